Background: an optimization exercise with open tools, aiming at small area. Do not read the settings as production practice. Where RTL was checked, it was by simulation tests only, not by an equivalence proof against the original. Runs are listed by start time; runs that overlapped did not see each other's results, and the first one shown may already differ from the original design. The series may have gaps, and a smaller design here may also do less where the tests do not look. No functional check of the RTL was part of runs 1 and 2. Power and IR drop assume default switching activity.

===== config.mk =====
export PLATFORM = sky130hd
export DESIGN_NAME = picoPPU
export DESIGN_NICKNAME = picoPPU
export VERILOG_FILES = /design/flow/design.v
export SDC_FILE = /design/flow/constraint.sdc
export NUM_CORES = 4
export LEC_CHECK = 0
export CAP_MARGIN = 20
export CORE_MARGIN = 2
export CORE_UTILIZATION = 45
export PLACE_DENSITY = 0.6
export SLEW_MARGIN = 20

===== constraint.sdc =====
create_clock -name core_clock -period 12.0 [get_ports {clk}]
set_input_delay 2.4000 -clock core_clock [delete_from_list [all_inputs] [get_ports {clk}]]
set_output_delay 2.4000 -clock core_clock [all_outputs]
set_load 0.01 [all_outputs]

===== design.v =====
module color_decoder( color , vga_color );
input wire [5:0] color ;
output reg [11:0] vga_color ;  
always @(*)
begin
    case (color)
        6'h00: vga_color = { 4'h5 , 4'h5 , 4'h5  } ;
        6'h01: vga_color = { 4'h0 , 4'h1 , 4'h7 } ;
        6'h02: vga_color = { 4'h0 , 4'h1 , 4'h9  } ; 
        6'h03: vga_color = { 4'h3 , 4'h0 , 4'h8 } ;
        6'h04: vga_color = { 4'h4 , 4'h0 , 4'h6  } ; 
        6'h05: vga_color = { 4'h5 , 4'h0 , 4'h3 } ;
        6'h06: vga_color = { 4'h5 , 4'h0 , 4'h0  } ; 
        6'h07: vga_color = { 4'h3 , 4'h1 , 4'h0 } ;
        6'h08: vga_color = { 4'h2 , 4'h2 , 4'h0  } ; 
        6'h09: vga_color = { 4'h0 , 4'h3 , 4'h0 } ;
        6'h0a: vga_color = { 4'h0 , 4'h4 , 4'h0  } ; 
        6'h0b: vga_color = { 4'h0 , 4'h4 , 4'h0 } ;
        6'h0c: vga_color = { 4'h0 , 4'h3 , 4'h3  } ;
        6'h0d: vga_color = { 4'h0 , 4'h0 , 4'h0 } ;
        6'h0e: vga_color = { 4'h0 , 4'h0 , 4'h0  } ;
        6'h0f: vga_color = { 4'h0 , 4'h0 , 4'h0 } ;
        6'h10: vga_color = { 4'h9 , 4'h9 , 4'h9  } ; 
        6'h11: vga_color = { 4'h0 , 4'h4 , 4'hC } ;
        6'h12: vga_color = { 4'h3 , 4'h3 , 4'hE  } ; 
        6'h13: vga_color = { 4'h5 , 4'h1 , 4'hE } ; 
        6'h14: vga_color = { 4'h8 , 4'h1 , 4'hB  } ; 
        6'h15: vga_color = { 4'hA , 4'h1 , 4'h6 } ; 
        6'h16: vga_color = { 4'h9 , 4'h2 , 4'h2  } ; 
        6'h17: vga_color = { 4'h7 , 4'h3 , 4'h0 } ; 
        6'h18: vga_color = { 4'h5 , 4'h5 , 4'h0  } ;  
        6'h19: vga_color = { 4'h2 , 4'h7 , 4'h0 } ; 
        6'h1a: vga_color = { 4'h0 , 4'h7 , 4'h0  } ;  
        6'h1b: vga_color = { 4'h0 , 4'h7 , 4'h2 } ;
        6'h1c: vga_color = { 4'h0 , 4'h6 , 4'h7 } ;
        6'h1d: vga_color = { 4'h0 , 4'h0 , 4'h0 } ;
        6'h1e: vga_color = { 4'h0 , 4'h0 , 4'h0 } ;
        6'h1f: vga_color = { 4'h0 , 4'h0 , 4'h0 } ;
        6'h20: vga_color = { 4'hE , 4'hE , 4'hE } ;
        6'h21: vga_color = { 4'h4 , 4'h9 , 4'hE } ;
        6'h22: vga_color = { 4'h7 , 4'h7 , 4'hE } ;
        6'h23: vga_color = { 4'hB , 4'h6 , 4'hE } ;
        6'h24: vga_color = { 4'hE , 4'h5 , 4'hE } ;
        6'h25: vga_color = { 4'hE , 4'h5 , 4'hB } ;
        6'h26: vga_color = { 4'hE , 4'h6 , 4'h6 } ;
        6'h27: vga_color = { 4'hD , 4'h8 , 4'h2 } ;
        6'h28: vga_color = { 4'hA , 4'hA , 4'h0 } ;
        6'h29: vga_color = { 4'h7 , 4'hC , 4'h0 } ;
        6'h2a: vga_color = { 4'h4 , 4'hD , 4'h2 } ;
        6'h2b: vga_color = { 4'h3 , 4'hC , 4'h6 } ;
        6'h2c: vga_color = { 4'h3 , 4'hB , 4'hC } ;
        6'h2d: vga_color = { 4'h3 , 4'h3 , 4'h3 } ;
        6'h2e: vga_color = { 4'h0 , 4'h0 , 4'h0 } ;
        6'h2f: vga_color = { 4'h0 , 4'h0 , 4'h0 } ;
        6'h30: vga_color = { 4'hE , 4'hE , 4'hE } ;
        6'h31: vga_color = { 4'hA , 4'hC , 4'hE } ;
        6'h32: vga_color = { 4'hB , 4'hB , 4'hE } ;
        6'h33: vga_color = { 4'hD , 4'hB , 4'hE } ;
        6'h34: vga_color = { 4'hE , 4'hA , 4'hE } ;
        6'h35: vga_color = { 4'hE , 4'hA , 4'hD } ;
        6'h36: vga_color = { 4'hE , 4'hB , 4'hB } ;
        6'h37: vga_color = { 4'hE , 4'hC , 4'h9 } ;
        6'h38: vga_color = { 4'hC , 4'hD , 4'h7 } ;
        6'h39: vga_color = { 4'hB , 4'hD , 4'h7 } ;
        6'h3a: vga_color = { 4'hA , 4'hE , 4'h9 } ;
        6'h3b: vga_color = { 4'h9 , 4'hE , 4'hB } ;
        6'h3c: vga_color = { 4'hA , 4'hD , 4'hE } ;
        6'h3d: vga_color = { 4'hA , 4'hA , 4'hA } ;
        6'h3e: vga_color = { 4'h0 , 4'h0 , 4'h0 } ;
        6'h3f: vga_color = { 4'h0 , 4'h0 , 4'h0 } ;
        default: vga_color = { 4'h0 , 4'h0 , 4'h0 } ; 
    endcase
end
endmodule
module vga_sync(clk , pix_en , reset_n , Hsync , Vsync , video_on , v_count , h_count , v_blank , h_blank );
  input clk , pix_en , reset_n;  
  output wire Hsync , Vsync;
	output wire video_on; 
	output reg  [9:0] v_count;
	output reg  [9:0] h_count;
  output wire v_blank , h_blank ;
    wire h_countmaxed = (h_count == 799);  
    wire v_countmaxed = (v_count == 524);  
    always @(posedge clk )
    begin
      if ( !reset_n )
        h_count <= 0 ;
      else if ( pix_en )
      begin
        if (h_countmaxed)
          h_count <= 0;
        else
          h_count <= h_count + 1;
      end
    end
    always @(posedge clk )
    begin
      if ( !reset_n )
        v_count <= 480 ;  
      else if ( pix_en )
      begin
        if (h_countmaxed)
        begin
          if(v_countmaxed)
            v_count <= 0;
          else
            v_count <= v_count + 1;
        end
      end
    end
    assign Hsync = ~(h_count >= (640 + 16) && (h_count < (640 + 16 + 96)));    
    assign Vsync = ~(v_count >= (480 + 10) && (v_count < (480 + 10 + 2)));    
    assign video_on = (h_count < 640) && (v_count < 480);
    assign v_blank = (v_count >= 480) ;
    assign h_blank = ( h_count >= 640 ) ;  
endmodule
module oam_ram #( parameter AW = 8 , parameter DEPTH = 256 ) ( clk , addr , din , dout , en , we ) ;
input wire clk ;
input wire [AW-1:0] addr ;
input wire [15:0] din ;
output reg [15:0] dout ;
input wire en , we ;
reg [15:0] mem [0:DEPTH-1] ;
always @( posedge clk )
begin
    if ( en )
    begin
        if ( we )
            mem[addr] <= din ;
        dout <= mem[addr] ;
    end
end
endmodule
module cpu_interface( clk , reset_n , data_in , data_out , data_oe , cs , we_b , reg_select ,
      oam_addr , oam_dout , oam_we , oam_en ,
      mem_addr , mem_dout , mem_en , mem_we , v_blank , cpu_nmi );
input clk , v_blank , reset_n;
input wire cs , we_b ;
input wire [2:0] reg_select ;
input wire [7:0] data_in ;
output wire [7:0] data_out ;
output wire data_oe ;
output reg cpu_nmi;
output reg [7:0] oam_addr ; 
output reg [15:0] oam_dout;
output reg oam_we , oam_en;
output reg [15:0] mem_addr ;
output reg [7:0] mem_dout;
output reg mem_en , mem_we ;
wire our_time_input = (!we_b && cs);
reg [7:0] ppu_ctrl ;
wire oam_addr_inc = ppu_ctrl[0] ;  
wire mem_addr_inc = ppu_ctrl[1] ;  
wire enable_nmi = ppu_ctrl[2] ;
wire rendering = ppu_ctrl[3] ;  
reg oam_data_second ;  
reg[1:0] state;
reg oam_write;
reg [7:0] save_data ;
reg [2:0] reg_sel_save ;
reg pipeline ;
reg pipeline2 ;
reg pipeline3 ; 
always@( posedge clk )
begin
    if ( our_time_input )
    begin
        save_data <= data_in ;
        reg_sel_save <= reg_select ;
    end
end
always @( posedge clk )
begin
    pipeline <= our_time_input ;
    pipeline2 <= pipeline ;
    pipeline3 <= pipeline2 ; 
end
always@( posedge clk )  
begin
    if ( !reset_n )
    begin
        oam_addr <= 0;
        oam_dout <= 0;
        mem_addr <= 0;
        mem_dout <= 0;
        ppu_ctrl <= 0;
        oam_write <= 0;
        state <= 2 ;
        oam_data_second <= 0 ;
    end
    else
    begin
        if ( !pipeline2 && pipeline3 && !state )
        begin
            case (reg_sel_save)
                0:  
                    ppu_ctrl <= save_data ;
                1:  
                begin
                    mem_addr <= { mem_addr[7:0] , save_data };
                end
                2:  
                begin
                    mem_dout <= save_data ;  
                    oam_write <= 0 ; 
                    state <= 1;
                end
                3:  
                begin
                    oam_addr <= save_data ; 
                end
                4:  
                begin
                    oam_data_second <= oam_data_second + 1;
                    if ( oam_data_second )  
                    begin
                        oam_write <= 1 ;  
                        state <= 1 ; 
                    end
                    oam_dout <= { oam_dout[7:0] , save_data }; 
                end
            endcase
        end
        else 
        begin
            case (state)
                1:
                begin
                    state <= 2;
                    if ( oam_write && oam_addr_inc )
                        oam_addr <= oam_addr + 1;
                    else if ( mem_addr_inc )
                        mem_addr <= mem_addr + 1;
                end
                2:
                begin
                    state <= 0;  
                end 
            endcase   
        end
    end
end
reg[7:0] driver;
assign data_out = driver ;
assign data_oe = cs && we_b ;
always @(*)
begin
    if ( cs && we_b )
    begin
        case (reg_select)
            0:
                driver = { 7'b0 , v_blank }  ;  
            1:
                driver = mem_addr[7:0] ;
            2:
                driver = mem_dout ;
            3:
                driver = oam_addr ;
            4:
                driver = oam_dout[7:0] ;
            default:
                driver = 8'hFF ;
        endcase
    end
    else begin
        driver = 8'h00 ;
    end
end
always @(*)
begin
    oam_we = 0;
    oam_en = 0;
    mem_we = 0;
    mem_en = 0;
    case(state)
        1:
        begin
            if ( oam_write )
            begin
                oam_we = 1 ;
                oam_en = 1 ;
            end
            else
            begin
                mem_we = 1;
                mem_en = 1;
            end
        end
    endcase
end
reg nmi_done;
reg [3:0] nmi_counter;
always @( posedge clk )
begin
    if ( !reset_n )
    begin
        nmi_done <= 0;
        nmi_counter <= 0;
        cpu_nmi <= 1;  
    end
    else if ( v_blank )
    begin
        if ( !nmi_done && ppu_ctrl[2] )  
        begin
            nmi_counter <= nmi_counter + 1;
            cpu_nmi <= 0;
            if ( nmi_counter == 4'b1111 )
            begin
                nmi_done <= 1 ;
                cpu_nmi <= 1 ;
            end
        end
    end
    else
    begin
        nmi_done <= 0 ;
        nmi_counter <= 0 ;
    end
end
endmodule
module sprite_engine ( clk , vga_clk , reset_n ,
          sec_oam_addr , sec_oam_din , sec_oam_dout , sec_oam_en , sec_oam_we ,
          prim_oam_addr , prim_oam_din , prim_oam_en , prim_oam_we,
          main_mem_b_addr , main_mem_b_din , main_mem_b_en ,
          inter_mem_addr , inter_mem_din , inter_mem_we ,   
                        v_counter , h_blank , v_blank , color_out ) ;
input wire [15:0] inter_mem_addr ;
input wire [7:0] inter_mem_din ;
input wire inter_mem_we ;
output reg [13:0]main_mem_b_addr ;
input wire [31:0]main_mem_b_din ;
output reg main_mem_b_en ;
input clk , vga_clk , reset_n , h_blank , v_blank ;
output reg [5:0] color_out ;
input wire [9:0] v_counter ;  
output reg [4:0] sec_oam_addr ;  
output reg sec_oam_we ;  
input wire [15:0] sec_oam_din ;  
output reg [15:0] sec_oam_dout ;  
output reg sec_oam_en ;  
output reg [7:0] prim_oam_addr ;  
input wire [15:0] prim_oam_din ;
output reg prim_oam_en ;
output reg prim_oam_we ;
reg [4:0] state ;
reg [15:0] read_buffer ;
reg [1:0] entries_to_copy ;
reg[2:0] sprites_left ;
reg[2:0] unit_index ;
reg [1:0] fields_index ;
reg [1:0] wait_counter ;  
reg [15:0] read_buffer2 ;
reg [4:0] sprite_row ;  
always @(*) sprite_row = (v_counter+1) - read_buffer ;
reg [1:0] bit_plane ; 
integer i ;
integer j ;
integer k ;
reg [15:0] x_counter [7:0] ;
reg [4:0] attr_reg[7:0] ;  
reg [31:0] pix_shift_reg [7:0][3:0] ;
reg[5:0] palette_mem[7:0][15:0] ;  
always @( posedge clk )
begin
    if ( inter_mem_we )  
    begin
        palette_mem[inter_mem_addr[6:4]][inter_mem_addr[3:0]] <= inter_mem_din[5:0]; 
    end    
end
reg[3:0] color_number;
reg[3:0] pix_shift_color[7:0] ;  
reg[2:0] palette_number;  
always@( * )
begin
    color_number = 0 ;  
    palette_number = 0 ;
        for ( k = 0 ; k < 8 ; k = k + 1 )
    begin
        pix_shift_color[k] = { pix_shift_reg[k][3][31] , pix_shift_reg[k][2][31] , pix_shift_reg[k][1][31] , pix_shift_reg[k][0][31] } ;
    end
    if ( x_counter[0] == 0 && pix_shift_color[0] )
    begin
        color_number = pix_shift_color[0] ;
        palette_number = attr_reg[0][2:0] ;
    end
    else if ( x_counter[1] == 0 && pix_shift_color[1] )
    begin
        color_number = pix_shift_color[1] ;
        palette_number = attr_reg[1][2:0] ; 
    end
    else if ( x_counter[2] == 0 && pix_shift_color[2] )
    begin
        color_number = pix_shift_color[2] ;
        palette_number = attr_reg[2][2:0] ;
    end
    else if ( x_counter[3] == 0 && pix_shift_color[3] )
    begin
        color_number = pix_shift_color[3] ;
        palette_number = attr_reg[3][2:0] ;
    end
    else if ( x_counter[4] == 0 && pix_shift_color[4] )
    begin
        color_number = pix_shift_color[4] ;
        palette_number = attr_reg[4][2:0] ;
    end
    else if ( x_counter[5] == 0 && pix_shift_color[5] )
    begin
        color_number = pix_shift_color[5] ;
        palette_number = attr_reg[5][2:0] ;
    end
    else if ( x_counter[6] == 0 && pix_shift_color[6] )
    begin
        color_number = pix_shift_color[6] ;
        palette_number = attr_reg[6][2:0] ;
    end
    else if ( x_counter[7] == 0 && pix_shift_color[7] )
    begin
        color_number = pix_shift_color[7] ;
        palette_number = attr_reg[7][2:0] ;
    end
    color_out = palette_mem[palette_number][color_number] ;  
end
reg wait_for_down ;
always@ ( posedge clk )  
begin
    if ( !reset_n )
    begin
        state <= 0 ;  
        sec_oam_addr <= 0;
        sec_oam_dout <= 16'hFFFF ;  
        prim_oam_addr <= 0 ;
        sprites_left <= 8 ;  
        unit_index <= 0 ;
        fields_index <= 0 ;
        main_mem_b_addr <= 0;
        wait_for_down <= 0;
        read_buffer <= 0 ;
        entries_to_copy <= 0 ;
        sprites_left <= 0 ;
        unit_index <= 0 ;
        fields_index <= 0 ;
        wait_counter <= 0 ;
        read_buffer2 <= 0 ;
        bit_plane <= 0 ;
    end
    else if ( !v_blank )
    begin
        if ( !vga_clk )
            wait_for_down <= 0 ;
        else if ( !h_blank && vga_clk && !wait_for_down )  
        begin
            wait_for_down <= 1; 
            for ( i = 0 ; i < 8 ; i = i + 1 )
            begin
                if ( x_counter[i] == 0 )  
                begin
                    for ( j = 0 ; j < 4 ; j = j + 1 )
                        pix_shift_reg[i][j][31:0] <= { pix_shift_reg[i][j][30:0] , 1'b0 } ;
                end
                else
                    x_counter[i] <= x_counter[i] - 1;
            end
        end
        else
        begin
            case (state)
                0:  
                begin
                    sec_oam_addr <= sec_oam_addr + 1 ;
                    if ( sec_oam_addr == 23 )  
                    begin
                        sec_oam_addr <= 0 ;
                        state <= 1 ;                
                    end
                end
                1:  
                begin
                    state <= 2 ;
                end
                2:  
                begin
                    state <= 3 ;
                end
                3:
                begin
                    read_buffer <= prim_oam_din ;  
                    state <= 4 ;
                end
                4:
                begin
                    if ( !(read_buffer > (v_counter+1) || (v_counter+1) > (read_buffer+31)) )  
                    begin
                        state <= 5;
                        entries_to_copy <= 3 ;  
                        sprites_left <= sprites_left - 1 ;
                    end
                    else if ( prim_oam_addr == 189 )  
                    begin
                        state <= 10 ;
                        sec_oam_addr <= 0 ;
                    end
                    else
                    begin
                        prim_oam_addr <= prim_oam_addr + 3 ;  
                        state <= 1 ;  
                    end
                end
                5:
                begin  
                state <= 6 ; 
                end
                6:
                begin
                    state <= 7; 
                end
                7:
                begin
                    sec_oam_dout <= prim_oam_din;  
                    entries_to_copy <= entries_to_copy-1 ; 
                    state <= 9 ;
                end
                9:
                begin
                    if ( prim_oam_addr == 191 || sprites_left == 0 )  
                    begin
                        state <= 10 ;
                        sec_oam_addr <= 0 ;
                    end
                    else 
                    begin
                        sec_oam_addr <= sec_oam_addr + 1;
                        prim_oam_addr <= prim_oam_addr + 1;
                        if ( entries_to_copy == 0 )  
                            state <= 1 ;
                        else
                            state <= 5;  
                    end
                end
                10:
                begin  
                    if ( h_blank ) 
                        state <= 11; 
                    else 
                        state <= 10 ;
                end
                11:
                begin
                    state <= 12 ;
                end
                12:
                begin
                    state <= 13 ;
                end
                13:
                begin
                    if ( fields_index == 0 )  
                    begin
                        fields_index <= fields_index + 1;
                        state <= 11 ;
                        read_buffer <= sec_oam_din ;  
                    end
                    else if ( fields_index == 1 )
                    begin
                        fields_index <= fields_index + 1;
                        state <= 11 ;
                        x_counter[unit_index] <= sec_oam_din ;  
                    end
                    else if ( fields_index == 2 )  
                    begin
                        read_buffer2 <= sec_oam_din[6:0] ;  
                        attr_reg[unit_index] <= sec_oam_din[11:7] ;  
                        state <= 14 ;
                        bit_plane <= 0;
                        wait_counter <= 0 ;  
                        fields_index <= 0 ;  
                    end
                    sec_oam_addr <= sec_oam_addr + 1;
                end
                14:  
                begin
                    main_mem_b_addr <= { read_buffer2[6:0] , bit_plane , sprite_row } ;
                    state <= 15;
                end
                15:
                begin
                    if ( wait_counter == 3 )  
                    begin
                        pix_shift_reg[unit_index][bit_plane][31:0] <= {main_mem_b_din[7:0] , main_mem_b_din[15:8] , main_mem_b_din[23:16] , main_mem_b_din[31:24] } ; 
                        if( bit_plane == 3 )  
                        begin
                            if ( sec_oam_addr == 24 )  
                                state <= 16;  
                            else
                            begin
                                state <= 11 ;  
                                unit_index <= unit_index + 1 ; 
                            end
                        end
                        else
                        begin
                            state <= 14;  
                        end
                        bit_plane <= bit_plane + 1;  
                    end
                    wait_counter <= wait_counter + 1 ;  
                end
            endcase
        end
    end
end
always@ (*)
begin
    prim_oam_en = 0 ;
    prim_oam_we = 0 ;
    sec_oam_en = 0 ;
    sec_oam_we = 0 ;
    main_mem_b_en = 0;
    case (state)
        0:
        begin
            sec_oam_en = 1 ;
            sec_oam_we = 1 ; 
        end 
        1:
        begin
            prim_oam_en = 1 ;
            prim_oam_we = 0 ;
        end
        2:
        begin
            prim_oam_en = 1 ;
            prim_oam_we = 0 ; 
        end
        5:
        begin
            prim_oam_en = 1; 
            prim_oam_we = 0; 
        end
        6:
        begin
            prim_oam_en = 1; 
            prim_oam_we = 0; 
        end
        9:
        begin
            sec_oam_en = 1;
            sec_oam_we = 1; 
        end
        11:
        begin
            sec_oam_en = 1;
            sec_oam_we = 0;
        end
        12:
        begin
            sec_oam_en = 1;
            sec_oam_we = 0;
        end
        15:
        begin
            main_mem_b_en = 1 ;
        end
    endcase
end
endmodule
module picoPPU( clk , btnC , JC , NMI , JB_i , JB_o , JB_oe , vgaRed , vgaGreen , vgaBlue , Hsync , Vsync ,
                  pat_addr , pat_en , pat_data ) ;
input clk , btnC ;
output [3:0] vgaRed ;
output [3:0] vgaGreen ;
output [3:0] vgaBlue ;
output wire Hsync , Vsync ;
input wire [7:0] JB_i ; 
output wire [7:0] JB_o ;
output wire JB_oe ;
output wire [13:0] pat_addr ;
output wire pat_en ;
input wire [31:0] pat_data ;
input wire [6:0] JC ; 
output wire NMI ;
wire video_enable;
wire [9:0] v_count ;
wire [9:0] h_count ;
reg [1:0] divider ;
always@( posedge clk )
begin
    if ( btnC )
        divider <= 0 ;
    else
        divider <= divider + 1 ;
end
wire clk_25Mhz = divider[1] ;  
wire pix_en = ( divider == 2'd1 ) ;  
wire [4:0] spr_sec_oam_addr ;
wire spr_sec_oam_we ;  
wire [15:0] spr_sec_oam_din ;  
wire [15:0] spr_sec_oam_dout ;  
wire spr_sec_oam_en ;  
reg [7:0] prim_oam_addr ;
reg prim_oam_we , prim_oam_en ; 
wire [15:0] prim_oam_din ;
wire [15:0] prim_oam_dout ; 
reg  main_mem_a_we ;
wire v_blank , h_blank ;
wire [5:0] pix_out ;
wire [7:0] spr_prim_oam_addr ;
wire [15:0] spr_prim_oam_din ;
wire  spr_prim_oam_en , spr_prim_oam_we ;
wire [13:0] spr_main_mem_b_addr ;
wire [31:0] spr_main_mem_b_din ;
wire spr_main_mem_b_en ;
wire reset_n = !btnC ;
wire spr_reset_n = !(h_count == 799) && reset_n ;
wire chip_select = !JC[1] && JC[2] && JC[3] ;  
wire [7:0] inter_prim_oam_addr ;
wire [15:0] inter_prim_oam_dout ;
wire inter_prim_oam_en , inter_prim_oam_we ; 
wire [15:0] inter_main_mem_a_addr ;
wire [7:0] inter_main_mem_a_dout ;
wire inter_main_mem_a_en , inter_main_mem_a_we  ;
assign prim_oam_din = inter_prim_oam_dout ; 
assign spr_prim_oam_din = prim_oam_dout ;  
always @(*)
begin
    if ( v_blank )  
    begin
        prim_oam_addr = inter_prim_oam_addr ;
        prim_oam_en = inter_prim_oam_en;
        prim_oam_we = inter_prim_oam_we;
        main_mem_a_we = inter_main_mem_a_we ; 
    end
    else
    begin
        prim_oam_addr = spr_prim_oam_addr ;
        prim_oam_en = spr_prim_oam_en ;
        prim_oam_we = spr_prim_oam_we ; 
        main_mem_a_we = 0 ; 
    end
end
cpu_interface pico_ppu_interface (.clk(clk) , .reset_n(reset_n) , .data_in(JB_i) , .data_out(JB_o) , .data_oe(JB_oe) , .cs(chip_select) ,
         .we_b(JC[0]) , .reg_select(JC[6:4]) ,
         .oam_addr(inter_prim_oam_addr) , .oam_dout(inter_prim_oam_dout) , .oam_we(inter_prim_oam_we) ,
         .oam_en(inter_prim_oam_en) ,
         .mem_addr(inter_main_mem_a_addr) , .mem_dout(inter_main_mem_a_dout) , .mem_en(inter_main_mem_a_en) ,
         .mem_we(inter_main_mem_a_we) , .v_blank(v_blank) , .cpu_nmi(NMI) ) ;
sprite_engine myEngine ( .clk(clk) , .vga_clk(clk_25Mhz) , .reset_n(spr_reset_n) ,
         .sec_oam_addr(spr_sec_oam_addr) , .sec_oam_din(spr_sec_oam_din) , .sec_oam_dout(spr_sec_oam_dout) , .sec_oam_en(spr_sec_oam_en) , .sec_oam_we(spr_sec_oam_we) ,
         .prim_oam_addr(spr_prim_oam_addr) , .prim_oam_din(spr_prim_oam_din) , .prim_oam_en(spr_prim_oam_en) , .prim_oam_we(spr_prim_oam_we) ,
         .main_mem_b_addr(spr_main_mem_b_addr) , .main_mem_b_din(spr_main_mem_b_din) , .main_mem_b_en(spr_main_mem_b_en) ,
         .inter_mem_addr(inter_main_mem_a_addr) , .inter_mem_din(inter_main_mem_a_dout) , .inter_mem_we(inter_main_mem_a_we) ,
         .v_counter(v_count) , .h_blank(h_blank) , .v_blank(v_blank) , .color_out(pix_out) ) ;
assign pat_addr = spr_main_mem_b_addr ;
assign pat_en = spr_main_mem_b_en ;
assign spr_main_mem_b_din = pat_data ;
oam_ram #( .AW(8) , .DEPTH(256) ) my_prim_oam ( .clk(clk) , .addr(prim_oam_addr) ,
             .din(prim_oam_din) , .dout(prim_oam_dout) , .en(prim_oam_en) , .we(prim_oam_we) ) ;
oam_ram #( .AW(5) , .DEPTH(24) ) my_sec_oam ( .clk(clk) , .addr(spr_sec_oam_addr) , .din(spr_sec_oam_dout) ,
             .dout(spr_sec_oam_din) , .en(spr_sec_oam_en) , .we(spr_sec_oam_we) ) ;
wire [11:0] decoder_out ; 
color_decoder ppu_color_decoder ( .color(pix_out) , .vga_color(decoder_out)  ) ;
vga_sync ppu_vga_sync ( .clk(clk) , .pix_en(pix_en) , .reset_n(reset_n) , .Hsync(Hsync) , .Vsync(Vsync) , .video_on(video_enable) , .v_count(v_count) , .h_count(h_count) , .v_blank(v_blank) , .h_blank(h_blank)  ) ;
assign {vgaRed , vgaGreen , vgaBlue } = video_enable ? decoder_out : 12'd0 ;  
endmodule

===== run.sh =====
#!/bin/bash
# synth_recipe.tcl (not shown) runs the flow's synth.tcl, then flattens the netlist and writes it again
# the make line also repeats each setting of config.mk as NAME=value (left out here)
make -C /OpenROAD-flow-scripts/flow DESIGN_CONFIG=/design/flow/config.mk WORK_HOME=/design/flow/orfs CLKGATE_MAP_FILE= SYNTH_SCRIPT=/design/flow/synth_recipe.tcl finish

==> notes.md, run 1 <==
Synth Instances 14500; Num CTS Buffers 676; Max-Cap Viols 0; worst-margin pin slew 1.27 ns; worst-path cell chain nor4_1, nand4_1, nand2b_1, a311o_1, a211o_1, nand2_2, buf_4, mux2i_1, mux2i_1, a21oi_1, nand3_1, o21ai_0, a21oi_1, and3_1, inv_1, ha_1, inv_1, nand2_1, o21a_1, o211ai_1, o22ai_1, clkdlybuf4s50_1; final wirelength 731000 um; setup violators final 0; Clock Skew 0.0637 ns; hpwl dp 436000 um; Main synth FF type edfxtp_1; clk sinks 6634; DR DRC count 0; largest net degree at the start of global routing 210; Final Max Slew Viols 0; CP max stage cell nor4_1; 1st-iter DRT viols 16500; Slew Limit Headroom 0.156; worst hold path stage count 0; R2R depth 12; Initial Utilization 0.451; H-tree level count 6; CP startpoint kind register; status no timing/DRC/antenna violations; min-delay worst type register to register; max FFs per register 4096; RSZ-0062 raised after global routing false; FF+latch count, synth 6634; post-synthesis net count 14600; cell taking the most area after synthesis edfxtp_1; WS Path Type register to primary output; initial antenna violation count 34; RD Place Congestion 0.921; setup bufs post-CTS 0; Worst path max stage delay 0.83 ns; CP delay by family, top simple AND/OR/NAND/NOR gates; r2r startpoint ppu_vga_sync.v_count[6]; crit path DAT 9.25 ns; reg2reg setup slack 5.02 ns; buffers added on ports 87; highest clock rate 85.8 MHz; DR WL/cell 31.3 um; grt total ovfl 0; Area Overhead vs Synth 13.2%; post-synthesis async set-or-reset flop share 0; GRT Overall Usage 0.240; Root Driver clkbuf_16; Resize count post-CTS 0; post-synthesis mux area share 0.145; Worst Setup End Kind primary output; Seq/Total Area, Yosys 0.743; Via density 6.09; crit path from myEngine.x_counter[5][9]; CTS Hold Buffers Added 0; Worst-path clk slew 0.06 ns; worst hold path startpoint pico_ppu_interface.pipeline; top cells by area, synth edfxtp_1 (73%), mux4_2 (9.7%), mux2_2 (4.3%), a22oi_1 (1.5%), dfxtp_1 (1.3%); compound-cell area share of the yosys netlist 0.0459; vias 143000; CTS tree done; largest family of logic cells by synthesized area multiplexers; Rows 282; Bufs and invs on worst path 4; commonest non-fill, non-tap cell in the layout edfxtp_1; Fin. Hold Viols 0; first-pass GRT wire length 1040000 um; final setup TNS 0 ns; syn_area_per_cell 18.3 sq um; die height 773 um; simple-gate share of the synthesized area 0.0422; worst hold slack 0.327 ns; Worst-Skew Late Latency 1.11 ns; I/O pins 88; xor-xnor portion of the synthesized cell area 0.00471; post-synth top area share 0.730; Post-synth EDFFs 6466; die area 597000 sq um; r2r endpoint my_prim_oam.dout[13]; Adder-Cell Fraction of Synth Area 0.00387; fin crit period 11.65 ns; synthesized cell area 266000 sq um; Die Wd 773 um; Synthesis Warnings 8; area post-placement 279000 sq um; layout cells sized above 1 0.259; Data required, critical path 9.60 ns; vias in the first global route 140000; Unique masters post-synth 103; Critical Path Fanout Max 21; Post-DRT Antenna Nets 0; finished layout cell area 301000 sq um; commonest cells after routing, fill and taps aside edfxtp_1 (6466), mux4_2 (1142), mux2_2 (1022); Layout Nets 15100; end of the worst hold path pico_ppu_interface.pipeline2; router iterations before antenna repair 6; CTS Buffer Depth 4; Final period util 0.971; core area 589000 sq um
## worst register-to-register path, stage by stage (launching register included)
cell	delay, ns
dfxtp_1	0.44
nand4_1	0.25
nand2b_1	0.14
buf_4	0.25
mux2i_4	0.66
buf_4	0.66
buf_12	0.52
mux4_2	0.76
a22oi_1	0.19
a21oi_1	0.17
or4_1	0.78
nor4_2	0.98
nand4_1	0.71
## cell families (layout without fill, tap and decap cells)
logic type,Yosys count,after routing
buffers and inverters,1021,2085
DFF,6634,6634
and+or+nand+nor,2480,2480
AOI/OAI and AO/OA,1833,1833
adders and majority gates,81,81
xor gates and xnor gates,143,143
other,0,15
muxes,2305,2305
## cells in the mapped netlist (all sizes together), types with 30 or more instances
library cell,instances
a311oi,36
xnor2,90
nor3,127
nand3,225
a31oi,68
mux2,1022
clkbuf,603
a22oi,530
a221oi,30
and2,36
and3,64
dfxtp,168
mux4,1142
xor2,53
nor4,98
a211oi,65
nand2,790
or4,39
inv,84
or3,37
buf,332
o21ai,169
nor2,861
nand4,69
a21oi,610
ha,79
o211ai,39
edfxtp,6466
mux2i,141
## through the flow
stage           util  setup slack, ns  instances
6_report       0.511            0.350      23400
3_3_place_gp   0.473             1.86      22100
3_5_place_dp   0.473             1.70      22100
4_1_cts        0.510            0.489      23400
2_1_floorplan      -             3.87      14500
5_1_grt        0.511           0.0677      23400
## metal layers
metal  routed length [um]  global-route usage  share of wire
met3                62500              0.0445          0.086
met1               295000               0.335           0.40
met2               344000               0.380           0.47
met5                  137                   0        0.00019
met4                30000              0.0880          0.041
## worst max path at each step
stage             endpoint  cells after the start
6_report       vgaGreen[0]                     22
5_1_grt        vgaGreen[0]                     22
4_1_cts        vgaGreen[0]                     22
3_5_place_dp   vgaGreen[0]                     22
3_3_place_gp   vgaGreen[0]                     23
2_1_floorplan   vgaBlue[1]                     29
## layout make-up
type,instances,area [sq um]
Fill cell,47300,288000
Multi-Input combinational cell,6842,64900
Antenna cell,15,37.5
Tap cell,7810,9770
Timing Repair Buffer,761,6190
Inverter,86,323
Clock inverter,392,4120
Sequential cell,6634,198000
Clock buffer,846,17800
Power of run 1 is not shown: the default activity estimate is doubtful for this run.
==> run 2, diff against run 1 <==
==> design.v (replaced) <==
module color_decoder( color , vga_color );
input wire [5:0] color ;
output reg [11:0] vga_color ;  
always @(*)
begin
    case (color)
        6'h00: vga_color = { 4'h5 , 4'h5 , 4'h5  } ;
        6'h01: vga_color = { 4'h0 , 4'h1 , 4'h7 } ;
        6'h02: vga_color = { 4'h0 , 4'h1 , 4'h9  } ; 
        6'h03: vga_color = { 4'h3 , 4'h0 , 4'h8 } ;
        6'h04: vga_color = { 4'h4 , 4'h0 , 4'h6  } ; 
        6'h05: vga_color = { 4'h5 , 4'h0 , 4'h3 } ;
        6'h06: vga_color = { 4'h5 , 4'h0 , 4'h0  } ; 
        6'h07: vga_color = { 4'h3 , 4'h1 , 4'h0 } ;
        6'h08: vga_color = { 4'h2 , 4'h2 , 4'h0  } ; 
        6'h09: vga_color = { 4'h0 , 4'h3 , 4'h0 } ;
        6'h0a: vga_color = { 4'h0 , 4'h4 , 4'h0  } ; 
        6'h0b: vga_color = { 4'h0 , 4'h4 , 4'h0 } ;
        6'h0c: vga_color = { 4'h0 , 4'h3 , 4'h3  } ;
        6'h0d: vga_color = { 4'h0 , 4'h0 , 4'h0 } ;
        6'h0e: vga_color = { 4'h0 , 4'h0 , 4'h0  } ;
        6'h0f: vga_color = { 4'h0 , 4'h0 , 4'h0 } ;
        6'h10: vga_color = { 4'h9 , 4'h9 , 4'h9  } ; 
        6'h11: vga_color = { 4'h0 , 4'h4 , 4'hC } ;
        6'h12: vga_color = { 4'h3 , 4'h3 , 4'hE  } ; 
        6'h13: vga_color = { 4'h5 , 4'h1 , 4'hE } ; 
        6'h14: vga_color = { 4'h8 , 4'h1 , 4'hB  } ; 
        6'h15: vga_color = { 4'hA , 4'h1 , 4'h6 } ; 
        6'h16: vga_color = { 4'h9 , 4'h2 , 4'h2  } ; 
        6'h17: vga_color = { 4'h7 , 4'h3 , 4'h0 } ; 
        6'h18: vga_color = { 4'h5 , 4'h5 , 4'h0  } ;  
        6'h19: vga_color = { 4'h2 , 4'h7 , 4'h0 } ; 
        6'h1a: vga_color = { 4'h0 , 4'h7 , 4'h0  } ;  
        6'h1b: vga_color = { 4'h0 , 4'h7 , 4'h2 } ;
        6'h1c: vga_color = { 4'h0 , 4'h6 , 4'h7 } ;
        6'h1d: vga_color = { 4'h0 , 4'h0 , 4'h0 } ;
        6'h1e: vga_color = { 4'h0 , 4'h0 , 4'h0 } ;
        6'h1f: vga_color = { 4'h0 , 4'h0 , 4'h0 } ;
        6'h20: vga_color = { 4'hE , 4'hE , 4'hE } ;
        6'h21: vga_color = { 4'h4 , 4'h9 , 4'hE } ;
        6'h22: vga_color = { 4'h7 , 4'h7 , 4'hE } ;
        6'h23: vga_color = { 4'hB , 4'h6 , 4'hE } ;
        6'h24: vga_color = { 4'hE , 4'h5 , 4'hE } ;
        6'h25: vga_color = { 4'hE , 4'h5 , 4'hB } ;
        6'h26: vga_color = { 4'hE , 4'h6 , 4'h6 } ;
        6'h27: vga_color = { 4'hD , 4'h8 , 4'h2 } ;
        6'h28: vga_color = { 4'hA , 4'hA , 4'h0 } ;
        6'h29: vga_color = { 4'h7 , 4'hC , 4'h0 } ;
        6'h2a: vga_color = { 4'h4 , 4'hD , 4'h2 } ;
        6'h2b: vga_color = { 4'h3 , 4'hC , 4'h6 } ;
        6'h2c: vga_color = { 4'h3 , 4'hB , 4'hC } ;
        6'h2d: vga_color = { 4'h3 , 4'h3 , 4'h3 } ;
        6'h2e: vga_color = { 4'h0 , 4'h0 , 4'h0 } ;
        6'h2f: vga_color = { 4'h0 , 4'h0 , 4'h0 } ;
        6'h30: vga_color = { 4'hE , 4'hE , 4'hE } ;
        6'h31: vga_color = { 4'hA , 4'hC , 4'hE } ;
        6'h32: vga_color = { 4'hB , 4'hB , 4'hE } ;
        6'h33: vga_color = { 4'hD , 4'hB , 4'hE } ;
        6'h34: vga_color = { 4'hE , 4'hA , 4'hE } ;
        6'h35: vga_color = { 4'hE , 4'hA , 4'hD } ;
        6'h36: vga_color = { 4'hE , 4'hB , 4'hB } ;
        6'h37: vga_color = { 4'hE , 4'hC , 4'h9 } ;
        6'h38: vga_color = { 4'hC , 4'hD , 4'h7 } ;
        6'h39: vga_color = { 4'hB , 4'hD , 4'h7 } ;
        6'h3a: vga_color = { 4'hA , 4'hE , 4'h9 } ;
        6'h3b: vga_color = { 4'h9 , 4'hE , 4'hB } ;
        6'h3c: vga_color = { 4'hA , 4'hD , 4'hE } ;
        6'h3d: vga_color = { 4'hA , 4'hA , 4'hA } ;
        6'h3e: vga_color = { 4'h0 , 4'h0 , 4'h0 } ;
        6'h3f: vga_color = { 4'h0 , 4'h0 , 4'h0 } ;
        default: vga_color = { 4'h0 , 4'h0 , 4'h0 } ; 
    endcase
end
endmodule
module vga_sync(clk , pix_en , reset_n , Hsync , Vsync , video_on , v_count , h_count , v_blank , h_blank );
  input clk , pix_en , reset_n;  
  output wire Hsync , Vsync;
	output wire video_on; 
	output reg  [9:0] v_count;
	output reg  [9:0] h_count;
  output wire v_blank , h_blank ;
    wire h_countmaxed = (h_count == 799);  
    wire v_countmaxed = (v_count == 524);  
    always @(posedge clk )
    begin
      if ( !reset_n )
        h_count <= 0 ;
      else if ( pix_en )
      begin
        if (h_countmaxed)
          h_count <= 0;
        else
          h_count <= h_count + 1;
      end
    end
    always @(posedge clk )
    begin
      if ( !reset_n )
        v_count <= 480 ;  
      else if ( pix_en )
      begin
        if (h_countmaxed)
        begin
          if(v_countmaxed)
            v_count <= 0;
          else
            v_count <= v_count + 1;
        end
      end
    end
    assign Hsync = ~(h_count >= (640 + 16) && (h_count < (640 + 16 + 96)));    
    assign Vsync = ~(v_count >= (480 + 10) && (v_count < (480 + 10 + 2)));    
    assign video_on = (h_count < 640) && (v_count < 480);
    assign v_blank = (v_count >= 480) ;
    assign h_blank = ( h_count >= 640 ) ;  
endmodule
module oam_ram ( clk , reset , cyc , st , st_addr , st_data , y , x , t ) ;
input wire clk , reset ;
input wire [5:0] cyc ;
input wire st ;
input wire [7:0] st_addr ;
input wire [15:0] st_data ;
output wire [8:0] y ;
output wire [9:0] x ;
output wire [9:0] t ;
wire [16:0] prod = st_addr * 9'd171 ;
wire [5:0] st_spr = prod[14:9] ;
wire [1:0] st_fld = st_addr - { st_spr , 1'b0 } - st_spr ;
reg pv ;
reg [5:0] ps ;
reg [1:0] pf ;
reg [9:0] pd ;
wire sat9 = |st_data[15:9] ;
wire sat10 = |st_data[15:10] ;
wire [5:0] pdiff = cyc + 6'd1 - ps ;
wire tap_hit = pv && ( pdiff[3:0] == 4'd0 ) ;
always @( posedge clk )
begin
    if ( reset )
        pv <= 0 ;
    else if ( st && st_addr < 8'd192 )
    begin
        pv <= 1 ;
        ps <= st_spr ;
        pf <= st_fld ;
        if ( st_fld == 2'd0 )
            pd <= { 1'b0 , sat9 ? 9'h1FF : st_data[8:0] } ;
        else if ( st_fld == 2'd1 )
            pd <= sat10 ? 10'h3FF : st_data[9:0] ;
        else
            pd <= st_data[9:0] ;
    end
    else if ( tap_hit )
        pv <= 0 ;
end
reg [64*29-1:0] r ;
genvar j ;
generate
    for ( j = 0 ; j < 64 ; j = j + 1 )
    begin : stage
        wire [28:0] prev = r[((j + 63) % 64)*29 +: 29] ;
        if ( j % 16 == 0 )
        begin : tap
            wire hit = tap_hit && ( pdiff[5:4] == j / 16 ) ;
            always @( posedge clk )
            begin
                r[j*29 +: 9]      <= ( hit && pf == 2'd0 ) ? pd[8:0] : prev[8:0] ;
                r[j*29 + 9 +: 10] <= ( hit && pf == 2'd1 ) ? pd : prev[18:9] ;
                r[j*29 + 19 +: 10] <= ( hit && pf == 2'd2 ) ? pd : prev[28:19] ;
            end
        end
        else
        begin : sh
            always @( posedge clk )
                r[j*29 +: 29] <= prev ;
        end
    end
endgenerate
assign y = r[8:0] ;
assign x = r[18:9] ;
assign t = r[28:19] ;
endmodule
module cpu_interface( clk , reset_n , data_in , data_out , data_oe , cs , we_b , reg_select ,
      oam_addr , oam_dout , oam_we , oam_en ,
      mem_addr , mem_dout , mem_en , mem_we , v_blank , cpu_nmi );
input clk , v_blank , reset_n;
input wire cs , we_b ;
input wire [2:0] reg_select ;
input wire [7:0] data_in ;
output wire [7:0] data_out ;
output wire data_oe ;
output reg cpu_nmi;
output reg [7:0] oam_addr ; 
output reg [15:0] oam_dout;
output reg oam_we , oam_en;
output reg [15:0] mem_addr ;
output reg [7:0] mem_dout;
output reg mem_en , mem_we ;
wire our_time_input = (!we_b && cs);
reg [7:0] ppu_ctrl ;
wire oam_addr_inc = ppu_ctrl[0] ;  
wire mem_addr_inc = ppu_ctrl[1] ;  
wire enable_nmi = ppu_ctrl[2] ;
wire rendering = ppu_ctrl[3] ;  
reg oam_data_second ;  
reg[1:0] state;
reg oam_write;
reg [7:0] save_data ;
reg [2:0] reg_sel_save ;
reg pipeline ;
reg pipeline2 ;
reg pipeline3 ; 
always@( posedge clk )
begin
    if ( our_time_input )
    begin
        save_data <= data_in ;
        reg_sel_save <= reg_select ;
    end
end
always @( posedge clk )
begin
    pipeline <= our_time_input ;
    pipeline2 <= pipeline ;
    pipeline3 <= pipeline2 ; 
end
always@( posedge clk )  
begin
    if ( !reset_n )
    begin
        oam_addr <= 0;
        oam_dout <= 0;
        mem_addr <= 0;
        mem_dout <= 0;
        ppu_ctrl <= 0;
        oam_write <= 0;
        state <= 2 ;
        oam_data_second <= 0 ;
    end
    else
    begin
        if ( !pipeline2 && pipeline3 && !state )
        begin
            case (reg_sel_save)
                0:  
                    ppu_ctrl <= save_data ;
                1:  
                begin
                    mem_addr <= { mem_addr[7:0] , save_data };
                end
                2:  
                begin
                    mem_dout <= save_data ;  
                    oam_write <= 0 ; 
                    state <= 1;
                end
                3:  
                begin
                    oam_addr <= save_data ; 
                end
                4:  
                begin
                    oam_data_second <= oam_data_second + 1;
                    if ( oam_data_second )  
                    begin
                        oam_write <= 1 ;  
                        state <= 1 ; 
                    end
                    oam_dout <= { oam_dout[7:0] , save_data }; 
                end
            endcase
        end
        else 
        begin
            case (state)
                1:
                begin
                    state <= 2;
                    if ( oam_write && oam_addr_inc )
                        oam_addr <= oam_addr + 1;
                    else if ( mem_addr_inc )
                        mem_addr <= mem_addr + 1;
                end
                2:
                begin
                    state <= 0;  
                end 
            endcase   
        end
    end
end
reg[7:0] driver;
assign data_out = driver ;
assign data_oe = cs && we_b ;
always @(*)
begin
    if ( cs && we_b )
    begin
        case (reg_select)
            0:
                driver = { 7'b0 , v_blank }  ;  
            1:
                driver = mem_addr[7:0] ;
            2:
                driver = mem_dout ;
            3:
                driver = oam_addr ;
            4:
                driver = oam_dout[7:0] ;
            default:
                driver = 8'hFF ;
        endcase
    end
    else begin
        driver = 8'h00 ;
    end
end
always @(*)
begin
    oam_we = 0;
    oam_en = 0;
    mem_we = 0;
    mem_en = 0;
    case(state)
        1:
        begin
            if ( oam_write )
            begin
                oam_we = 1 ;
                oam_en = 1 ;
            end
            else
            begin
                mem_we = 1;
                mem_en = 1;
            end
        end
    endcase
end
reg nmi_done;
reg [3:0] nmi_counter;
always @( posedge clk )
begin
    if ( !reset_n )
    begin
        nmi_done <= 0;
        nmi_counter <= 0;
        cpu_nmi <= 1;  
    end
    else if ( v_blank )
    begin
        if ( !nmi_done && ppu_ctrl[2] )  
        begin
            nmi_counter <= nmi_counter + 1;
            cpu_nmi <= 0;
            if ( nmi_counter == 4'b1111 )
            begin
                nmi_done <= 1 ;
                cpu_nmi <= 1 ;
            end
        end
    end
    else
    begin
        nmi_done <= 0 ;
        nmi_counter <= 0 ;
    end
end
endmodule
module sprite_engine ( clk , reset , divider , h_count , v_count , h_blank , v_blank ,
        oam_y , oam_x , oam_t ,
        pat_addr , pat_en , pat_data ,
        pal_we , pal_addr , pal_din , color_out ) ;
input wire clk , reset ;
input wire [1:0] divider ;
input wire [9:0] h_count , v_count ;
input wire h_blank , v_blank ;
input wire [8:0] oam_y ;
input wire [9:0] oam_x ;
input wire [9:0] oam_t ;
output reg [13:0] pat_addr ;
output wire pat_en ;
input wire [31:0] pat_data ;
input wire pal_we ;
input wire [6:0] pal_addr ;
input wire [5:0] pal_din ;
output wire [5:0] color_out ;
integer i ;
genvar g ;
wire [9:0] vp1 = v_count + 10'd1 ;
wire eval_win = !v_blank && ( h_count[9:4] == 6'd1 ) ;
wire [10:0] ydiff = { 1'b0 , vp1 } - { 2'b0 , oam_y } ;
wire match = ( ydiff[10:5] == 6'd0 ) ;
wire take = eval_win && match ;
reg [3:0] count ;
always @( posedge clk )
begin
    if ( h_count[9:4] == 6'd0 )
        count <= 0 ;
    else if ( take && !count[3] )
        count <= count + 1 ;
end
reg [4:0] s_row [0:7] ;
reg [9:0] s_x [0:6] ;
reg [9:0] s_t [0:6] ;
generate
    for ( g = 0 ; g < 8 ; g = g + 1 )
    begin : slot
        always @( posedge clk )
            if ( take && count == g )
                s_row[g] <= ydiff[4:0] ;
        if ( g < 7 )
        begin : xt
            always @( posedge clk )
                if ( take && count == g )
                begin
                    s_x[g] <= oam_x ;
                    s_t[g] <= oam_t ;
                end
        end
    end
endgenerate
localparam S_WAIT = 3'd0 , S_F0 = 3'd1 , S_F1 = 3'd2 , S_F2 = 3'd3 , S_ADDR = 3'd4 , S_READ = 3'd5 , S_IDLE = 3'd6 ;
reg [2:0] st ;
reg [1:0] fi , bp , wc ;
reg [2:0] ui ;
wire eng_rst = reset || ( h_count == 10'd799 ) ;
wire step = !v_blank && divider[1] && h_blank ;
wire u_valid = ( count > { 1'b0 , ui } ) ;
wire [4:0] vp2 = vp1[4:0] + 5'd1 ;
wire [6:0] f_tile = ( u_valid && ui != 3'd7 ) ? s_t[ui][6:0] : 7'h7F ;
wire [4:0] f_row = u_valid ? s_row[ui] : vp2 ;
assign pat_en = ( st == S_READ ) ;
wire pat_take = step && st == S_READ && wc == 2'd3 && ui != 3'd7 ;
always @( posedge clk )
begin
    if ( eng_rst )
    begin
        st <= S_WAIT ;
        fi <= 0 ;
        ui <= 0 ;
        bp <= 0 ;
        wc <= 0 ;
    end
    else if ( step )
    begin
        case ( st )
            S_WAIT : st <= S_F0 ;
            S_F0 : st <= S_F1 ;
            S_F1 : st <= S_F2 ;
            S_F2 :
            begin
                if ( fi == 2'd2 )
                begin
                    st <= S_ADDR ;
                    fi <= 0 ;
                    bp <= 0 ;
                    wc <= 0 ;
                end
                else
                begin
                    fi <= fi + 1 ;
                    st <= S_F0 ;
                end
            end
            S_ADDR :
            begin
                pat_addr <= { f_tile , bp , f_row } ;
                st <= S_READ ;
            end
            S_READ :
            begin
                if ( wc == 2'd3 )
                begin
                    if ( bp == 2'd3 )
                    begin
                        if ( ui == 3'd7 )
                            st <= S_IDLE ;
                        else
                        begin
                            st <= S_F0 ;
                            ui <= ui + 1 ;
                        end
                    end
                    else
                        st <= S_ADDR ;
                    bp <= bp + 1 ;
                end
                wc <= wc + 1 ;
            end
            default : ;
        endcase
    end
end
reg [32*28-1:0] w ;
wire [31:0] pat_word = { pat_data[7:0] , pat_data[15:8] , pat_data[23:16] , pat_data[31:24] } ;
always @( posedge clk )
    if ( pat_take )
        w <= { w[32*27-1:0] , pat_word } ;
wire unit_load = !v_blank && h_count == 10'd640 && divider == 2'd2 ;
reg [9:0] u_x [0:6] ;
reg [2:0] u_pal [0:6] ;
reg [6:0] u_v ;
generate
    for ( g = 0 ; g < 7 ; g = g + 1 )
    begin : unit
        always @( posedge clk )
            if ( unit_load )
            begin
                u_x[g] <= s_x[g] ;
                u_pal[g] <= s_t[g][9:7] ;
                u_v[g] <= ( count > g ) ;
            end
    end
endgenerate
wire [9:0] s_cnt = h_count + { 9'd0 , ( divider != 2'd2 ) } ;
reg [3:0] u_col [0:6] ;
reg [10:0] kd ;
reg [3:0] color_number ;
reg [2:0] palette_number ;
always @(*)
begin
    for ( i = 0 ; i < 7 ; i = i + 1 )
    begin
        kd = { 1'b0 , s_cnt } - { 1'b0 , u_x[i] } ;
        if ( u_v[i] && kd[10:5] == 6'd0 )
            u_col[i] = { w[32*(27-4*i-3) + 31 - kd[4:0]] , w[32*(27-4*i-2) + 31 - kd[4:0]] ,
                         w[32*(27-4*i-1) + 31 - kd[4:0]] , w[32*(27-4*i) + 31 - kd[4:0]] } ;
        else
            u_col[i] = 4'd0 ;
    end
    color_number = 0 ;
    palette_number = 0 ;
    for ( i = 6 ; i >= 0 ; i = i - 1 )
        if ( u_col[i] != 4'd0 )
        begin
            color_number = u_col[i] ;
            palette_number = u_pal[i] ;
        end
end
wire [128*6-1:0] pm ;
generate
    for ( g = 0 ; g < 128 ; g = g + 1 )
    begin : pal
        if ( g >= 16 && g % 16 == 0 )
        begin : unused
            assign pm[g*6 +: 6] = 6'd0 ;
        end
        else
        begin : used
            reg [5:0] e ;
            always @( posedge clk )
                if ( pal_we && pal_addr == g )
                    e <= pal_din ;
            assign pm[g*6 +: 6] = e ;
        end
    end
endgenerate
assign color_out = pm[ { palette_number , color_number } * 6 +: 6 ] ;
endmodule
module picoPPU( clk , btnC , JC , NMI , JB_i , JB_o , JB_oe , vgaRed , vgaGreen , vgaBlue , Hsync , Vsync ,
                  pat_addr , pat_en , pat_data ) ;
input clk , btnC ;
output [3:0] vgaRed ;
output [3:0] vgaGreen ;
output [3:0] vgaBlue ;
output wire Hsync , Vsync ;
input wire [7:0] JB_i ; 
output wire [7:0] JB_o ;
output wire JB_oe ;
output wire [13:0] pat_addr ;
output wire pat_en ;
input wire [31:0] pat_data ;
input wire [6:0] JC ; 
output wire NMI ;
wire video_enable ;
wire [9:0] v_count ;
wire [9:0] h_count ;
wire v_blank , h_blank ;
reg [1:0] divider ;
always @( posedge clk )
begin
    if ( btnC )
        divider <= 0 ;
    else
        divider <= divider + 1 ;
end
wire pix_en = ( divider == 2'd1 ) ;
wire reset_n = !btnC ;
wire chip_select = !JC[1] && JC[2] && JC[3] ;  
wire [7:0] inter_oam_addr ;
wire [15:0] inter_oam_dout ;
wire inter_oam_we , inter_oam_en ;
wire [15:0] inter_mem_addr ;
wire [7:0] inter_mem_dout ;
wire inter_mem_we , inter_mem_en ;
cpu_interface pico_ppu_interface (.clk(clk) , .reset_n(reset_n) , .data_in(JB_i) , .data_out(JB_o) , .data_oe(JB_oe) , .cs(chip_select) ,
         .we_b(JC[0]) , .reg_select(JC[6:4]) ,
         .oam_addr(inter_oam_addr) , .oam_dout(inter_oam_dout) , .oam_we(inter_oam_we) ,
         .oam_en(inter_oam_en) ,
         .mem_addr(inter_mem_addr) , .mem_dout(inter_mem_dout) , .mem_en(inter_mem_en) ,
         .mem_we(inter_mem_we) , .v_blank(v_blank) , .cpu_nmi(NMI) ) ;
wire [5:0] cyc = { h_count[3:0] , ~divider[1] , divider[0] } ;
wire [8:0] oam_y ;
wire [9:0] oam_x , oam_t ;
oam_ram prim_oam ( .clk(clk) , .reset(btnC) , .cyc(cyc) , .st(inter_oam_we && v_blank) , .st_addr(inter_oam_addr) ,
         .st_data(inter_oam_dout) , .y(oam_y) , .x(oam_x) , .t(oam_t) ) ;
wire [5:0] pix_out ;
sprite_engine engine ( .clk(clk) , .reset(btnC) , .divider(divider) , .h_count(h_count) , .v_count(v_count) ,
         .h_blank(h_blank) , .v_blank(v_blank) , .oam_y(oam_y) , .oam_x(oam_x) , .oam_t(oam_t) ,
         .pat_addr(pat_addr) , .pat_en(pat_en) , .pat_data(pat_data) ,
         .pal_we(inter_mem_we) , .pal_addr(inter_mem_addr[6:0]) , .pal_din(inter_mem_dout[5:0]) , .color_out(pix_out) ) ;
wire [11:0] decoder_out ;
color_decoder ppu_color_decoder ( .color(pix_out) , .vga_color(decoder_out) ) ;
vga_sync ppu_vga_sync ( .clk(clk) , .pix_en(pix_en) , .reset_n(reset_n) , .Hsync(Hsync) , .Vsync(Vsync) , .video_on(video_enable) , .v_count(v_count) , .h_count(h_count) , .v_blank(v_blank) , .h_blank(h_blank) ) ;
assign { vgaRed , vgaGreen , vgaBlue } = video_enable ? decoder_out : 12'd0 ;
endmodule
==> run 2 against run 1 <==
  * Via count decreased by 56%
  * Clock skew up 0.046 ns
  * First-iteration DRC count decreased by 66%
  * Synthesized area fell by 53%
  * Register-to-register slack improved by 2.0 ns
  * Synthesized cell count is 48% lower
  * Setup slack got worse by 0.15 ns
  * Final area fell by 52%
  * Hold slack worse by 0.063 ns
  * Final cell count decreased by 49%
  * Utilization rose by 1.2 points
  * Flip-flop and latch count shrank 2740
  * Critical path type unchanged
  * Highest routed layer unchanged
==> notes.md, run 2 <==
status no timing/DRC/antenna violations; Final period util 0.983; I/O pins 88; reg2reg setup slack 6.99 ns; Max-Cap Viols 0; area post-placement 132000 sq um; commonest non-fill, non-tap cell in the layout dfxtp_1; Synthesis Warnings 12; hpwl dp 169000 um; synthesized cell area 126000 sq um; commonest cells after routing, fill and taps aside dfxtp_1 (1945), edfxtp_1 (1943), nand2_1 (465); post-synthesis async set-or-reset flop share 0; final setup TNS 0 ns; Worst path max stage delay 0.67 ns; worst-margin pin slew 1.16 ns; DR DRC count 0; DP Worst Slack 0.276 ns; vias 63100; setup violators final 0; Area Overhead vs Synth 15.8%; Unique masters post-synth 111; Clock Skew 0.110 ns; post-synth top area share 0.464; syn_area_per_cell 16.7 sq um; final setup margin 0.204 ns; Worst-Skew Late Latency 0.97 ns; die height 533 um; Num CTS Buffers 372; Worst-path clk slew 0.07 ns; CP max stage cell fa_2; Leakage 0.0521 uW; core area 279000 sq um; H-tree level count 5; final wirelength 267000 um; Post-DRT Antenna Nets 0; Critical Path Fanout Max 20; Design Power 26800 uW; Worst IR Drop VDD 192 uV; largest net degree at the start of global routing 233; layout cells sized above 1 0.173; post-synthesis net count 7779; router iterations before antenna repair 6; CTS tree done; Initial Utilization 0.451; Seq/Total Area, Yosys 0.775; Worst Setup End Kind primary output; Via density 5.24; vias in the first global route 63900; Synth Instances 7536; die area 284000 sq um; Main synth FF type dfxtp_1; clk sinks 3894; GRT Overall Usage 0.183; cell taking the most area after synthesis edfxtp_1; first-pass GRT wire length 399000 um; Rows 194; CTS Buffer Depth 4; highest clock rate 84.8 MHz; min-delay worst type register to register; synth cell count leaders dfxtp_1 (1951), edfxtp_1 (1943), nand2_1 (467); count leader, synth dfxtp_1; Fin. Hold Viols 0; Placed Cells incl. Taps 11300; WS Path Type register to primary output; finished layout cell area 146000 sq um; Post-synth EDFFs 1943; Biggest register prim_oam.r; 1st-iter DRT viols 5678; max FFs per register 1856; CP startpoint kind register; Root Driver clkbuf_16; buffers added on ports 87; CP most frequent cell buf_4; Finished Layout Cells 12000; grt total ovfl 0; Final Max Slew Viols 0; FF+latch count, synth 3894; crit path DAT 9.40 ns; Data required, critical path 9.60 ns; Slew Limit Headroom 0.224; initial antenna violation count 8; Layout Nets 8243; DR WL/cell 22.2 um; Pwr per Cell Area 184 nW/um^2; Die Wd 533 um; fin crit period 11.80 ns; top cells by area, synth edfxtp_1 (46%), dfxtp_1 (31%), mux4_2 (4.2%), mux2i_1 (2.8%), ha_1 (1.7%); RD Place Congestion 0.887
==> run 2: cell types whose count changed after synthesis, moves of 95 or more <==
cell      delta
mux2i_1    +205
nor2_1     -540
clkbuf_1   -499
inv_1      +115
a21oi_1    -403
mux2_2     -850
ha_1        +95
a22oi_1    -496
dfxtp_1   +1783
edfxtp_1  -4523
mux4_2     -906
nand2_1    -322
buf_1      -223
==> run 2: power by group <==
group	internal (uW)	switching, uW	leakage, uW
clock	6740	4930	0.00608
combinational	643	665	0.0132
sequential	13800	5.88	0.0328
total	21200	5600	0.0521
==> run 2: kinds of logic (layout without fill, tap and decap cells) <==
family | count (synthesis) | count (layout) | synth area share
muxes | 756 | 756 | 0.0854
buffers and inverters | 465 | 1238 | 0.0178
adders and majority gates | 195 | 195 | 0.0206
xor gates and xnor gates | 80 | 80 | 0.00584
and+or+nand+nor | 1307 | 1307 | 0.0480
DFF | 3894 | 3894 | 0.775
AOI/OAI and AO/OA | 839 | 839 | 0.0475
other | 0 | 2 | 0
==> run 2: stage by stage <==
stage	hold WS, ns	util
finish	0.263	0.522
global route	0.253	0.522
CTS	0.243	0.520
detailed placement	0.312	0.474
global placement	0.310	0.474
floorplan	0.310	-
==> run 2: area by class of cell <==
class	count	area [sq um]
antenna	2	5.00
clock inverter	193	1970
sequential	3894	97400
inverter	201	754
multi-input combinational	3177	26800
tap	3724	4660
fill	22500	133000
timing repair buffer	354	3580
clock buffer	490	10400
==> run 2: worst max-delay path: cells and delay by family, from the launching register on <==
kind                     cells  cell delay, ns
AO/OA/AOI/OAI                7            1.88
buffers and inverters       12            2.54
AND/OR/NAND/NOR              6            1.60
multiplexers                 2            0.68
flip-flops                   1            0.38
adder cells (fa/ha/maj)      4            1.34
==> run 2: worst paths after layout <==
path | from | endpoint | depth (start not counted)
setup / recovery | divider[1] | vgaBlue[1] | 31
hold / removal | prim_oam.r[878] | prim_oam.r[907] | 0
setup reg to reg | ppu_vga_sync.v_count[0] | engine.s_t[3][9] | 14
hold reg to reg | prim_oam.r[878] | prim_oam.r[907] | 0
==> run 2: routing by layer <==
metal | vias to the layer above | part of all wire | track usage
met4 | 2 | 0.031 | 0.0605
met5 | - | 0.000067 | 0
met2 | 2030 | 0.48 | 0.299
li1 | 28900 | - | -
met1 | 31600 | 0.43 | 0.253
met3 | 481 | 0.062 | 0.0279
==> run 2: what timing repair did <==
item,in CTS,in global routing
endpoints found under the setup margin,12,12
resized for setup,53,90
pin swaps,8,16
gates cloned,3,6
buffers inserted,16,12
hold buffers,0,0
==> run 3, diff against run 2 <==
--- a/design.v
+++ b/design.v
@@ -115,5 +115,5 @@
     assign h_blank = ( h_count >= 640 ) ;  
 endmodule
-module oam_ram ( clk , reset , cyc , st , st_addr , st_data , y , x , t ) ;
+module oam_ram ( clk , reset , cyc , st , st_addr , st_data , y , tsel , ty , tx , tt ) ;
 input wire clk , reset ;
 input wire [5:0] cyc ;
@@ -121,7 +121,9 @@
 input wire [7:0] st_addr ;
 input wire [15:0] st_data ;
-output wire [8:0] y ;
-output wire [9:0] x ;
-output wire [9:0] t ;
+output wire [8:0] y ;       
+input wire [1:0] tsel ;     
+output reg [4:0] ty ;
+output reg [9:0] tx ;
+output reg [9:0] tt ;
 wire [16:0] prod = st_addr * 9'd171 ;
 wire [5:0] st_spr = prod[14:9] ;
@@ -178,6 +180,13 @@
 endgenerate
 assign y = r[8:0] ;
-assign x = r[18:9] ;
-assign t = r[28:19] ;
+always @(*)
+begin
+    case ( tsel )
+        2'd0 : { tt , tx , ty } = { r[0*29+9 +: 20] , r[0*29 +: 5] } ;
+        2'd1 : { tt , tx , ty } = { r[16*29+9 +: 20] , r[16*29 +: 5] } ;
+        2'd2 : { tt , tx , ty } = { r[32*29+9 +: 20] , r[32*29 +: 5] } ;
+        default : { tt , tx , ty } = { r[48*29+9 +: 20] , r[48*29 +: 5] } ;
+    endcase
+end
 endmodule
 module cpu_interface( clk , reset_n , data_in , data_out , data_oe , cs , we_b , reg_select ,
@@ -369,5 +378,5 @@
 endmodule
 module sprite_engine ( clk , reset , divider , h_count , v_count , h_blank , v_blank ,
-        oam_y , oam_x , oam_t ,
+        oam_y , tsel , oam_ty , oam_tx , oam_tt ,
         pat_addr , pat_en , pat_data ,
         pal_we , pal_addr , pal_din , color_out ) ;
@@ -377,7 +386,9 @@
 input wire h_blank , v_blank ;
 input wire [8:0] oam_y ;
-input wire [9:0] oam_x ;
-input wire [9:0] oam_t ;
-output reg [13:0] pat_addr ;
+output wire [1:0] tsel ;
+input wire [4:0] oam_ty ;
+input wire [9:0] oam_tx ;
+input wire [9:0] oam_tt ;
+output wire [13:0] pat_addr ;
 output wire pat_en ;
 input wire [31:0] pat_data ;
@@ -401,24 +412,18 @@
         count <= count + 1 ;
 end
-reg [4:0] s_row [0:7] ;
-reg [9:0] s_x [0:6] ;
-reg [9:0] s_t [0:6] ;
+wire [5:0] cyc = { h_count[3:0] , ~divider[1] , divider[0] } ;
+reg [5:0] s_idx [0:6] ;
+reg [4:0] s_row7 ;
 generate
-    for ( g = 0 ; g < 8 ; g = g + 1 )
+    for ( g = 0 ; g < 7 ; g = g + 1 )
     begin : slot
         always @( posedge clk )
             if ( take && count == g )
-                s_row[g] <= ydiff[4:0] ;
-        if ( g < 7 )
-        begin : xt
-            always @( posedge clk )
-                if ( take && count == g )
-                begin
-                    s_x[g] <= oam_x ;
-                    s_t[g] <= oam_t ;
-                end
-        end
+                s_idx[g] <= cyc ;
     end
 endgenerate
+always @( posedge clk )
+    if ( take && count == 4'd7 )
+        s_row7 <= ydiff[4:0] ;
 localparam S_WAIT = 3'd0 , S_F0 = 3'd1 , S_F1 = 3'd2 , S_F2 = 3'd3 , S_ADDR = 3'd4 , S_READ = 3'd5 , S_IDLE = 3'd6 ;
 reg [2:0] st ;
@@ -429,6 +434,24 @@
 wire u_valid = ( count > { 1'b0 , ui } ) ;
 wire [4:0] vp2 = vp1[4:0] + 5'd1 ;
-wire [6:0] f_tile = ( u_valid && ui != 3'd7 ) ? s_t[ui][6:0] : 7'h7F ;
-wire [4:0] f_row = u_valid ? s_row[ui] : vp2 ;
+wire [5:0] rd = cyc - s_idx[ui] ;
+assign tsel = rd[5:4] ;
+wire rd_hit = ( rd[3:0] == 4'd0 ) ;
+wire win = !v_blank && h_blank && ( st == S_WAIT || st == S_F0 || st == S_F1 || st == S_F2 || st == S_ADDR ) ;
+wire cap = win && ( ui == 3'd7 || !u_valid || rd_hit ) ;
+reg [6:0] pa_tile ;
+reg [1:0] pa_plane ;
+reg [4:0] pa_row ;
+assign pat_addr = { pa_tile , pa_plane , pa_row } ;
+always @( posedge clk )
+    if ( cap )
+    begin
+        pa_tile <= ( u_valid && ui != 3'd7 ) ? oam_tt[6:0] : 7'h7F ;
+        if ( !u_valid )
+            pa_row <= vp2 ;
+        else if ( ui == 3'd7 )
+            pa_row <= s_row7 ;
+        else
+            pa_row <= vp1[4:0] - oam_ty ;
+    end
 assign pat_en = ( st == S_READ ) ;
 wire pat_take = step && st == S_READ && wc == 2'd3 && ui != 3'd7 ;
@@ -466,5 +489,5 @@
             S_ADDR :
             begin
-                pat_addr <= { f_tile , bp , f_row } ;
+                pa_plane <= bp ;
                 st <= S_READ ;
             end
@@ -498,5 +521,4 @@
     if ( pat_take )
         w <= { w[32*27-1:0] , pat_word } ;
-wire unit_load = !v_blank && h_count == 10'd640 && divider == 2'd2 ;
 reg [9:0] u_x [0:6] ;
 reg [2:0] u_pal [0:6] ;
@@ -506,9 +528,9 @@
     begin : unit
         always @( posedge clk )
-            if ( unit_load )
+            if ( cap && ui == g )
             begin
-                u_x[g] <= s_x[g] ;
-                u_pal[g] <= s_t[g][9:7] ;
-                u_v[g] <= ( count > g ) ;
+                u_x[g] <= oam_tx ;
+                u_pal[g] <= oam_tt[9:7] ;
+                u_v[g] <= u_valid ;
             end
     end
@@ -603,10 +625,12 @@
 wire [5:0] cyc = { h_count[3:0] , ~divider[1] , divider[0] } ;
 wire [8:0] oam_y ;
-wire [9:0] oam_x , oam_t ;
+wire [1:0] tsel ;
+wire [4:0] oam_ty ;
+wire [9:0] oam_tx , oam_tt ;
 oam_ram prim_oam ( .clk(clk) , .reset(btnC) , .cyc(cyc) , .st(inter_oam_we && v_blank) , .st_addr(inter_oam_addr) ,
-         .st_data(inter_oam_dout) , .y(oam_y) , .x(oam_x) , .t(oam_t) ) ;
+         .st_data(inter_oam_dout) , .y(oam_y) , .tsel(tsel) , .ty(oam_ty) , .tx(oam_tx) , .tt(oam_tt) ) ;
 wire [5:0] pix_out ;
 sprite_engine engine ( .clk(clk) , .reset(btnC) , .divider(divider) , .h_count(h_count) , .v_count(v_count) ,
-         .h_blank(h_blank) , .v_blank(v_blank) , .oam_y(oam_y) , .oam_x(oam_x) , .oam_t(oam_t) ,
+         .h_blank(h_blank) , .v_blank(v_blank) , .oam_y(oam_y) , .tsel(tsel) , .oam_ty(oam_ty) , .oam_tx(oam_tx) , .oam_tt(oam_tt) ,
          .pat_addr(pat_addr) , .pat_en(pat_en) , .pat_data(pat_data) ,
          .pal_we(inter_mem_we) , .pal_addr(inter_mem_addr[6:0]) , .pal_din(inter_mem_dout[5:0]) , .color_out(pix_out) ) ;
==> run 3 against run 2 <==
  * Still clean
  * Count of clock-buffer cells in the layout is 29 higher
  * Synthesized area is 2.0% lower
  * Synthesized cell count rose by 2.2%
  * Clock power decreased by 3%
  * Sequential power decreased by 4%
  * Register-to-register slack got worse by 2.0 ns
  * Critical path type unchanged
==> notes.md, run 3 <==
status no timing/DRC/antenna violations; 1st-iter DRT viols 5869; max FFs per register 1856; Worst IR Drop VDD 142 uV; initial antenna violation count 6; CP delay by family, top compound AO/OA/AOI/OAI gates; Final Max Slew Viols 0; r2r startpoint engine.ui[2]; Biggest register prim_oam.r; setup violators final 0; Placed Cells incl. Taps 11300; CTS tree done; Worst-Skew Late Latency 1.03 ns; Worst path max stage delay 0.97 ns; post-synthesis net count 7957; vias in the first global route 64600; highest clock rate 84.8 MHz; CP max stage cell fa_4; layout cells sized above 1 0.169; final setup TNS 0 ns; post-synthesis async set-or-reset flop share 0; Via density 5.35; top cells by area, synth edfxtp_1 (44%), dfxtp_1 (32%), mux4_2 (3.8%), mux2i_1 (2.9%), ha_1 (1.9%); R2R depth 24; Main synth FF type dfxtp_1; finished layout cell area 143000 sq um; core area 273000 sq um; synthesized cell area 123000 sq um; count leader, synth dfxtp_1; largest net degree at the start of global routing 210; Rows 192; Seq/Total Area, Yosys 0.759; FF+latch count, synth 3761; synth cell count leaders dfxtp_1 (1951), edfxtp_1 (1810), nand2_1 (494); Num CTS Buffers 373; Initial Utilization 0.451; worst hold path stage count 0; WS Path Type register to primary output; end of the worst hold path prim_oam.r[1736]; Area Overhead vs Synth 16.0%; Finished Layout Cells 12000; Synth Instances 7701; I/O pins 88; Leakage 0.0516 uW; router iterations before antenna repair 8; grt total ovfl 0; Post-synth EDFFs 1810; Comb pwr share 0.057; Max-Cap Viols 0; Bufs and invs on worst path 12; die area 278000 sq um; fillcell total 22000; CP most frequent cell inv_1; buffers added on ports 87; clk sinks 3761; GRT Overall Usage 0.195; min-delay worst type register to register; sequential fraction of design power 0.512; vias 64200; Unique masters post-synth 115; first-pass GRT wire length 412000 um; Pwr per Cell Area 182 nW/um^2; commonest cells after routing, fill and taps aside dfxtp_1 (1945), edfxtp_1 (1810), nand2_1 (484); Sw Pwr 5450 uW; Critical Path Fanout Max 34; DR WL/cell 23.0 um; final wirelength 276000 um; worst-margin pin slew 1.17 ns; post-synth top area share 0.441; Data required, critical path 9.60 ns; RD Place Congestion 0.940; Worst Setup End Kind primary output; met3 wire len 17900 um; die height 527 um; r2r endpoint engine.pa_row[4]; fin crit period 11.79 ns; Sw Share 0.209; Slew Limit Headroom 0.219; Clock Skew 0.123 ns; CP startpoint kind register; crit path DAT 9.39 ns; reg2reg setup slack 4.98 ns; Root Driver clkbuf_16; worst hold path startpoint prim_oam.r[1707]; clock power share 0.432; Worst-path clk slew 0.06 ns; Final period util 0.982; Layout Nets 8397; Die Wd 527 um; top routing layer in use met5; hpwl dp 176000 um; RSZ-0062 raised after global routing true; syn_area_per_cell 16.0 sq um; commonest non-fill, non-tap cell in the layout dfxtp_1; cell taking the most area after synthesis edfxtp_1; H-tree level count 5; M1 WL 118000 um; Int Pwr 20600 uW; area post-placement 129000 sq um; DR DRC count 0; Fin. Hold Viols 0; Synthesis Warnings 10; CTS Buffer Depth 4; Post-DRT Antenna Nets 0; metal2 WL 130000 um
==> run 3: cell types whose count changed in the layout (fill, tap and decap cells not counted), sizes merged, moves of 19 or more <==
cell,before,now
a2111oi,11,48
and3,38,64
clkbuf,496,525
clkinv,133,101
edfxtp,1943,1810
inv,217,237
mux4,236,207
nand2,468,495
nor2,320,339
nor2b,34,70
nor3,79,57
nor4,16,58
o211ai,26,52
==> run 3: logic make-up (layout without fill, tap and decap cells) <==
group	Yosys count	after routing	synth area share
DFF	3761	3761	0.759
and+or+nand+nor	1463	1463	0.0567
AOI/OAI and AO/OA	907	907	0.0526
muxes	741	741	0.0831
buffers and inverters	527	1252	0.0197
adders and majority gates	207	207	0.0224
xor gates and xnor gates	95	95	0.00709
other	0	2	0
==> run 3: timing repair <==
action / in CTS / in global routing
resized for setup: 77 / 138
pin swaps: 13 / 18
gates cloned: 8 / 6
endpoints found under the setup margin: 12 / 12
buffers inserted: 27 / 26
hold buffers: 0 / 0
==> run 3: worst reg2reg max path, delay by kind of cell (launching register included) <==
| kind | cells | cell delay, ns |
|---|---|---|
| DFF | 1 | 0.88 |
| and+or+nand+nor | 3 | 0.32 |
| muxes | 1 | 0.66 |
| buffers and inverters | 4 | 1.14 |
| xor gates and xnor gates | 3 | 0.44 |
| AOI/OAI and AO/OA | 9 | 1.86 |
| adders and majority gates | 4 | 1.38 |
==> run 3: cell type report <==
class                   count  area [sq um]  area share
diodes                      2          5.00   0.0000350
well taps                3589          4490      0.0314
repair buffers            366          3870      0.0271
clock buffers             519         10600      0.0743
multi-input cells        3413         28300       0.198
clock inverters           141          1310     0.00913
inverters                 226           848     0.00594
flip-flops and latches   3761         93400       0.654
==> run 3: power groups by stage <==
| stage | sequential, uW | clock [uW] | combinational (uW) |
|---|---|---|---|
| finish | 13300 | 11300 | 1480 |
| global route | 13300 | 12000 | 1580 |
| CTS | 13300 | 11500 | 1430 |
| detailed placement | 13600 | 0 | 1360 |
| global placement | 13600 | 0 | 1350 |
| floorplan | 13600 | 0 | 933 |
==> run 3: worst max path at each step <==
stage	start	depth (start not counted)	slack (ns)	to
floorplan	ppu_vga_sync.v_count[5]	8	-20.74	engine.ui[0]
global placement	divider[0]	32	-0.16	vgaGreen[2]
detailed placement	divider[0]	32	-0.13	vgaGreen[2]
CTS	divider[0]	35	0.002	vgaRed[2]
global route	divider[0]	35	-0.1	vgaRed[0]
finish	divider[0]	34	0.21	vgaRed[0]
==> run 3: metrics by stage <==
stage               hold slack (ns)  worst slack (ns)  utilization  power [uW]
detailed placement            0.312            -0.135        0.473       15000
global route                  0.231           -0.0976        0.524       26900
floorplan                     0.310            -20.74            -       14500
finish                        0.238             0.210        0.524       26100
CTS                           0.231           0.00150        0.520       26300
global placement              0.310            -0.156        0.473       15000
==> run 3: routing by layer <==
| layer | track usage | vias up |
|---|---|---|
| met5 | 0 | - |
| met1 | 0.262 | 32000 |
| met4 | 0.0739 | 2 |
| met3 | 0.0375 | 632 |
| li1 | - | 29400 |
| met2 | 0.315 | 2166 |
==> run 4, diff against run 3 <==
--- a/config.mk
+++ b/config.mk
@@ -9,4 +9,6 @@
 export CORE_MARGIN = 2
 export CORE_UTILIZATION = 45
+export CTS_CLUSTER_DIAMETER = 80
+export CTS_CLUSTER_SIZE = 30
 export PLACE_DENSITY = 0.6
 export SLEW_MARGIN = 20
==> run 4 against run 3 <==
  * Critical path type unchanged
  * Final cell count fell by 3.2%
  * Critical path depth up 2
  * Wire length is 1.9% lower
  * Synthesized area unchanged
  * Utilization fell by 2.3 points
  * Via count decreased by 2.3%
  * Critical endpoint unchanged
  * Largest power group unchanged
  * Combinational power is 3% higher
  * Flip-flop and latch count unchanged
  * Clock power is about 40% lower
  * Sequential power hardly changed
  * Die area stayed put
==> notes.md, run 4 <==
status no timing/DRC/antenna violations; clk sinks 3761; synth cell count leaders dfxtp_1 (1951), edfxtp_1 (1810), nand2_1 (494); Final period util 0.980; initial antenna violation count 2; Via density 5.39; count leader, synth dfxtp_1; worst-margin pin slew 1.21 ns; Main synth FF type dfxtp_1; Synthesis Warnings 10; cell taking the most area after synthesis edfxtp_1; CTS Buffer Depth 3; Critical Path Fanout Max 34; commonest non-fill, non-tap cell in the layout dfxtp_1; FF+latch count, synth 3761; top cells by area, synth edfxtp_1 (44%), dfxtp_1 (32%), mux4_2 (3.8%), mux2i_1 (2.9%), ha_1 (1.9%); commonest cells after routing, fill and taps aside dfxtp_1 (1945), edfxtp_1 (1810), nand2_1 (484); syn_area_per_cell 16.0 sq um; Area Overhead vs Synth 11.0%; die height 527 um; CTS tree done; fin crit period 11.76 ns; setup violators final 0; Post-synth EDFFs 1810; Worst-path clk slew 0.10 ns; Synth Instances 7701; Data required, critical path 9.60 ns; Worst path max stage delay 0.94 ns; layout cells sized above 1 0.142; post-synth top area share 0.441; Pwr per Cell Area 159 nW/um^2; Clock Skew 0.0506 ns; first-pass GRT wire length 402000 um; Die Wd 527 um; Biggest register prim_oam.r; GRT Overall Usage 0.190; Worst IR Drop VDD 135 uV; buffers added on ports 87; die area 278000 sq um; Slew Limit Headroom 0.192; highest clock rate 85.0 MHz; DR WL/cell 23.3 um; worst hold path stage count 0; Final Max Slew Viols 0; Placed Cells incl. Taps 11300; router iterations before antenna repair 7; core area 273000 sq um; grt total ovfl 0; max FFs per register 1856; Seq/Total Area, Yosys 0.759; final wirelength 271000 um; Leakage 0.0484 uW; R2R depth 24; area post-placement 129000 sq um; CTS Hold Buffers Added 0; H-tree level count 4; Post-DRT Antenna Nets 0; crit path DAT 9.36 ns; Finished Layout Cells 11600; Layout Nets 8202; Max-Cap Viols 0; 1st-iter DRT viols 6181; DR DRC count 0; Unique masters post-synth 115; Worst-Skew Late Latency 0.88 ns; worst hold slack 0.300 ns; min-delay worst type register to register; CP most frequent cell inv_1; largest net degree at the start of global routing 210; post-synthesis async set-or-reset flop share 0; finished layout cell area 137000 sq um; Root Driver clkbuf_16; I/O pins 88; hpwl dp 176000 um; RD Place Congestion 0.940; Worst Setup End Kind primary output; Fin. Hold Viols 0; CP startpoint kind register; Initial Utilization 0.451; Num CTS Buffers 161; synthesized cell area 123000 sq um; CP max stage cell fa_4; Rows 192; vias 62800; vias in the first global route 62100; post-synthesis net count 7957; WS Path Type register to primary output
[run 4: cell counts after synthesis]
No cell type changed its count.
[run 4: metrics by stage]
stage | utilization | power [uW] | TNS, ns | worst slack, ns
after detailed placement | 0.473 | 15000 | -0.426 | -0.135
after global routing | 0.501 | 22400 | -0.251 | -0.0525
after floorplan | - | 14500 | - | -20.74
after CTS | 0.496 | 21700 | 0 | 0.00123
final | 0.501 | 21700 | 0 | 0.241
after global placement | 0.473 | 15000 | -0.348 | -0.156
[run 4: cells by family after synthesis]
kind of cell               Yosys count  share of synthesized area
and+or+nand+nor                   1463                     0.0567
buffers and inverters              527                     0.0197
adders and majority gates          207                     0.0224
xor gates and xnor gates            95                    0.00709
muxes                              741                     0.0831
DFF                               3761                      0.759
AOI/OAI and AO/OA                  907                     0.0526
[run 4: layout make-up]
class                      instances  area (sq um)
fill                           22700        136000
sequential                      3761         93400
clock inverter                    70          1180
multi-input combinational       3413         28500
inverter                         226           848
timing repair buffer             383          4050
antenna                            2          5.00
tap                             3589          4490
clock buffer                     189          4200
[run 4: what timing repair did]
action / in CTS / in global routing
resized for setup: 78 / 165
cloned: 7 / 11
buffers inserted: 26 / 39
pin swaps: 15 / 23
setup endpoints to repair: 12 / 12
[run 4: worst paths after layout]
check / endpoint / slack, ns / start
setup / recovery: vgaRed[0] / 0.24 / divider[0]
hold / removal: prim_oam.r[758] / 0.30 / prim_oam.r[729]
setup reg to reg: engine.pa_row[4] / 5.01 / engine.ui[2]
hold reg to reg: prim_oam.r[758] / 0.30 / prim_oam.r[729]
[run 4: metal layers]
| metal | global-route usage | vias to the layer above | part of all wire |
|---|---|---|---|
| met5 | 0 | - | 0 |
| met4 | 0.0657 | 0 | 0.035 |
| met3 | 0.0301 | 469 | 0.060 |
| met2 | 0.309 | 2008 | 0.47 |
| met1 | 0.260 | 31500 | 0.43 |
| li1 | - | 28800 | - |
[run 4: worst max-delay path, delay by kind of cell, from the launching register on]
family / cells / cell delay, ns
AO/OA/AOI/OAI: 9 / 2.37
buffers and inverters: 13 / 2.24
adder cells (fa/ha/maj): 5 / 1.68
AND/OR/NAND/NOR: 5 / 0.96
multiplexers: 4 / 0.80
flip-flops: 1 / 0.34
[run 4: report_power, final]
part	switching, uW	leakage, uW	internal [uW]	total (uW)
clock	4060	0.00257	2770	6830
sequential	5.29	0.0320	13300	13300
combinational	781	0.0138	734	1520
total	4850	0.0484	16800	21700
==> run 5, diff against run 4 <==
--- a/design.v
+++ b/design.v
@@ -73,5 +73,5 @@
 end
 endmodule
-module vga_sync(clk , pix_en , reset_n , Hsync , Vsync , video_on , v_count , h_count , v_blank , h_blank );
+module vga_sync(clk , pix_en , reset_n , Hsync , Vsync , video_on , v_count , h_count , v_blank , h_blank , video_on_next );
   input clk , pix_en , reset_n;  
   output wire Hsync , Vsync;
@@ -80,6 +80,10 @@
 	output reg  [9:0] h_count;
   output wire v_blank , h_blank ;
+  output wire video_on_next ;  
     wire h_countmaxed = (h_count == 799);  
     wire v_countmaxed = (v_count == 524);  
+    wire [9:0] h_next = !reset_n ? 10'd0 : !pix_en ? h_count : h_countmaxed ? 10'd0 : h_count + 10'd1 ;
+    wire [9:0] v_next = !reset_n ? 10'd480 : !( pix_en && h_countmaxed ) ? v_count : v_countmaxed ? 10'd0 : v_count + 10'd1 ;
+    assign video_on_next = (h_next < 640) && (v_next < 480);
     always @(posedge clk )
     begin
@@ -120,5 +124,5 @@
 input wire st ;
 input wire [7:0] st_addr ;
-input wire [15:0] st_data ;
+input wire [10:0] st_data ;    
 output wire [8:0] y ;       
 input wire [1:0] tsel ;     
@@ -133,6 +137,6 @@
 reg [1:0] pf ;
 reg [9:0] pd ;
-wire sat9 = |st_data[15:9] ;
-wire sat10 = |st_data[15:10] ;
+wire sat10 = st_data[10] ;
+wire sat9 = st_data[10] | st_data[9] ;
 wire [5:0] pdiff = cyc + 6'd1 - ps ;
 wire tap_hit = pv && ( pdiff[3:0] == 4'd0 ) ;
@@ -201,5 +205,5 @@
 output reg cpu_nmi;
 output reg [7:0] oam_addr ; 
-output reg [15:0] oam_dout;
+output reg [10:0] oam_dout;  
 output reg oam_we , oam_en;
 output reg [15:0] mem_addr ;
@@ -276,5 +280,5 @@
                         state <= 1 ; 
                     end
-                    oam_dout <= { oam_dout[7:0] , save_data }; 
+                    oam_dout <= { |oam_dout[7:2] , oam_dout[1:0] , save_data }; 
                 end
             endcase
@@ -396,5 +400,5 @@
 input wire [6:0] pal_addr ;
 input wire [5:0] pal_din ;
-output wire [5:0] color_out ;
+output wire [5:0] color_out ;  
 integer i ;
 genvar g ;
@@ -437,5 +441,5 @@
 assign tsel = rd[5:4] ;
 wire rd_hit = ( rd[3:0] == 4'd0 ) ;
-wire win = !v_blank && h_blank && ( st == S_WAIT || st == S_F0 || st == S_F1 || st == S_F2 || st == S_ADDR ) ;
+wire win = !v_blank && h_blank && !eng_rst && ( st == S_WAIT || st == S_F0 || st == S_F1 || st == S_F2 || st == S_ADDR ) ;
 wire cap = win && ( ui == 3'd7 || !u_valid || rd_hit ) ;
 reg [6:0] pa_tile ;
@@ -536,5 +540,5 @@
     end
 endgenerate
-wire [9:0] s_cnt = h_count + { 9'd0 , ( divider != 2'd2 ) } ;
+wire [9:0] s_cnt = ( h_count == 10'd799 ) ? 10'd0 : h_count + 10'd1 ;
 reg [3:0] u_col [0:6] ;
 reg [10:0] kd ;
@@ -579,5 +583,6 @@
     end
 endgenerate
-assign color_out = pm[ { palette_number , color_number } * 6 +: 6 ] ;
+wire [6:0] pal_sel = { palette_number , color_number } ;
+assign color_out = ( pal_we && pal_addr == pal_sel ) ? pal_din : pm[ pal_sel * 6 +: 6 ] ;
 endmodule
 module picoPPU( clk , btnC , JC , NMI , JB_i , JB_o , JB_oe , vgaRed , vgaGreen , vgaBlue , Hsync , Vsync ,
@@ -597,4 +602,5 @@
 output wire NMI ;
 wire video_enable ;
+wire video_on_next ;
 wire [9:0] v_count ;
 wire [9:0] h_count ;
@@ -612,5 +618,5 @@
 wire chip_select = !JC[1] && JC[2] && JC[3] ;  
 wire [7:0] inter_oam_addr ;
-wire [15:0] inter_oam_dout ;
+wire [10:0] inter_oam_dout ;
 wire inter_oam_we , inter_oam_en ;
 wire [15:0] inter_mem_addr ;
@@ -637,5 +643,8 @@
 wire [11:0] decoder_out ;
 color_decoder ppu_color_decoder ( .color(pix_out) , .vga_color(decoder_out) ) ;
-vga_sync ppu_vga_sync ( .clk(clk) , .pix_en(pix_en) , .reset_n(reset_n) , .Hsync(Hsync) , .Vsync(Vsync) , .video_on(video_enable) , .v_count(v_count) , .h_count(h_count) , .v_blank(v_blank) , .h_blank(h_blank) ) ;
-assign { vgaRed , vgaGreen , vgaBlue } = video_enable ? decoder_out : 12'd0 ;
+vga_sync ppu_vga_sync ( .clk(clk) , .pix_en(pix_en) , .reset_n(reset_n) , .Hsync(Hsync) , .Vsync(Vsync) , .video_on(video_enable) , .v_count(v_count) , .h_count(h_count) , .v_blank(v_blank) , .h_blank(h_blank) , .video_on_next(video_on_next) ) ;
+reg [11:0] rgb ;
+always @( posedge clk )
+    rgb <= video_on_next ? decoder_out : 12'd0 ;
+assign { vgaRed , vgaGreen , vgaBlue } = rgb ;
 endmodule
==> run 5 against run 4 <==
  * Highest routed layer unchanged
  * Sequential power hardly changed
  * Non-clock buffer count is 150 lower
  * Hold slack worse by 0.018 ns
  * Clock skew is 0.030 ns higher
  * Wire length is 4.0% higher
  * Die area is 0.67% lower
==> notes.md, run 5 <==
area occupied by multi-input gates 26800 sq um; Area Overhead vs Synth 8.87%; Slew Limit Headroom 0.252; CTS tree done; syn_area_per_cell 16.1 sq um; hpwl dp 184000 um; WS Path Type register to register; vias in the first global route 61200; H-tree level count 4; highest clock rate 89.0 MHz; Rows 191; Placed Cells incl. Taps 11100; Worst Setup End Kind register; vias 62700; post-synth top area share 0.444; I/O pins 88; Via density 5.50; Unique masters post-synth 105; CP max stage cell fa_2; initial antenna violation count 12; setup violators final 0; FF+latch count, synth 3768; CP startpoint kind register; post-synthesis async set-or-reset flop share 0; Post-synth EDFFs 1810; fin crit period 11.23 ns; Critical Path Fanout Max 38; min-delay worst type register to register; Pwr per Cell Area 174 nW/um^2; clk sinks 3768; fillcell total 22700; buffers added on ports 87; CP delay by family, top compound AO/OA/AOI/OAI gates; Bufs and invs on worst path 7; Main synth FF type dfxtp_1; RSZ-0062 raised after global routing false; DR WL/cell 24.7 um; Finished Layout Cells 11400; first-pass GRT wire length 414000 um; die height 525 um; reg2reg setup slack 0.77 ns; Leakage 0.0471 uW; GRT Overall Usage 0.200; Clock Skew 0.0806 ns; core area 271000 sq um; status no timing/DRC/antenna violations; max FFs per register 1856; Worst-path clk slew 0.11 ns; Initial Utilization 0.452; Root Driver clkbuf_16; layout cells sized above 1 0.111; DR DRC count 0; commonest cells after routing, fill and taps aside dfxtp_1 (1952), edfxtp_1 (1810), nand2_1 (508); Biggest register prim_oam.r; Synthesis Warnings 10; grt total ovfl 0; Worst IR Drop VDD 152 uV; CTS Buffer Depth 3; top cells by area, synth edfxtp_1 (44%), dfxtp_1 (32%), mux4_2 (4.2%), mux2i_1 (2.3%), ha_1 (1.8%); Die Wd 525 um; setup bufs post-CTS 0; Max-Cap Viols 0; CP most frequent cell buf_4; Final period util 0.936; post-synthesis net count 7847; synth cell count leaders dfxtp_1 (1958), edfxtp_1 (1810), nand2_1 (509); synthesized cell area 122000 sq um; Num CTS Buffers 163; final setup TNS 0 ns; CTS Hold Buffers Added 0; Worst-Skew Late Latency 0.93 ns; cell taking the most area after synthesis edfxtp_1; Seq/Total Area, Yosys 0.765; Resize count post-CTS 0; Post-DRT Antenna Nets 0; router iterations before antenna repair 6; sequential cell area 93600 sq um; crit path DAT 12.02 ns; 1st-iter DRT viols 7023; Worst path max stage delay 1.07 ns; die area 276000 sq um; count leader, synth dfxtp_1; Final Max Slew Viols 0; Data required, critical path 12.78 ns; Layout Nets 7957; Synth Instances 7596; worst hold slack 0.282 ns; RD Place Congestion 0.945; commonest non-fill, non-tap cell in the layout dfxtp_1; Fin. Hold Viols 0; worst-margin pin slew 1.11 ns; largest net degree at the start of global routing 204; final wirelength 281000 um
==> run 5: path summary, 6_finish.rpt <==
path / end / depth (start not counted) / startpoint
max: rgb[2] / 33 / ppu_vga_sync.h_count[1]
min: prim_oam.r[1536] / 0 / prim_oam.r[1507]
max reg2reg: rgb[2] / 33 / ppu_vga_sync.h_count[1]
min reg2reg: prim_oam.r[1536] / 0 / prim_oam.r[1507]
==> run 5: per-stage QoR <==
stage	instance area, sq um	worst slack, ns	utilization	power [uW]
2_1_floorplan	122000	2.94	-	15400
3_3_place_gp	128000	1.17	0.472	16500
3_5_place_dp	128000	1.00	0.472	16500
4_1_cts	133000	1.01	0.492	23300
5_1_grt	133000	0.487	0.492	23900
6_report	133000	0.767	0.492	23100
==> run 5: power breakdown <==
group / internal (uW) / switching, uW / total, uW
sequential: 13300 / 5.95 / 13300
combinational: 932 / 1960 / 2890
clock: 2800 / 4100 / 6900
total: 17100 / 6070 / 23100
==> run 5: layout make-up <==
cell class,instances,area share
flip-flops and latches,3768,0.703
multi-input cells,3334,0.201
well taps,3570,0.0335
clock buffers,196,0.0323
repair buffers,233,0.0159
clock inverters,70,0.00826
inverters,206,0.00582
diodes,7,0.000132
==> run 5: per-layer routing <==
metal / GRT usage / part of all wire / vias up
met2: 0.298 / 0.44 / 2069
met4: 0.0732 / 0.038 / 0
met1: 0.296 / 0.46 / 32000
met3: 0.0323 / 0.062 / 441
met5: 0 / 0 / -
li1: - / - / 28200
==> run 5: kinds of logic after synthesis <==
kind of cell / synth area share
DFF: 0.765
AOI/OAI and AO/OA: 0.0521
and+or+nand+nor: 0.0565
muxes: 0.0797
xor gates and xnor gates: 0.00706
adders and majority gates: 0.0220
buffers and inverters: 0.0179
==> run 6, diff against run 5 <==
--- a/config.mk
+++ b/config.mk
@@ -8,7 +8,7 @@
 export CAP_MARGIN = 20
 export CORE_MARGIN = 2
-export CORE_UTILIZATION = 45
+export CORE_UTILIZATION = 60
 export CTS_CLUSTER_DIAMETER = 80
 export CTS_CLUSTER_SIZE = 30
-export PLACE_DENSITY = 0.6
+export PLACE_DENSITY = 0.7
 export SLEW_MARGIN = 20
==> run 6 against run 5 <==
  * Utilization increased by 16 points
  * Synthesized area is the same
  * Clock skew is 0.017 ns lower
  * First-iteration DRC count fell by 6.7%
  * Power down 1.5%
  * Critical path depth decreased by 6
  * Largest cell class unchanged
==> notes.md, run 6 <==
Num CTS Buffers 159; synth cell count leaders dfxtp_1 (1958), edfxtp_1 (1810), nand2_1 (509); Final period util 0.921; CP max stage cell fa_1; grt total ovfl 0; Leakage 0.0469 uW; RSZ-0062 raised after global routing false; final setup TNS 0 ns; post-synth top area share 0.444; commonest cells after routing, fill and taps aside dfxtp_1 (1952), edfxtp_1 (1810), nand2_1 (508); Worst IR Drop VDD 173 uV; status no timing/DRC/antenna violations; RD Place Congestion 0.972; initial antenna violation count 11; worst hold path stage count 0; Worst path max stage delay 1.17 ns; Resize count post-CTS 0; CTS Buffer Depth 3; Seq/Total Area, Yosys 0.765; die area 207000 sq um; Fin. Hold Viols 0; core area 202000 sq um; Biggest register prim_oam.r; Critical Path Fanout Max 17; CTS tree done; vias 62300; final setup margin 0.947 ns; Worst-Skew Late Latency 0.87 ns; post-synthesis async set-or-reset flop share 0; utilization after layout 0.651; commonest non-fill, non-tap cell in the layout dfxtp_1; H-tree level count 4; R2R depth 27; highest clock rate 90.5 MHz; finished layout cell area 132000 sq um; Area Overhead vs Synth 7.61%; Pwr per Cell Area 173 nW/um^2; die height 456 um; Post-DRT Antenna Nets 0; vias in the first global route 61500; Synthesis Warnings 10; Via density 5.96; count leader, synth dfxtp_1; FF+latch count, synth 3768; synthesized cell area 122000 sq um; fin crit period 11.05 ns; router iterations before antenna repair 10; final wirelength 265000 um; cell taking the most area after synthesis edfxtp_1; setup bufs post-CTS 0; WS Path Type register to register; Root Driver clkbuf_16; Initial Utilization 0.605; worst-margin pin slew 1.17 ns; fillcell total 14100; min-delay worst type register to register; top cells by area, synth edfxtp_1 (44%), dfxtp_1 (32%), mux4_2 (4.2%), mux2i_1 (2.3%), ha_1 (1.8%); post-synthesis net count 7847; Rows 165; syn_area_per_cell 16.1 sq um; CP startpoint kind register; Design Power 22800 uW; DR WL/cell 25.3 um; area post-placement 126000 sq um; Crit. path cell count 27; Bufs and invs on worst path 3; Data required, critical path 12.73 ns; Synth Instances 7596; Worst Setup End Kind register; DR DRC count 0; hpwl dp 175000 um; setup violators final 0; crit path DAT 11.78 ns; Clock Skew 0.0641 ns; buffers added on ports 87; Main synth FF type dfxtp_1; Worst-path clk slew 0.11 ns; layout cells sized above 1 0.108; Layout Nets 7933; GRT Overall Usage 0.253; Die Wd 456 um; Slew Limit Headroom 0.220; Post-synth EDFFs 1810; clk sinks 3768; 1st-iter DRT viols 6549; largest net degree at the start of global routing 183; CP delay by family, top compound AO/OA/AOI/OAI gates; max FFs per register 1856; CTS Hold Buffers Added 0; first-pass GRT wire length 395000 um; I/O pins 88; Unique masters post-synth 105; DP Worst Slack 1.37 ns; Max-Cap Viols 0; Final Max Slew Viols 0
-- run 6: cell counts after synthesis --
No cell type changed its count.
-- run 6: cell type report --
class	count	area, sq um	area share
diodes	8	20.0	0.000152
clock buffers	197	4200	0.0319
clock inverters	62	946	0.00719
inverters	206	774	0.00588
multi-input cells	3334	26900	0.204
flip-flops and latches	3768	93600	0.711
well taps	2672	3340	0.0254
repair buffers	213	1920	0.0146
-- run 6: worst register-to-register path, delay by kind of cell, from the launching register on --
| kind | cells | cell delay, ns |
|---|---|---|
| simple gates | 8 | 2.78 |
| mux | 1 | 0.44 |
| fa+ha+maj | 4 | 2.16 |
| compound gates | 11 | 4.48 |
| flops | 1 | 0.64 |
| buf+inv | 3 | 0.45 |
-- run 6: cells by family (layout without fill, tap and decap cells) --
kind of cell / Yosys count / in the layout / share of synthesized area
other: 0 / 8 / 0
AO/OA/AOI/OAI: 896 / 896 / 0.0521
AND/OR/NAND/NOR: 1473 / 1473 / 0.0565
multiplexers: 667 / 667 / 0.0797
flip-flops: 3768 / 3768 / 0.765
adder cells (fa/ha/maj): 202 / 202 / 0.0220
buffers and inverters: 494 / 678 / 0.0179
XOR/XNOR: 96 / 96 / 0.00706
-- run 6: per-layer routing --
| layer | up-vias | wire length [um] | track usage |
|---|---|---|---|
| li1 | 28100 | - | - |
| met1 | 31100 | 108000 | 0.348 |
| met2 | 2565 | 126000 | 0.407 |
| met3 | 530 | 20900 | 0.0487 |
| met4 | 8 | 9540 | 0.0842 |
| met5 | - | 53 | 0 |
-- run 6: power breakdown --
part	total [uW]	internal (uW)	switching [uW]	leakage [uW]
Clock	6620	2670	3960	0.00246
Sequential	13300	13300	7.30	0.0325
Combinational	2820	915	1910	0.0120
Total	22800	16900	5870	0.0469
-- run 6: worst paths after layout --
check / start / to / slack, ns
min reg2reg: prim_oam.r[423] / prim_oam.r[452] / 0.32
max reg2reg: ppu_vga_sync.h_count[0] / rgb[6] / 0.95
min: prim_oam.r[423] / prim_oam.r[452] / 0.32
max: ppu_vga_sync.h_count[0] / rgb[6] / 0.95
-- run 6: per-stage QoR --
step | hold WS [ns] | cells
floorplan | 0.310 | 7596
global placement | 0.310 | 10200
detailed placement | 0.312 | 10200
CTS | 0.319 | 10500
global route | 0.319 | 10500
finish | 0.318 | 10500

## afterwards: timing with drivers on the ports
In the flow no input, the clock included, has a driving cell. The finished layouts below were timed again as built, in two steps.
Step 1 sets driving cells, clkbuf_16 on the clock port and buf_2 on the other inputs (assumed; they add their load-dependent delay and slew).
Step 2 times the ports against the registers' clock, not the clock port: input delays grow and output delays shrink by t, the midpoint of the rising clock arrivals with the driver on.
Slacks: ideal / step 1 / step 2; pairs: ideal / step 1.
| run | shift t [ns] | slack for setup (ns) | worst register clock-pin slew, ns | worst data-port slew with drivers (ns) | cell pins on the clock port's net |
|---|---|---|---|---|---|
| run 1 | 1.219 | 0.350 / 0.225 / 1.444 | 0.07 / 0.07 | 0.30 | 1 |
| run 2 | 0.994 | 0.204 / 0.115 / 1.109 | 0.07 / 0.07 | 0.05 | 1 |
| run 3 | 1.044 | 0.210 / 0.121 / 1.165 | 0.07 / 0.07 | 0.05 | 1 |
| run 4 | 0.954 | 0.241 / 0.155 / 1.109 | 0.12 / 0.12 | 0.05 | 1 |
| run 5 | 0.966 | 0.767 / 0.767 / 0.767 | 0.12 / 0.12 | 0.17 | 1 |
| run 6 | 0.927 | 0.947 / 0.947 / 0.947 | 0.12 / 0.12 | 0.11 | 1 |
After both steps setup and hold are still met in every run listed.
